Source: an optimization exercise on an open RTL-to-GDS flow (aim: small area). Production flows keep margins and buffers that such runs may drop. Where RTL was checked, it was by simulation tests only, not by an equivalence proof against the original. The runs stand in the order in which they began. Some may have run side by side, so a run need not build on the results above it, and the first need not be the original design. Some runs may be left out. An edit can pass the tests and still lose a function that they never use. Function not checked in runs 2 and 3: the RTL went through the layout flow alone. No driver is modelled on the clock port, so clocking that relies on it looks cheaper here than on a real chip.

==> flow/design.v <==
`timescale 1ns / 1ps
`default_nettype none
module saa1099s
(
   input wire   clk_sys,
   input wire   ce,       
   input wire   rst_n,
   input wire   cs_n,
   input wire   a0,       
   input wire   wr_n,
   input wire   [7:0] din,
   output wire  [7:0] out_l,
   output wire  [7:0] out_r
);
reg [7:0] amplit0, amplit1, amplit2, amplit3, amplit4, amplit5;
reg [7:0] freq0, freq1, freq2, freq3, freq4, freq5;
reg [7:0] oct10, oct32, oct54;
reg [7:0] freqenable;
reg [7:0] noiseenable;
reg [7:0] noisegen;
reg [7:0] envelope0, envelope1;
reg [7:0] ctrl;
reg [4:0] addr;
wire      rst = ~rst_n | ctrl[1];
reg       wr;
reg       old_wr;
always @(posedge clk_sys) begin
	old_wr <= wr_n;
	wr <= 0;
	if(~rst_n) begin
		addr <= 0;
		{amplit0, amplit1, amplit2, amplit3, amplit4, amplit5} <= 0;
		{freq0, freq1, freq2, freq3, freq4, freq5} <= 0;
		{oct10, oct32, oct54} <= 0;
		{freqenable, noiseenable, noisegen} <= 0;
		{envelope0, envelope1} <= 0;
		ctrl <= 0;
	end
	else begin
		if(!cs_n & old_wr & !wr_n) begin
			wr <= 1;
			if(a0) addr <= din[4:0];
			else begin
				case (addr)
                    5'h00: amplit0    <= din;
                    5'h01: amplit1    <= din;
                    5'h02: amplit2    <= din;
                    5'h03: amplit3    <= din;
                    5'h04: amplit4    <= din;
                    5'h05: amplit5    <= din;
                    5'h08: freq0      <= din;
                    5'h09: freq1      <= din;
                    5'h0A: freq2      <= din;
                    5'h0B: freq3      <= din;
                    5'h0C: freq4      <= din;
                    5'h0D: freq5      <= din;
                    5'h10: oct10      <= din;
                    5'h11: oct32      <= din;
                    5'h12: oct54      <= din;
                    5'h14: freqenable <= din;
                    5'h15: noiseenable<= din;
                    5'h16: noisegen   <= din;
                    5'h18: envelope0  <= din;
                    5'h19: envelope1  <= din;
                    5'h1C: ctrl       <= din;
				endcase
			end
		end
	end
end
wire [21:0] out0;
saa1099_triplet top
(
    .rst        (rst        				),
    .clk_sys    (clk_sys    				),
    .ce         (ce         				),
	.vol		   ({amplit0, amplit1, amplit2}),
	.env			(envelope0					),
	.freq			({freq0, freq1, freq2}	),
	.octave		({oct10[2:0], oct10[6:4], oct32[2:0]}),
	.freq_en		(freqenable [2:0]			),
	.noise_en	(noiseenable[2:0]			),
	.noise_freq	(noisegen   [1:0]			),
	.wr_addr		(wr &  a0 & (din[4:0] == 'h18)),
	.wr_data		(wr & !a0 & (addr == 'h18)),
	.out			(out0							)
);
wire [21:0] out1;
saa1099_triplet bottom
(
    .rst        (rst        				),
    .clk_sys    (clk_sys    				),
    .ce         (ce         				),
	.vol		({amplit3, amplit4, amplit5}),
	.env			(envelope1					),
	.freq			({freq3, freq4, freq5}	),
	.octave		({oct32[6:4], oct54[2:0], oct54[6:4]}),
	.freq_en		(freqenable [5:3]			),
	.noise_en	(noiseenable[5:3]			),
	.noise_freq	(noisegen   [5:4]			),
	.wr_addr		(wr &  a0 & (din[4:0] == 'h19)),
	.wr_data		(wr & !a0 & (addr == 'h19)),
	.out			(out1							)
);
saa1099_output_mixer outmix_l(.ce(ce), .clk_sys(clk_sys), .en(ctrl[0]), .in0(out0[10:0]),  .in1(out1[10:0]),  .out(out_l));
saa1099_output_mixer outmix_r(.ce(ce), .clk_sys(clk_sys), .en(ctrl[0]), .in0(out0[21:11]), .in1(out1[21:11]), .out(out_r));
endmodule
module saa1099_triplet
(
    input wire   rst,
    input wire   clk_sys,
    input wire   ce,
    input wire [23:0] vol,
    input wire [7:0] env,
    input wire [23:0] freq,
    input wire [8:0] octave,
    input wire [2:0] freq_en,
    input wire [2:0] noise_en,
    input wire [1:0] noise_freq,
    input wire  wr_addr,
    input wire  wr_data,
    output wire [21:0] out
);
wire       tone0, tone1, tone2, noise;
wire       pulse_noise, pulse_envelope;
wire[21:0] out0, out1, out2;
saa1099_tone  freq_gen0(.rst(rst), .clk_sys(clk_sys), .ce(ce), .out(tone0), .octave(octave[8:6]), .freq(freq[23:16]), .pulse(pulse_noise));
saa1099_tone  freq_gen1(.rst(rst), .clk_sys(clk_sys), .ce(ce), .out(tone1), .octave(octave[5:3]), .freq(freq[15: 8]), .pulse(pulse_envelope));
saa1099_tone  freq_gen2(.rst(rst), .clk_sys(clk_sys), .ce(ce), .out(tone2), .octave(octave[2:0]), .freq(freq[ 7: 0]), .pulse());
saa1099_noise noise_gen(.rst(rst), .clk_sys(clk_sys), .ce(ce), .pulse_noise(pulse_noise), .noise_freq(noise_freq), .out(noise));
saa1099_amp amp0(.rst(rst), .clk_sys(clk_sys), .noise(noise), .wr_addr(wr_addr), .wr_data(wr_data), .pulse_envelope(pulse_envelope), .mixmode({noise_en[0], freq_en[0]}), .tone(tone0), .envreg(0),   .vol(vol[23:16]), .out(out0));
saa1099_amp amp1(.rst(rst), .clk_sys(clk_sys), .noise(noise), .wr_addr(wr_addr), .wr_data(wr_data), .pulse_envelope(pulse_envelope), .mixmode({noise_en[1], freq_en[1]}), .tone(tone1), .envreg(0),   .vol(vol[15: 8]), .out(out1));
saa1099_amp amp2(.rst(rst), .clk_sys(clk_sys), .noise(noise), .wr_addr(wr_addr), .wr_data(wr_data), .pulse_envelope(pulse_envelope), .mixmode({noise_en[2], freq_en[2]}), .tone(tone2), .envreg(env), .vol(vol[ 7: 0]), .out(out2));
assign out[10: 0] = out0[ 8:0] + out1[ 8:0] + out2[ 8:0];
assign out[21:11] = out0[17:9] + out1[17:9] + out2[17:9];
endmodule
module saa1099_tone
(
    input wire  rst,
    input wire  clk_sys,
    input wire  ce,
    input wire  [ 8:0] octave,
    input wire  [23:0] freq,
    output reg  out,
    output reg  pulse
);
wire [16:0] fcount = ((17'd511 - freq) << (4'd8 - octave)) - 1'd1;
    reg [16:0] count;
always @(posedge clk_sys) begin
    pulse <= 0;
	if(rst) begin
		count <= fcount;
		out   <= 0;
	end else if(ce) begin
		if(!count) begin
			count <= fcount;
			pulse <= 1;
			out <= ~out;
		end else begin
			count <= count - 1'd1;
		end
	end
end
endmodule
module saa1099_noise
(
    input wire       rst,
    input wire       clk_sys,
    input wire       ce,
    input wire       pulse_noise,
    input wire [1:0] noise_freq,
    output wire      out
);
reg  [16:0] lfsr;
wire [16:0] new_lfsr = {(lfsr[0] ^ lfsr[2] ^ !lfsr), lfsr[16:1]};
wire [10:0] fcount = (11'd256 << noise_freq) - 1'b1;
reg [10:0] count;
always @(posedge clk_sys) begin
	if(rst) begin
		count <= fcount;
		lfsr  <= 0;
	end else
	if(noise_freq != 3) begin
		if(ce) begin
			if(!count) begin
				count <= fcount;
				lfsr <= new_lfsr;
			end else begin
				count <= count - 1'd1;
			end
		end
	end else if(pulse_noise) begin
		lfsr <= new_lfsr;
	end
end
assign out = lfsr[0];
endmodule
module saa1099_amp
(
    input wire        rst,
    input wire        clk_sys,
    input wire  [7:0] envreg,
    input wire  [1:0] mixmode,
    input wire        tone,
    input wire        noise,
    input wire        wr_addr,
    input wire        wr_data,
    input wire        pulse_envelope,
    input wire [23:0] vol,
    output reg [17:0] out
);
wire    phases[0:7];
assign  phases[0] = 0;
assign  phases[1] = 0;
assign  phases[2] = 0;
assign  phases[3] = 0;
assign  phases[4] = 1;
assign  phases[5] = 1;
assign  phases[6] = 0;
assign  phases[7] = 0;
wire [1:0] env[0:7][0:1];
assign  env[0][0] = 0;
assign  env[0][1] = 0;
assign  env[1][0] = 1;
assign  env[1][1] = 1;
assign  env[2][0] = 2;
assign  env[2][1] = 0;
assign  env[3][0] = 2;
assign  env[3][1] = 0;
assign  env[4][0] = 3;
assign  env[4][1] = 2;
assign  env[5][0] = 3;
assign  env[5][1] = 2;
assign  env[6][0] = 3;
assign  env[6][1] = 0;
assign  env[7][0] = 3;
assign  env[7][1] = 0;
wire [3:0] levels[0:3][0:15];
assign  levels[0][0]  =  0;
assign  levels[0][1]  =  0;
assign  levels[0][2]  =  0;
assign  levels[0][3]  =  0;
assign  levels[0][4]  =  0;
assign  levels[0][5]  =  0;
assign  levels[0][6]  =  0;
assign  levels[0][7]  =  0;
assign  levels[0][8]  =  0;
assign  levels[0][9]  =  0;
assign  levels[0][10] =  0;
assign  levels[0][11] =  0;
assign  levels[0][12] =  0;
assign  levels[0][13] =  0;
assign  levels[0][14] =  0;
assign  levels[0][15] =  0;
assign  levels[1][0]  =  15;
assign  levels[1][1]  =  15;
assign  levels[1][2]  =  15;
assign  levels[1][3]  =  15;
assign  levels[1][4]  =  15;
assign  levels[1][5]  =  15;
assign  levels[1][6]  =  15;
assign  levels[1][7]  =  15;
assign  levels[1][8]  =  15;
assign  levels[1][9]  =  15;
assign  levels[1][10] =  15;
assign  levels[1][11] =  15;
assign  levels[1][12] =  15;
assign  levels[1][13] =  15;
assign  levels[1][14] =  15;
assign  levels[1][15] =  15;
assign  levels[2][0]  =  15;
assign  levels[2][1]  =  14;
assign  levels[2][2]  =  13;
assign  levels[2][3]  =  12;
assign  levels[2][4]  =  11;
assign  levels[2][5]  =  10;
assign  levels[2][6]  =  9;
assign  levels[2][7]  =  8;
assign  levels[2][8]  =  7;
assign  levels[2][9]  =  6;
assign  levels[2][10] =  5;
assign  levels[2][11] =  4;
assign  levels[2][12] =  3;
assign  levels[2][13] =  2;
assign  levels[2][14] =  1;
assign  levels[2][15] =  0;
assign  levels[3][0]  =  0;
assign  levels[3][1]  =  1;
assign  levels[3][2]  =  2;
assign  levels[3][3]  =  3;
assign  levels[3][4]  =  4;
assign  levels[3][5]  =  5;
assign  levels[3][6]  =  6;
assign  levels[3][7]  =  7;
assign  levels[3][8]  =  8;
assign  levels[3][9]  =  9;
assign  levels[3][10] =  10;
assign  levels[3][11] =  11;
assign  levels[3][12] =  12;
assign  levels[3][13] =  13;
assign  levels[3][14] =  14;
assign  levels[3][15] =  15;
reg [2:0] shape;
reg       stereo;
wire      resolution = envreg[4];
wire      enable     = envreg[7];
reg [3:0] counter;
reg       phase;
wire[3:0] mask = {3'b000, resolution};
    reg clock;
    reg new_data;
always @(posedge clk_sys) begin
	if(rst | ~enable) begin
		new_data <= 0;
		stereo   <= envreg[0];
		shape    <= envreg[3:1];
		clock    <= envreg[5];
		phase    <= 0;
		counter  <= 0;
	end
	else begin
		if(wr_data) new_data <= 1;
		if(clock ? wr_addr : pulse_envelope) begin   
			counter <= counter + resolution + 1'd1;
			if((counter | mask) == 15) begin
				if(phase >= phases[shape]) begin
					if(~shape[0]) counter <= 15;
					if(new_data | shape[0]) begin  
						new_data <= 0;
						stereo   <= envreg[0];
						shape    <= envreg[3:1];
						clock    <= envreg[5];
						phase    <= 0;
						if(new_data) counter <= 0;
					end
				end else begin
					phase <= 1;
				end
			end
		end
	end
end
wire [3:0] env_l = levels[env[shape][phase]][counter] & ~mask;
wire [3:0] env_r = stereo ? (4'd15 & ~mask) - env_l : env_l;  
reg  [1:0] outmix;
    always @* begin
	case(mixmode)
		0: outmix <= 0;
		1: outmix <= {tone,  1'b0};
		2: outmix <= {noise, 1'b0};
		3: outmix <= {tone & ~noise, tone & noise};
	endcase
end
wire [8:0] vol_mix_l = {vol[3:1], vol[0] & ~enable, 5'b00000} >> outmix[0];
wire [8:0] vol_mix_r = {vol[7:5], vol[4] & ~enable, 5'b00000} >> outmix[0];
wire [8:0] env_out_l;
wire [8:0] env_out_r;
saa1099_mul_env mod_l(.vol(vol_mix_l[8:4]), .env(env_l), .out(env_out_l));
saa1099_mul_env mod_r(.vol(vol_mix_r[8:4]), .env(env_r), .out(env_out_r));
    always @* begin
	case({enable, outmix})
        3'b100:       out = {env_out_r, env_out_l};
        3'b101:       out = {env_out_r, env_out_l};
        3'b001:       out = {vol_mix_r, vol_mix_l};
        3'b010:       out = {vol_mix_r, vol_mix_l};
		     default: out = 0;
	endcase
end
endmodule
module saa1099_mul_env
(
    input wire  [4:0] vol,
    input wire  [3:0] env,
    output wire [8:0] out
);
assign out = (env[0] ? {4'b0000, vol        } : 9'd0)+
             (env[1] ? {3'b000 , vol, 1'b0  } : 9'd0)+
             (env[2] ? {2'b00  , vol, 2'b00 } : 9'd0)+
             (env[3] ? {1'b0   , vol, 3'b000} : 9'd0);
endmodule
module saa1099_output_mixer
(
    input wire        clk_sys,
    input wire        ce,
    input wire        en,
    input wire [10:0] in0,
    input wire [10:0] in1,
    output reg [ 7:0] out
);
wire [17:0] o = 18'd91 * ({1'b0,in0} + {1'b0,in1});
    reg ced;
always @(posedge clk_sys) begin
	ced <= ce;
	if(ced) out <= ~en ? 8'h00 : o[17:10];
end
endmodule
==> flow/run.sh <==
#!/bin/bash
# synth_recipe.tcl (not shown) runs the flow's synth.tcl, then flattens the netlist and writes it again
# the make line also repeats each setting of config.mk as NAME=value (left out here)
make -C /OpenROAD-flow-scripts/flow DESIGN_CONFIG=/design/flow/config.mk WORK_HOME=/design/flow/orfs CLKGATE_MAP_FILE= SYNTH_SCRIPT=/design/flow/synth_recipe.tcl finish
==> flow/config.mk <==
export PLATFORM = sky130hd
export DESIGN_NAME = saa1099s
export DESIGN_NICKNAME = saa1099s
export VERILOG_FILES = /design/flow/design.v
export SDC_FILE = /design/flow/constraint.sdc
export NUM_CORES = 4
export LEC_CHECK = 0
export CAP_MARGIN = 20
export CORE_MARGIN = 2
export CORE_UTILIZATION = 40
export SLEW_MARGIN = 20
==> flow/constraint.sdc <==
create_clock -name core_clock -period 20.0 [get_ports {clk_sys}]
set_input_delay 4.0000 -clock core_clock [delete_from_list [all_inputs] [get_ports {clk_sys}]]
set_output_delay 4.0000 -clock core_clock [all_outputs]
set_load 0.01 [all_outputs]
==> impl_metrics.toml, run 1 <==
[yosys]
synthMuxAreaShare = 0.1053
ys_seq_elements = 360
yosys_warnings = 19
synth_fa_ha_area_frac = 0.1471
yosys.area.top_type = "edfxtp_1"
syn-instance-count = 3451
synth_ff_type = "dfxtp_1"
ys_top_cells_by_area = "edfxtp_1 (15%), dfxtp_1 (14%), ha_1 (9.1%)"
synth_area_per_cell_um2 = 8.849
synth_simple_gate_area_frac = 0.2045
synth-compound-area-share = 0.1352
synth_seq_area_share = 0.2852
synth_edf_count = 150
yosys.area.top_type_share = 0.1475
postSynth.asyncResetShare = 0
synth-xor-area-share = 0.07510
syn-cell-area_um2 = 30540
synth.distinct_cells = 94
synth_top_family_by_area = "simple AND/OR/NAND/NOR gates"

[global_route]
grt_max_degree = 123
first_global_vias = 22460
overflow = 0
grt_pass1_wl_um = 118000
grt_usage = 0.1815
antenna_found_initial = 2

[drt]
num_vias = 23860
drt-initial-drc-count = 1418
drt_wl_total_um = 71780
drc = 0
drtPass1Iterations = 5
drt.antenna.violating_nets = 0
wl_per_cell_um = 16.26
via_per_inst = 5.403

[floorplanning]
start_util = 0.4028
die-width_um = 280.3
core_um2 = 75820
die_area_um2 = 78570
pin_count = 30
die_h_um = 280.3
row_count = 101

[timing]
rsz0062_at_grt = "false"
setup_viol_count_final = 0
fin_crit_sh = 0.4962
fin_skew_ps = 26.11
slew_headroom = 0.2650
fmax_ghz = 0.1008
worst_pin_slew_ps = 1099
setup_tns_ps = 0
min_period_ps = 9923
finalMaxSlewViolations = 0
hold_violations = 0

[hold_path]
hold_start = "envelope1[3]"
hold_depth = 0
holdPathEnd = "bottom.amp2.shape[2]"
hp-class = "flip-flop to flip-flop"

[cts]
htree_levels = 2
postCtsSetupBuffers = 0
cts.path.max_buffers = 3
cts_sinks = 360
cts-resized-gates = 0
clkTransAtPathRegs_ps = 60
insertion_delay_ps = 610
cts_buffers = 45
clock-root-buffer = "clkbuf_16"
hold_buffers = 0
cts_tree = "yes"

[setup_path]
crit_type = "flip-flop to flip-flop"
crit_arrival_ps = 10250
crit_top_cell = "inv_1"
required_ps = 20330
reg2reg_setup_slack_ps = 10080
critPathLaunchType = "flip-flop"
cp_slowest_cell = "fa_1"
critPathMaxFanout = 7
regToRegEndpoint = "outmix_r.out[6]"
ff2ff_path_depth = 44
worstReg2RegStart = "bottom.amp2.shape[2]"
cp-end-kind = "flip-flop"
max_stage_delay_ps = 530

[layout]
antennaDiodeCount = 0
area_growth_pct = 8.882
drive_gt1_frac = 0.06517
fin_nets = 3722

[job]
cap_violations = 0

[placement]
portBuffers = 29
hpwl_um = 52210
gp_congestion = 0.8506

[run_status]
status = "timing/DRC/antenna clean"
## flip-flops by register name (all words and copies together), names as in the netlist, 11 cells and up
name,count
top.freq_gen1.count,17
top.freq_gen0.count,17
top.noise_gen.count,11
bottom.freq_gen0.count,17
bottom.noise_gen.lfsr,17
bottom.noise_gen.count,11
top.freq_gen2.count,17
top.noise_gen.lfsr,17
bottom.freq_gen2.count,17
bottom.freq_gen1.count,17
## synthesized netlist by cell type (all sizes together), types with 17 or more instances
| cell | instances |
|---|---|
| nor2 | 306 |
| nand2 | 304 |
| mux2i | 230 |
| ha | 223 |
| dfxtp | 210 |
| inv | 203 |
| nor2b | 161 |
| edfxtp | 150 |
| a21oi | 149 |
| xnor2 | 138 |
| o21ai | 127 |
| xor2 | 120 |
| clkbuf | 113 |
| nor3 | 102 |
| nand3 | 87 |
| fa | 85 |
| buf | 49 |
| nor4 | 48 |
| or3 | 40 |
| and2 | 39 |
| a21o | 38 |
| a21boi | 35 |
| o211ai | 33 |
| o22ai | 32 |
| mux2 | 29 |
| nand2b | 28 |
| mux4 | 26 |
| a211oi | 25 |
| a31oi | 25 |
| o21a | 22 |
| o21bai | 20 |
| nand4 | 19 |
| and3 | 17 |
## logic make-up (layout without fill, tap and decap cells)
kind of cell | after synthesis | after routing
simple gates | 1244 | 1244
compound gates | 626 | 626
buf+inv | 369 | 350
flops | 360 | 360
fa+ha+maj | 308 | 308
mux | 285 | 285
xor+xnor | 258 | 258
other cells | 1 | 6
## how the worst max path moves through the flow
stage                          from               to  slack (ps)  cells past startpoint
6_report       bottom.amp2.shape[2]  outmix_r.out[6]       10080                     44
5_1_grt        bottom.amp2.shape[2]  outmix_r.out[6]        9300                     44
4_1_cts        bottom.amp2.shape[2]  outmix_r.out[6]       10070                     43
3_5_place_dp   bottom.amp2.shape[2]  outmix_r.out[6]       10090                     43
3_3_place_gp   bottom.amp2.shape[2]  outmix_r.out[6]       10240                     44
2_1_floorplan  bottom.amp2.shape[2]  outmix_r.out[6]       10860                     44
## layout by cell type (no fill, tap or decap), drive strengths merged, types with 127 or more instances in the layout
| cell | netlist | final |
|---|---|---|
| nand2 | 304 | 304 |
| a21oi | 149 | 149 |
| o21ai | 127 | 127 |
| xnor2 | 138 | 138 |
| ha | 223 | 223 |
| edfxtp | 150 | 150 |
| inv | 203 | 210 |
| nor2b | 161 | 161 |
| mux2i | 230 | 230 |
| nor2 | 306 | 306 |
| dfxtp | 210 | 210 |
## critical path, delay by kind of cell (launching register included)
family / cells / cell delay, ps
adders and majority gates: 13 / 4790
AOI/OAI and AO/OA: 13 / 2630
and+or+nand+nor: 9 / 1040
buffers and inverters: 8 / 560
DFF: 1 / 460
xor gates and xnor gates: 1 / 160
## final cells by class
| class | instances | area [um^2] |
|---|---|---|
| Multi-Input combinational cell | 2727 | 20440 |
| Tap cell | 978 | 1224 |
| Clock buffer | 61 | 1354 |
| Timing Repair Buffer | 59 | 516.7 |
| Fill cell | 7410 | 42570 |
| Sequential cell | 360 | 8708 |
| Clock inverter | 23 | 236.5 |
| Inverter | 207 | 777.0 |
## metrics by stage
stage            util  cell area, um^2  cells  worst slack, ps  hold WS [ps]
2_1_floorplan       -            30560   3456            10860         408.0
3_3_place_gp   0.4174            31650   4330            10240         412.7
3_5_place_dp   0.4174            31650   4330            10090         416.7
4_1_cts        0.4383            33240   4414            10070         432.0
5_1_grt        0.4385            33250   4415             9301         442.6
6_report       0.4385            33250   4415            10080         429.7
## layer usage
metal,vias up,GRT usage,share of wire
li1,12150,-,-
met1,11300,0.2544,0.49
met2,321,0.2990,0.46
met3,78,0.02332,0.032
met4,4,0.03688,0.015
met5,-,0,0.00032
Power of run 1 is not shown: the default activity estimate is doubtful for this run.
==> run 2, diff against run 1 <==
==> flow/design.v (replaced) <==
`timescale 1ns / 1ps
`default_nettype none
module saa1099s
(
   input wire   clk_sys,
   input wire   ce,       
   input wire   rst_n,
   input wire   cs_n,
   input wire   a0,       
   input wire   wr_n,
   input wire   [7:0] din,
   output wire  [7:0] out_l,
   output wire  [7:0] out_r
);
reg [7:0] amplit0, amplit1, amplit2, amplit3, amplit4, amplit5;
reg [7:0] freq0, freq1, freq2, freq3, freq4, freq5;
reg [2:0] oct0, oct1, oct2, oct3, oct4, oct5;
reg [5:0] freqenable;
reg [5:0] noiseenable;
reg [1:0] noisegen0, noisegen1;
reg [7:0] envelope0, envelope1;    
reg [1:0] ctrl;
reg [4:0] addr;
reg       wr;
reg       old_wr;
wire      we  = !cs_n & old_wr & !wr_n;
wire      wd  = rst_n & we & !a0;
wire [7:0] dw = din & {8{rst_n}};
wire      rst = ~rst_n | ctrl[1];
always @(posedge clk_sys) begin
	old_wr <= wr_n;
	wr     <= rst_n & we;
	if(~rst_n)        addr <= 0;
	else if(we & a0)  addr <= din[4:0];
	if(~rst_n | (wd & (addr == 5'h00))) amplit0 <= dw;
	if(~rst_n | (wd & (addr == 5'h01))) amplit1 <= dw;
	if(~rst_n | (wd & (addr == 5'h02))) amplit2 <= dw;
	if(~rst_n | (wd & (addr == 5'h03))) amplit3 <= dw;
	if(~rst_n | (wd & (addr == 5'h04))) amplit4 <= dw;
	if(~rst_n | (wd & (addr == 5'h05))) amplit5 <= dw;
	if(~rst_n | (wd & (addr == 5'h08))) freq0 <= dw;
	if(~rst_n | (wd & (addr == 5'h09))) freq1 <= dw;
	if(~rst_n | (wd & (addr == 5'h0A))) freq2 <= dw;
	if(~rst_n | (wd & (addr == 5'h0B))) freq3 <= dw;
	if(~rst_n | (wd & (addr == 5'h0C))) freq4 <= dw;
	if(~rst_n | (wd & (addr == 5'h0D))) freq5 <= dw;
	if(~rst_n | (wd & (addr == 5'h10))) {oct1, oct0} <= {dw[6:4], dw[2:0]};
	if(~rst_n | (wd & (addr == 5'h11))) {oct3, oct2} <= {dw[6:4], dw[2:0]};
	if(~rst_n | (wd & (addr == 5'h12))) {oct5, oct4} <= {dw[6:4], dw[2:0]};
	if(~rst_n | (wd & (addr == 5'h14))) freqenable  <= dw[5:0];
	if(~rst_n | (wd & (addr == 5'h15))) noiseenable <= dw[5:0];
	if(~rst_n | (wd & (addr == 5'h16))) {noisegen1, noisegen0} <= {dw[5:4], dw[1:0]};
	if(~rst_n | (wd & (addr == 5'h18))) envelope0 <= dw;
	if(~rst_n | (wd & (addr == 5'h19))) envelope1 <= dw;
	if(~rst_n | (wd & (addr == 5'h1C))) ctrl <= dw[1:0];
end
wire [2:0] tone0, tone1;
wire       noise0, noise1;
wire [3:0] envl0, envr0, envl1, envr1;
saa1099_triplet top
(
	.rst        (rst),
	.clk_sys    (clk_sys),
	.ce         (ce),
	.env        (envelope0),
	.freq0      (freq0),
	.freq1      (freq1),
	.freq2      (freq2),
	.oct0       (oct0),
	.oct1       (oct1),
	.oct2       (oct2),
	.noise_freq (noisegen0),
	.wr_addr    (wr &  a0 & (din[4:0] == 5'h18)),
	.wr_data    (wr & !a0 & (addr == 5'h18)),
	.tone       (tone0),
	.noise      (noise0),
	.env_l      (envl0),
	.env_r      (envr0)
);
saa1099_triplet bottom
(
	.rst        (rst),
	.clk_sys    (clk_sys),
	.ce         (ce),
	.env        (envelope1),
	.freq0      (freq3),
	.freq1      (freq4),
	.freq2      (freq5),
	.oct0       (oct3),
	.oct1       (oct4),
	.oct2       (oct5),
	.noise_freq (noisegen1),
	.wr_addr    (wr &  a0 & (din[4:0] == 5'h19)),
	.wr_data    (wr & !a0 & (addr == 5'h19)),
	.tone       (tone1),
	.noise      (noise1),
	.env_l      (envl1),
	.env_r      (envr1)
);
wire [5:0] tone  = {tone1, tone0};
wire [5:0] noise = {{3{noise1}}, {3{noise0}}};
wire [5:0] fe    = freqenable;
wire [5:0] ne    = noiseenable;
wire [5:0] on_a  = (fe & ~ne & tone) | (ne & ~fe & noise) | (fe & ne & tone & ~noise);
wire [5:0] half_a = fe & ne & tone & noise;
wire       een0  = envelope0[7];
wire       een1  = envelope1[7];
wire [5:0] on    = on_a   & ~{een1, 2'b00, een0, 2'b00};
wire [5:0] half  = half_a & ~{een1, 2'b00, een0, 2'b00};
wire       sh2_0 = een0 & ~on_a[2] & ~half_a[2];
wire       sh1_0 = een0 & half_a[2];
wire       sh2_1 = een1 & ~on_a[5] & ~half_a[5];
wire       sh1_1 = een1 & half_a[5];
wire [4:0] epl2  = ({5{sh2_0}} & {envl0, 1'b0}) | ({5{sh1_0}} & {1'b0, envl0});
wire [4:0] epr2  = ({5{sh2_0}} & {envr0, 1'b0}) | ({5{sh1_0}} & {1'b0, envr0});
wire [4:0] epl5  = ({5{sh2_1}} & {envl1, 1'b0}) | ({5{sh1_1}} & {1'b0, envl1});
wire [4:0] epr5  = ({5{sh2_1}} & {envr1, 1'b0}) | ({5{sh1_1}} & {1'b0, envr1});
wire [7:0] ol, orr;
saa1099_mix mix_l(.v0(amplit0[3:0]), .v1(amplit1[3:0]), .v2(amplit2[3:0]), .v3(amplit3[3:0]), .v4(amplit4[3:0]), .v5(amplit5[3:0]),
                  .on(on), .half(half), .ep2(epl2), .ep5(epl5), .o(ol));
saa1099_mix mix_r(.v0(amplit0[7:4]), .v1(amplit1[7:4]), .v2(amplit2[7:4]), .v3(amplit3[7:4]), .v4(amplit4[7:4]), .v5(amplit5[7:4]),
                  .on(on), .half(half), .ep2(epr2), .ep5(epr5), .o(orr));
reg       ced;
reg [7:0] out_l_r, out_r_r;
always @(posedge clk_sys) begin
	ced <= ce;
	if(ced) begin
		out_l_r <= ol  & {8{ctrl[0]}};
		out_r_r <= orr & {8{ctrl[0]}};
	end
end
assign out_l = out_l_r;
assign out_r = out_r_r;
endmodule
module saa1099_triplet
(
	input  wire       rst,
	input  wire       clk_sys,
	input  wire       ce,
	input  wire [7:0] env,
	input  wire [7:0] freq0, freq1, freq2,
	input  wire [2:0] oct0, oct1, oct2,
	input  wire [1:0] noise_freq,
	input  wire       wr_addr,
	input  wire       wr_data,
	output wire [2:0] tone,
	output wire       noise,
	output wire [3:0] env_l,
	output wire [3:0] env_r
);
wire pulse_noise, pulse_envelope;
saa1099_tone  freq_gen0(.rst(rst), .clk_sys(clk_sys), .ce(ce), .oct(oct0), .freq(freq0), .out(tone[0]), .pulse(pulse_noise));
saa1099_tone  freq_gen1(.rst(rst), .clk_sys(clk_sys), .ce(ce), .oct(oct1), .freq(freq1), .out(tone[1]), .pulse(pulse_envelope));
saa1099_tone  freq_gen2(.rst(rst), .clk_sys(clk_sys), .ce(ce), .oct(oct2), .freq(freq2), .out(tone[2]), .pulse());
saa1099_noise noise_gen(.rst(rst), .clk_sys(clk_sys), .ce(ce), .pulse_noise(pulse_noise), .noise_freq(noise_freq), .out(noise));
saa1099_env   env_gen  (.rst(rst), .clk_sys(clk_sys), .envreg(env), .wr_addr(wr_addr), .wr_data(wr_data),
                        .pulse_envelope(pulse_envelope), .env_l(env_l), .env_r(env_r));
endmodule
module saa1099_tone
(
	input  wire       rst,
	input  wire       clk_sys,
	input  wire       ce,
	input  wire [2:0] oct,
	input  wire [7:0] freq,
	output reg        out,
	output reg        pulse
);
reg [8:0] hi;
reg [7:0] lo;
reg [2:0] octl;
wire       lo_z  = (lo == 8'd0);
wire       zero  = lo_z & (hi == 9'd1);
wire       fire  = ce & zero;
wire       load  = rst | fire;
wire [7:0] lo_d  = lo - {7'd0, ce};
wire [8:0] hi_d  = hi - {8'd0, ce & lo_z};
wire [2:0] octn  = load ? oct : octl;
always @(posedge clk_sys) begin
	octl  <= octn;
	lo    <= (lo_d | {8{rst}}) & (8'hFF >> octn);
	hi    <= load ? {1'b1, ~freq} : hi_d;
	pulse <= ~rst & fire;
	out   <= ~rst & (out ^ fire);
end
endmodule
module saa1099_noise
(
	input  wire       rst,
	input  wire       clk_sys,
	input  wire       ce,
	input  wire       pulse_noise,
	input  wire [1:0] noise_freq,
	output wire       out
);
reg  [16:0] lfsr;
wire [16:0] new_lfsr = {(lfsr[0] ^ lfsr[2] ^ !lfsr), lfsr[16:1]};
reg  [10:0] count;
wire        ext   = (noise_freq == 2'd3);
wire        run   = ce & ~ext;
wire        cz    = (count == 11'd0);
wire [10:0] dec   = count - {10'd0, run};
wire [2:0]  m     = {ext, noise_freq[1], noise_freq != 2'd0};
wire        ld    = rst | (run & cz);
wire        step  = ext ? pulse_noise : (run & cz);
always @(posedge clk_sys) begin
	count[7:0]  <= dec[7:0] | {8{rst}};
	count[10:8] <= ld ? m : dec[10:8];
	if(rst)       lfsr <= 0;
	else if(step) lfsr <= new_lfsr;
end
assign out = lfsr[0];
endmodule
module saa1099_env
(
	input  wire       rst,
	input  wire       clk_sys,
	input  wire [7:0] envreg,
	input  wire       wr_addr,
	input  wire       wr_data,
	input  wire       pulse_envelope,
	output wire [3:0] env_l,
	output wire [3:0] env_r
);
reg [2:0] shape;
reg       stereo;
wire      resolution = envreg[4];
wire      enable     = envreg[7];
reg [3:0] counter;
reg       phase;
wire[3:0] mask = {3'b000, resolution};
reg       clock;
reg       new_data;
wire      phase_ok = ~(shape[2] & ~shape[1]) | phase;    
always @(posedge clk_sys) begin
	if(rst | ~enable) begin
		new_data <= 0;
		stereo   <= envreg[0];
		shape    <= envreg[3:1];
		clock    <= envreg[5];
		phase    <= 0;
		counter  <= 0;
	end
	else begin
		if(wr_data) new_data <= 1;
		if(clock ? wr_addr : pulse_envelope) begin
			counter <= counter + resolution + 1'd1;
			if((counter | mask) == 15) begin
				if(phase_ok) begin
					if(~shape[0]) counter <= 15;
					if(new_data | shape[0]) begin
						new_data <= 0;
						stereo   <= envreg[0];
						shape    <= envreg[3:1];
						clock    <= envreg[5];
						phase    <= 0;
						if(new_data) counter <= 0;
					end
				end else begin
					phase <= 1;
				end
			end
		end
	end
end
reg [1:0] sel;
always @* begin
	case(shape)
		3'd0:       sel = 2'd0;
		3'd1:       sel = 2'd1;
		3'd2, 3'd3: sel = phase ? 2'd0 : 2'd2;
		3'd4, 3'd5: sel = phase ? 2'd2 : 2'd3;
		default:    sel = phase ? 2'd0 : 2'd3;
	endcase
end
wire [3:0] lev = (sel == 2'd0) ? 4'd0 :
                 (sel == 2'd1) ? 4'd15 :
                 (sel == 2'd2) ? ~counter : counter;
assign env_l = lev & ~mask;
assign env_r = env_l ^ ({4{stereo}} & ~mask);
endmodule
module saa1099_mix
(
	input  wire [3:0] v0, v1, v2, v3, v4, v5,
	input  wire [5:0] on,
	input  wire [5:0] half,
	input  wire [4:0] ep2, ep5,
	output wire [7:0] o
);
wire s1 = (v2[1] & ep2[0]) ^ (v5[1] & ep5[0]);
wire s2 = (v2[1] & ep2[0]) & (v5[1] & ep5[0]);
wire s3 = (v2[1] & ep2[1]) ^ (v2[2] & ep2[0]) ^ (v5[1] & ep5[1]);
wire s4 = ((v2[1] & ep2[1]) & (v2[2] & ep2[0])) | ((v2[1] & ep2[1]) & (v5[1] & ep5[1])) | ((v2[2] & ep2[0]) & (v5[1] & ep5[1]));
wire s5 = (v5[2] & ep5[0]) ^ s2 ^ s3;
wire s6 = ((v5[2] & ep5[0]) & s2) | ((v5[2] & ep5[0]) & s3) | (s2 & s3);
wire s7 = (v2[1] & ep2[2]) ^ (v2[2] & ep2[1]) ^ (v2[3] & ep2[0]);
wire s8 = ((v2[1] & ep2[2]) & (v2[2] & ep2[1])) | ((v2[1] & ep2[2]) & (v2[3] & ep2[0])) | ((v2[2] & ep2[1]) & (v2[3] & ep2[0]));
wire s9 = (v5[1] & ep5[2]) ^ (v5[2] & ep5[1]) ^ (v5[3] & ep5[0]);
wire s10 = ((v5[1] & ep5[2]) & (v5[2] & ep5[1])) | ((v5[1] & ep5[2]) & (v5[3] & ep5[0])) | ((v5[2] & ep5[1]) & (v5[3] & ep5[0]));
wire s11 = s4 ^ s7 ^ s9;
wire s12 = (s4 & s7) | (s4 & s9) | (s7 & s9);
wire s13 = s6 ^ s11;
wire s14 = s6 & s11;
wire s15 = (half[0] & v0[0]) ^ (half[1] & v1[0]) ^ (half[3] & v3[0]);
wire s16 = ((half[0] & v0[0]) & (half[1] & v1[0])) | ((half[0] & v0[0]) & (half[3] & v3[0])) | ((half[1] & v1[0]) & (half[3] & v3[0]));
wire s17 = (half[4] & v4[0]) ^ ((v2[1] & ep2[3]) | (half[2] & v2[0])) ^ (v2[2] & ep2[2]);
wire s18 = ((half[4] & v4[0]) & ((v2[1] & ep2[3]) | (half[2] & v2[0]))) | ((half[4] & v4[0]) & (v2[2] & ep2[2])) | (((v2[1] & ep2[3]) | (half[2] & v2[0])) & (v2[2] & ep2[2]));
wire s19 = (v2[3] & ep2[1]) ^ ((v5[1] & ep5[3]) | (half[5] & v5[0])) ^ (v5[2] & ep5[2]);
wire s20 = ((v2[3] & ep2[1]) & ((v5[1] & ep5[3]) | (half[5] & v5[0]))) | ((v2[3] & ep2[1]) & (v5[2] & ep5[2])) | (((v5[1] & ep5[3]) | (half[5] & v5[0])) & (v5[2] & ep5[2]));
wire s21 = (v5[3] & ep5[1]) ^ s15 ^ s8;
wire s22 = ((v5[3] & ep5[1]) & s15) | ((v5[3] & ep5[1]) & s8) | (s15 & s8);
wire s23 = s10 ^ s17 ^ s19;
wire s24 = (s10 & s17) | (s10 & s19) | (s17 & s19);
wire s25 = s12 ^ s21 ^ s23;
wire s26 = (s12 & s21) | (s12 & s23) | (s21 & s23);
wire s27 = s14 ^ s25;
wire s28 = s14 & s25;
wire s29 = ((on[0] & v0[0]) | (half[0] & v0[1])) ^ ((on[1] & v1[0]) | (half[1] & v1[1])) ^ ((on[3] & v3[0]) | (half[3] & v3[1]));
wire s30 = (((on[0] & v0[0]) | (half[0] & v0[1])) & ((on[1] & v1[0]) | (half[1] & v1[1]))) | (((on[0] & v0[0]) | (half[0] & v0[1])) & ((on[3] & v3[0]) | (half[3] & v3[1]))) | (((on[1] & v1[0]) | (half[1] & v1[1])) & ((on[3] & v3[0]) | (half[3] & v3[1])));
wire s31 = ((on[4] & v4[0]) | (half[4] & v4[1])) ^ ((v2[1] & ep2[4]) | ((on[2] & v2[0]) | (half[2] & v2[1]))) ^ (v2[2] & ep2[3]);
wire s32 = (((on[4] & v4[0]) | (half[4] & v4[1])) & ((v2[1] & ep2[4]) | ((on[2] & v2[0]) | (half[2] & v2[1])))) | (((on[4] & v4[0]) | (half[4] & v4[1])) & (v2[2] & ep2[3])) | (((v2[1] & ep2[4]) | ((on[2] & v2[0]) | (half[2] & v2[1]))) & (v2[2] & ep2[3]));
wire s33 = (v2[3] & ep2[2]) ^ ((v5[1] & ep5[4]) | ((on[5] & v5[0]) | (half[5] & v5[1]))) ^ (v5[2] & ep5[3]);
wire s34 = ((v2[3] & ep2[2]) & ((v5[1] & ep5[4]) | ((on[5] & v5[0]) | (half[5] & v5[1])))) | ((v2[3] & ep2[2]) & (v5[2] & ep5[3])) | (((v5[1] & ep5[4]) | ((on[5] & v5[0]) | (half[5] & v5[1]))) & (v5[2] & ep5[3]));
wire s35 = (v5[3] & ep5[2]) ^ s16 ^ s29;
wire s36 = ((v5[3] & ep5[2]) & s16) | ((v5[3] & ep5[2]) & s29) | (s16 & s29);
wire s37 = s18 ^ s20 ^ s31;
wire s38 = (s18 & s20) | (s18 & s31) | (s20 & s31);
wire s39 = s33 ^ s22 ^ s35;
wire s40 = (s33 & s22) | (s33 & s35) | (s22 & s35);
wire s41 = s24 ^ s37 ^ s39;
wire s42 = (s24 & s37) | (s24 & s39) | (s37 & s39);
wire s43 = s26 ^ s28 ^ s41;
wire s44 = (s26 & s28) | (s26 & s41) | (s28 & s41);
wire s45 = ((on[0] & v0[1]) | (half[0] & v0[2])) ^ ((on[1] & v1[1]) | (half[1] & v1[2])) ^ ((on[3] & v3[1]) | (half[3] & v3[2]));
wire s46 = (((on[0] & v0[1]) | (half[0] & v0[2])) & ((on[1] & v1[1]) | (half[1] & v1[2]))) | (((on[0] & v0[1]) | (half[0] & v0[2])) & ((on[3] & v3[1]) | (half[3] & v3[2]))) | (((on[1] & v1[1]) | (half[1] & v1[2])) & ((on[3] & v3[1]) | (half[3] & v3[2])));
wire s47 = ((on[4] & v4[1]) | (half[4] & v4[2])) ^ ((v2[2] & ep2[4]) | ((on[2] & v2[1]) | (half[2] & v2[2]))) ^ (v2[3] & ep2[3]);
wire s48 = (((on[4] & v4[1]) | (half[4] & v4[2])) & ((v2[2] & ep2[4]) | ((on[2] & v2[1]) | (half[2] & v2[2])))) | (((on[4] & v4[1]) | (half[4] & v4[2])) & (v2[3] & ep2[3])) | (((v2[2] & ep2[4]) | ((on[2] & v2[1]) | (half[2] & v2[2]))) & (v2[3] & ep2[3]));
wire s49 = ((v5[2] & ep5[4]) | ((on[5] & v5[1]) | (half[5] & v5[2]))) ^ (v5[3] & ep5[3]) ^ s30;
wire s50 = (((v5[2] & ep5[4]) | ((on[5] & v5[1]) | (half[5] & v5[2]))) & (v5[3] & ep5[3])) | (((v5[2] & ep5[4]) | ((on[5] & v5[1]) | (half[5] & v5[2]))) & s30) | ((v5[3] & ep5[3]) & s30);
wire s51 = s45 ^ s32 ^ s34;
wire s52 = (s45 & s32) | (s45 & s34) | (s32 & s34);
wire s53 = s47 ^ s36 ^ s49;
wire s54 = (s47 & s36) | (s47 & s49) | (s36 & s49);
wire s55 = s38 ^ s51 ^ s40;
wire s56 = (s38 & s51) | (s38 & s40) | (s51 & s40);
wire s57 = s53 ^ s42 ^ s55;
wire s58 = (s53 & s42) | (s53 & s55) | (s42 & s55);
wire s59 = s44 ^ s57;
wire s60 = s44 & s57;
wire s61 = ((on[0] & v0[2]) | (half[0] & v0[3])) ^ ((on[1] & v1[2]) | (half[1] & v1[3])) ^ ((on[3] & v3[2]) | (half[3] & v3[3]));
wire s62 = (((on[0] & v0[2]) | (half[0] & v0[3])) & ((on[1] & v1[2]) | (half[1] & v1[3]))) | (((on[0] & v0[2]) | (half[0] & v0[3])) & ((on[3] & v3[2]) | (half[3] & v3[3]))) | (((on[1] & v1[2]) | (half[1] & v1[3])) & ((on[3] & v3[2]) | (half[3] & v3[3])));
wire s63 = ((on[4] & v4[2]) | (half[4] & v4[3])) ^ ((v2[3] & ep2[4]) | ((on[2] & v2[2]) | (half[2] & v2[3]))) ^ ((v5[3] & ep5[4]) | ((on[5] & v5[2]) | (half[5] & v5[3])));
wire s64 = (((on[4] & v4[2]) | (half[4] & v4[3])) & ((v2[3] & ep2[4]) | ((on[2] & v2[2]) | (half[2] & v2[3])))) | (((on[4] & v4[2]) | (half[4] & v4[3])) & ((v5[3] & ep5[4]) | ((on[5] & v5[2]) | (half[5] & v5[3])))) | (((v2[3] & ep2[4]) | ((on[2] & v2[2]) | (half[2] & v2[3]))) & ((v5[3] & ep5[4]) | ((on[5] & v5[2]) | (half[5] & v5[3]))));
wire s65 = s46 ^ s61 ^ s48;
wire s66 = (s46 & s61) | (s46 & s48) | (s61 & s48);
wire s67 = s50 ^ s63 ^ s52;
wire s68 = (s50 & s63) | (s50 & s52) | (s63 & s52);
wire s69 = s65 ^ s54 ^ s67;
wire s70 = (s65 & s54) | (s65 & s67) | (s54 & s67);
wire s71 = s56 ^ s69 ^ s58;
wire s72 = (s56 & s69) | (s56 & s58) | (s69 & s58);
wire s73 = s60 ^ s71;
wire s74 = s60 & s71;
wire s75 = (on[0] & v0[3]) ^ (on[1] & v1[3]) ^ (on[3] & v3[3]);
wire s76 = ((on[0] & v0[3]) & (on[1] & v1[3])) | ((on[0] & v0[3]) & (on[3] & v3[3])) | ((on[1] & v1[3]) & (on[3] & v3[3]));
wire s77 = (on[4] & v4[3]) ^ (on[2] & v2[3]) ^ (on[5] & v5[3]);
wire s78 = ((on[4] & v4[3]) & (on[2] & v2[3])) | ((on[4] & v4[3]) & (on[5] & v5[3])) | ((on[2] & v2[3]) & (on[5] & v5[3]));
wire s79 = s62 ^ s75 ^ s64;
wire s80 = (s62 & s75) | (s62 & s64) | (s75 & s64);
wire s81 = s77 ^ s66 ^ s79;
wire s82 = (s77 & s66) | (s77 & s79) | (s66 & s79);
wire s83 = s68 ^ s81 ^ s70;
wire s84 = (s68 & s81) | (s68 & s70) | (s81 & s70);
wire s85 = s83 ^ s72 ^ s74;
wire s86 = (s83 & s72) | (s83 & s74) | (s72 & s74);
wire s87 = s76 ^ s78 ^ s80;
wire s88 = (s76 & s78) | (s76 & s80) | (s78 & s80);
wire s89 = s82 ^ s87 ^ s84;
wire s90 = (s82 & s87) | (s82 & s84) | (s87 & s84);
wire s91 = s89 ^ s86;
wire s92 = s89 & s86;
wire s93 = s88 ^ s90 ^ s92;
wire s94 = (s88 & s90) | (s88 & s92) | (s90 & s92);
wire p95 = s1 ^ s5;
wire p96 = s1 & s5;
wire p97 = s5 ^ s13 ^ p96;
wire p98 = (s5 & s13) | (s5 & p96) | (s13 & p96);
wire p99 = s1 ^ s13 ^ p98;
wire p100 = (s1 & s13) | (s1 & p98) | (s13 & p98);
wire p101 = s27 ^ p99;
wire p102 = s27 & p99;
wire p103 = s1 ^ s5 ^ s27;
wire p104 = (s1 & s5) | (s1 & s27) | (s5 & s27);
wire p105 = p100 ^ s43 ^ p103;
wire p106 = (p100 & s43) | (p100 & p103) | (s43 & p103);
wire p107 = p102 ^ p105;
wire p108 = p102 & p105;
wire p109 = s5 ^ s13 ^ p104;
wire p110 = (s5 & s13) | (s5 & p104) | (s13 & p104);
wire p111 = s43 ^ s59 ^ p106;
wire p112 = (s43 & s59) | (s43 & p106) | (s59 & p106);
wire p113 = p109 ^ p108 ^ p111;
wire p114 = (p109 & p108) | (p109 & p111) | (p108 & p111);
wire p115 = s1 ^ s13 ^ s27;
wire p116 = (s1 & s13) | (s1 & s27) | (s13 & s27);
wire p117 = p115 ^ s59 ^ p110;
wire p118 = (p115 & s59) | (p115 & p110) | (s59 & p110);
wire p119 = s73 ^ p112 ^ p117;
wire p120 = (s73 & p112) | (s73 & p117) | (p112 & p117);
wire p121 = p114 ^ p119;
wire p122 = p114 & p119;
wire p123 = s5 ^ s27 ^ p116;
wire p124 = (s5 & s27) | (s5 & p116) | (s27 & p116);
wire p125 = s43 ^ p123 ^ s73;
wire p126 = (s43 & p123) | (s43 & s73) | (p123 & s73);
wire p127 = p118 ^ s85 ^ p125;
wire p128 = (p118 & s85) | (p118 & p125) | (s85 & p125);
wire p129 = p120 ^ p122 ^ p127;
wire p130 = (p120 & p122) | (p120 & p127) | (p122 & p127);
wire p131 = s13 ^ s43 ^ s59;
wire p132 = (s13 & s43) | (s13 & s59) | (s43 & s59);
wire p133 = p124 ^ p131 ^ p126;
wire p134 = (p124 & p131) | (p124 & p126) | (p131 & p126);
wire p135 = s85 ^ s91 ^ p128;
wire p136 = (s85 & s91) | (s85 & p128) | (s91 & p128);
wire p137 = p133 ^ p130 ^ p135;
wire p138 = (p133 & p130) | (p133 & p135) | (p130 & p135);
wire p139 = s27 ^ s59 ^ s73;
wire p140 = (s27 & s59) | (s27 & s73) | (s59 & s73);
wire p141 = p132 ^ p139 ^ s91;
wire p142 = (p132 & p139) | (p132 & s91) | (p139 & s91);
wire p143 = p134 ^ s93 ^ p141;
wire p144 = (p134 & s93) | (p134 & p141) | (s93 & p141);
wire p145 = p136 ^ p143 ^ p138;
wire p146 = (p136 & p143) | (p136 & p138) | (p143 & p138);
wire p147 = s43 ^ s73 ^ p140;
wire p148 = (s43 & s73) | (s43 & p140) | (s73 & p140);
wire p149 = s85 ^ p147 ^ s94;
wire p150 = (s85 & p147) | (s85 & s94) | (p147 & s94);
wire p151 = p142 ^ s93 ^ p144;
wire p152 = (p142 & s93) | (p142 & p144) | (s93 & p144);
wire p153 = p149 ^ p151 ^ p146;
wire p154 = (p149 & p151) | (p149 & p146) | (p151 & p146);
wire p155 = s59 ^ s85 ^ s91;
wire p156 = (s59 & s85) | (s59 & s91) | (s85 & s91);
wire p157 = p148 ^ s94 ^ p155;
wire p158 = (p148 & s94) | (p148 & p155) | (s94 & p155);
wire p159 = p150 ^ p157 ^ p152;
wire p160 = (p150 & p157) | (p150 & p152) | (p157 & p152);
wire p161 = p159 ^ p154;
wire p162 = p159 & p154;
wire p163 = s73 ^ s91 ^ p156;
wire p164 = (s73 & s91) | (s73 & p156) | (s91 & p156);
wire p165 = s93 ^ p158 ^ p163;
wire p166 = (s93 & p158) | (s93 & p163) | (p158 & p163);
wire p167 = p165 ^ p160 ^ p162;
wire p168 = (p165 & p160) | (p165 & p162) | (p160 & p162);
wire p169 = s85 ^ s94 ^ s93;
wire p170 = (s85 & s94) | (s85 & s93) | (s94 & s93);
wire p171 = p164 ^ p169 ^ p166;
wire p172 = (p164 & p169) | (p164 & p166) | (p169 & p166);
wire p173 = p171 ^ p168;
wire p174 = p171 & p168;
wire p175 = s91 ^ s94 ^ p170;
wire p176 = (s91 & s94) | (s91 & p170) | (s94 & p170);
wire p177 = p175 ^ p172 ^ p174;
wire p178 = (p175 & p172) | (p175 & p174) | (p172 & p174);
wire p179 = s93 ^ p176 ^ p178;
wire p180 = (s93 & p176) | (s93 & p178) | (p176 & p178);
wire p181 = s94 ^ p180;
wire p182 = s94 & p180;
assign o = {p181, p179, p177, p173, p167, p161, p153, p145};
endmodule
==> run 2 against run 1 <==
Against the previous run:
- wire length down 38%
- synthesized cell count fell by 43%
- sequential share of layout area increased by 13 points
- cell area down 29%
- still clean on timing, DRC and antenna
- utilization up 1.9 points
==> impl_metrics.toml, run 2 <==
[cts]
cts-resized-gates = 0
insertion_delay_ps = 570
cts_tree = "yes"
htree_levels = 2
hold_buffers = 0
cts_sinks = 378
cts_buffers = 42
postCtsSetupBuffers = 0
clkTransAtPathRegs_ps = 60
clock-root-buffer = "clkbuf_16"
cts.path.max_buffers = 3

[floorplanning]
die_h_um = 232.4
row_count = 83
die_area_um2 = 53990
start_util = 0.4057
die-width_um = 232.4
core_um2 = 51410
pin_count = 30

[yosys]
synth_seq_area_share = 0.4454
synth_common_cells = "inv_1 (212), dfxtp_1 (206), edfxtp_1 (172)"
yosys_warnings = 4
synth.most_common_cell = "inv_1"
ys_seq_elements = 378
yosys.area.top_type = "edfxtp_1"
synth_ff_type = "dfxtp_1"
synth_area_per_cell_um2 = 10.63
syn-cell-area_um2 = 20860
synth.distinct_cells = 86
syn-instance-count = 1962
postSynth.asyncResetShare = 0
yosys.area.top_type_share = 0.2476
synth_edf_count = 172
ys_top_cells_by_area = "edfxtp_1 (25%), dfxtp_1 (20%), fa_1 (13%)"

[setup_path]
worstReg2RegStart = "top.env_gen.shape[2]"
max_stage_delay_ps = 570
crit_arrival_ps = 10200
cp_slowest_cell = "fa_1"
reg2reg_setup_slack_ps = 10090
crit_type = "flip-flop to flip-flop"
cp-end-kind = "flip-flop"
required_ps = 20290
critPathMaxFanout = 12
critPathLaunchType = "flip-flop"
regToRegEndpoint = "out_r_r[7]"
crit_top_cell = "fa_1"
ff2ff_path_depth = 32

[global_route]
top_usage_layer = "met2"
met3_usage = 0.03021
use_met1 = 0.2279
grt_pass1_wl_um = 74370
first_global_vias = 14340
grt_usage = 0.1722
met2_usage = 0.2927
antenna_found_initial = 0
overflow = 0
grt_max_degree = 64

[layout]
top_regs = "bottom.noise_gen.lfsr: 17 flops, top.noise_gen.lfsr: 17 flops"
nFillCells = 4780
most-common-layout-cells = "inv_1 (212), dfxtp_1 (206), edfxtp_1 (172)"
finalInstanceArea_um2 = 23520
regArea_um2 = 9289
area_growth_pct = 12.75
post-route-util = 0.4575
drive_gt1_frac = 0.07143
fin_nets = 2223
multi_input_area_um2 = 10600
final_common_cell = "inv_1"
antennaDiodeCount = 0

[placement]
portBuffers = 29
hpwl_um = 31820
placed_area_um2 = 22000
gp_congestion = 0.8520

[drt]
drt.antenna.violating_nets = 0
drt_wl_total_um = 44810
drt-initial-drc-count = 955
wl_per_cell_um = 16.45
via_per_inst = 5.193
drtPass1Iterations = 5
num_vias = 14150
drc = 0

[timing]
setup_viol_count_final = 0
fin_skew_ps = 41.35
fmax_ghz = 0.1009
min_period_ps = 9909
finalMaxSlewViolations = 0
rsz0062_at_grt = "false"
fin_crit_sh = 0.4955
hold_violations = 0
slew_headroom = 0.2616
setup_tns_ps = 0
worst_pin_slew_ps = 1096

[hold_path]
holdPathEnd = "bottom.freq_gen1.hi[6]"
hold_start = "freq4[6]"
hold_depth = 1
hp-class = "flip-flop to flip-flop"

[job]
cap_violations = 0

[run_status]
status = "timing/DRC/antenna clean"
run 2: changes by cell type after synthesis, moves of 79 or more:
cell | previous run | this run
clkbuf_1 | 112 | 33
xnor2_1 | 136 | 56
nor2_1 | 299 | 119
nor2b_1 | 161 | 15
mux2i_1 | 230 | 62
ha_1 | 223 | 59
nand2_1 | 304 | 164
run 2: area by class of cell:
class / instances / area share
multi-input combinational: 1323 / 0.4507
sequential: 378 / 0.3950
clock buffer: 56 / 0.05081
tap: 680 / 0.03618
inverter: 212 / 0.03384
timing repair buffer: 53 / 0.01990
clock inverter: 22 / 0.01357
run 2: critical path, delay by kind of cell (launching register included):
family | cells | cell delay [ps]
XOR/XNOR | 1 | 130
AND/OR/NAND/NOR | 5 | 960
adder cells (fa/ha/maj) | 17 | 6800
AO/OA/AOI/OAI | 4 | 930
buffers and inverters | 5 | 290
flip-flops | 1 | 520
run 2: cell families (layout without fill, tap and decap cells):
logic type	count (synthesis)	count (layout)	synth area share
AND/OR/NAND/NOR	620	620	0.1533
flip-flops	378	378	0.4454
multiplexers	80	80	0.03965
buffers and inverters	261	343	0.04805
adder cells (fa/ha/maj)	200	200	0.1702
XOR/XNOR	98	98	0.04181
AO/OA/AOI/OAI	325	325	0.1016
run 2: worst max-delay path by stage:
stage	start	endpoint	slack [ps]	cells past startpoint
global route	top.env_gen.shape[2]	out_r_r[7]	9570	32
floorplan	top.env_gen.phase	out_r_r[7]	10610	33
finish	top.env_gen.shape[2]	out_r_r[7]	10090	32
detailed placement	top.env_gen.shape[2]	out_r_r[7]	10150	32
CTS	top.env_gen.shape[2]	out_r_r[7]	10090	32
global placement	top.env_gen.shape[2]	out_r_r[7]	10200	32
run 2: layer usage:
layer | routed length [um] | share of wire | up-vias
met3 | 2007 | 0.045 | 53
met1 | 20360 | 0.45 | 6912
met5 | 0 | 0 | -
li1 | - | - | 6924
met2 | 21690 | 0.48 | 258
met4 | 759 | 0.017 | 0
run 2: metrics by stage:
stage | instances | hold WS (ps) | setup WS (ps)
global placement | 2645 | 402.2 | 10200
global route | 2724 | 423.7 | 9566
detailed placement | 2646 | 404.5 | 10150
floorplan | 1962 | 399.1 | 10610
CTS | 2724 | 416.3 | 10090
finish | 2724 | 411.6 | 10090
Power of run 2 is not shown: the default activity estimate is doubtful for this run.
==> run 3, diff against run 2 <==
--- a/flow/config.mk
+++ b/flow/config.mk
@@ -8,4 +8,5 @@
 export CAP_MARGIN = 20
 export CORE_MARGIN = 2
-export CORE_UTILIZATION = 40
+export CORE_UTILIZATION = 60
+export CTS_BUF_LIST = sky130_fd_sc_hd__clkbuf_2 sky130_fd_sc_hd__clkbuf_4
 export SLEW_MARGIN = 20
==> run 3 against run 2 <==
Against the previous run:
- still clean on timing, DRC and antenna
- cell count down 4.5%
- cell area shrank 2.2%
- flip-flop and latch count did not move
- via count up 2.9%
- clock-buffer cell count grew 102
- clock skew up 37 ps
- wire length fell by 2.0%
- sequential share of layout area up 0.87 points
- first-iteration DRC count down 21%
- register-to-register slack better by 130 ps
- synthesized cell count stayed put
==> impl_metrics.toml, run 3 <==
[setup_path]
regToRegEndpoint = "out_r_r[7]"
required_ps = 20510
max_stage_delay_ps = 570
cp-end-kind = "flip-flop"
cp_slowest_cell = "fa_1"
crit_top_cell = "fa_1"
crit_type = "flip-flop to flip-flop"
ff2ff_path_depth = 32
critPathLaunchType = "flip-flop"
crit_arrival_ps = 10290
critPathMaxFanout = 12
reg2reg_setup_slack_ps = 10220
worstReg2RegStart = "top.env_gen.shape[2]"

[cts]
htree_levels = 3
hold_buffers = 0
insertion_delay_ps = 780
clock-root-buffer = "clkbuf_4"
cts_sinks = 378
clkTransAtPathRegs_ps = 60
cts.path.max_buffers = 3
postCtsSetupBuffers = 0
cts_tree = "yes"
cts-resized-gates = 0
cts_buffers = 97

[yosys]
syn-cell-area_um2 = 20860
synth_seq_area_share = 0.4454
yosys.area.top_type = "edfxtp_1"
synth.most_common_cell = "inv_1"
ys_seq_elements = 378
syn-instance-count = 1962
yosys_warnings = 4
synth_ff_type = "dfxtp_1"
synth_edf_count = 172
synth_area_per_cell_um2 = 10.63
ys_top_cells_by_area = "edfxtp_1 (25%), dfxtp_1 (20%), fa_1 (13%)"
synth.distinct_cells = 86
postSynth.asyncResetShare = 0
synth_common_cells = "inv_1 (212), dfxtp_1 (206), edfxtp_1 (172)"
yosys.area.top_type_share = 0.2476

[global_route]
grt_max_degree = 53
overflow = 0
antenna_found_initial = 2
grt_usage = 0.2527
grt_pass1_wl_um = 72060
first_global_vias = 14490

[floorplanning]
pin_count = 30
die_h_um = 190.4
die-width_um = 190.4
die_area_um2 = 36270
start_util = 0.6068
row_count = 68
core_um2 = 34370

[layout]
multi_input_area_um2 = 10590
top_regs = "bottom.noise_gen.lfsr: 17 flops, top.noise_gen.lfsr: 17 flops"
area_growth_pct = 10.32
fin_cells = 2601
regArea_um2 = 9289
final_common_cell = "inv_1"
nFillCells = 2731
fin_nets = 2276
most-common-layout-cells = "inv_1 (212), dfxtp_1 (206), edfxtp_1 (172)"
drive_gt1_frac = 0.1128

[timing]
fmax_ghz = 0.1023
min_period_ps = 9776
setup_viol_count_final = 0
finalMaxSlewViolations = 0
rsz0062_at_grt = "false"
slew_headroom = 0.2371
fin_skew_ps = 78.16
fin_crit_sh = 0.4888
setup_tns_ps = 0
worst_pin_slew_ps = 1132
hold_violations = 0

[drt]
drtPass1Iterations = 5
wl_per_cell_um = 16.89
num_vias = 14560
drt-initial-drc-count = 759
drc = 0
drt_wl_total_um = 43930
drt.antenna.violating_nets = 0
via_per_inst = 5.599

[placement]
hpwl_um = 31010
gp_congestion = 0.9120
portBuffers = 29
dp.cells = 2419

[hold_path]
hp-class = "flip-flop to flip-flop"
holdPathEnd = "top.freq_gen2.hi[1]"
hold_start = "freq2[1]"
hold_depth = 1

[job]
cap_violations = 0

[run_status]
status = "timing/DRC/antenna clean"
## run 3: cell families after synthesis
logic type	after synthesis	synth area share
multiplexers	80	0.03965
adder cells (fa/ha/maj)	200	0.1702
flip-flops	378	0.4454
buffers and inverters	261	0.04805
AO/OA/AOI/OAI	325	0.1016
XOR/XNOR	98	0.04181
AND/OR/NAND/NOR	620	0.1533
## run 3: worst max-delay path by stage
stage	slack [ps]	from	endpoint	cells past startpoint
floorplan	10610	top.env_gen.phase	out_r_r[7]	33
global placement	10230	top.env_gen.shape[2]	out_r_r[7]	32
detailed placement	10230	top.env_gen.shape[2]	out_r_r[7]	32
CTS	10200	top.env_gen.shape[2]	out_r_r[7]	32
global route	9680	top.env_gen.shape[2]	out_r_r[7]	32
finish	10220	top.env_gen.shape[2]	out_r_r[7]	32
## run 3: through the flow
step                      hold slack (ps)    util  area (um^2)  setup slack, ps
after floorplan                     399.1       -        20860            10610
after global placement              401.1  0.6310        21690            10230
after detailed placement            404.5  0.6314        21700            10230
after CTS                           392.6  0.6694        23010            10200
after global routing                420.1  0.6694        23010             9680
final                               375.6  0.6694        23010            10220
## run 3: worst max-delay path: cells and delay by family (launching register included)
kind,cells,cell delay [ps]
adders and majority gates,17,6710
buffers and inverters,5,280
DFF,1,520
and+or+nand+nor,5,970
AOI/OAI and AO/OA,4,940
xor gates and xnor gates,1,130
## run 3: metal layers
| layer | routed length (um) | part of all wire | vias up | global-route usage |
|---|---|---|---|---|
| met3 | 2318 | 0.053 | 80 | 0.05263 |
| met4 | 1216 | 0.028 | 0 | 0.09869 |
| met1 | 19570 | 0.45 | 7032 | 0.3305 |
| met2 | 20820 | 0.47 | 326 | 0.4144 |
| li1 | - | - | 7124 | - |
| met5 | 0 | 0 | - | 0 |
## run 3: area by class of cell
class	instances	share of cell area
Inverter	212	0.03458
Antenna cell	1	0.0001087
Sequential cell	378	0.4037
Multi-Input combinational cell	1323	0.4603
Clock buffer	158	0.05155
Timing Repair Buffer	51	0.01979
Tap cell	455	0.02474
Clock inverter	23	0.005220
Power of run 3 is not shown: the default activity estimate is doubtful for this run.
==> run 4, diff against run 3 <==
--- a/flow/design.v
+++ b/flow/design.v
@@ -167,18 +167,25 @@
 	output reg        pulse
 );
-reg [8:0] hi;
-reg [7:0] lo;
+reg [8:0] nh;
+reg [7:0] nl;
 reg [2:0] octl;
-wire       lo_z  = (lo == 8'd0);
-wire       zero  = lo_z & (hi == 9'd1);
-wire       fire  = ce & zero;
+reg [17:0] c;
+reg [16:0] s;
+integer i;
+always @* begin
+	c[0] = ce;
+	for(i = 0; i < 17; i = i + 1) begin
+		s[i]   = (i < 8 ? nl[i] : nh[i-8]) ^ c[i];
+		c[i+1] = c[i] & (i < 8 ? nl[i] : nh[i-8]);
+	end
+end
+wire       fire  = c[8] & ~nh[0] & &nh[8:1];      
 wire       load  = rst | fire;
-wire [7:0] lo_d  = lo - {7'd0, ce};
-wire [8:0] hi_d  = hi - {8'd0, ce & lo_z};
 wire [2:0] octn  = load ? oct : octl;
+wire [7:0] nmask = ~(8'hFF >> octn);
 always @(posedge clk_sys) begin
 	octl  <= octn;
-	lo    <= (lo_d | {8{rst}}) & (8'hFF >> octn);
-	hi    <= load ? {1'b1, ~freq} : hi_d;
+	nl    <= (s[7:0] & {8{~rst}}) | nmask;
+	nh    <= load ? {1'b0, freq} : s[16:8];
 	pulse <= ~rst & fire;
 	out   <= ~rst & (out ^ fire);
@@ -196,15 +203,22 @@
 reg  [16:0] lfsr;
 wire [16:0] new_lfsr = {(lfsr[0] ^ lfsr[2] ^ !lfsr), lfsr[16:1]};
-reg  [10:0] count;
+reg  [10:0] ncount;
 wire        ext   = (noise_freq == 2'd3);
-wire        run   = ce & ~ext;
-wire        cz    = (count == 11'd0);
-wire [10:0] dec   = count - {10'd0, run};
-wire [2:0]  m     = {ext, noise_freq[1], noise_freq != 2'd0};
-wire        ld    = rst | (run & cz);
-wire        step  = ext ? pulse_noise : (run & cz);
+reg  [11:0] c;
+reg  [10:0] s;
+integer i;
+always @* begin
+	c[0] = ce & ~ext;
+	for(i = 0; i < 11; i = i + 1) begin
+		s[i]   = ncount[i] ^ c[i];
+		c[i+1] = c[i] & ncount[i];
+	end
+end
+wire [2:0]  nm    = ~{ext, noise_freq[1], noise_freq != 2'd0};
+wire        ld    = rst | c[11];
+wire        step  = ext ? pulse_noise : c[11];
 always @(posedge clk_sys) begin
-	count[7:0]  <= dec[7:0] | {8{rst}};
-	count[10:8] <= ld ? m : dec[10:8];
+	ncount[7:0]  <= s[7:0] & {8{~rst}};
+	ncount[10:8] <= ld ? nm : s[10:8];
 	if(rst)       lfsr <= 0;
 	else if(step) lfsr <= new_lfsr;
--- a/flow/config.mk
+++ b/flow/config.mk
@@ -6,7 +6,10 @@
 export NUM_CORES = 4
 export LEC_CHECK = 0
+export ABC_AREA = 1
 export CAP_MARGIN = 20
 export CORE_MARGIN = 2
 export CORE_UTILIZATION = 60
-export CTS_BUF_LIST = sky130_fd_sc_hd__clkbuf_2 sky130_fd_sc_hd__clkbuf_4
+export CTS_BUF_LIST = sky130_fd_sc_hd__clkbuf_16
+export CTS_CLUSTER_DIAMETER = 100
+export CTS_CLUSTER_SIZE = 30
 export SLEW_MARGIN = 20
==> run 4 against run 3 <==
Against the previous run:
- still clean on timing, DRC and antenna
- die area down 2.5%
- utilization shrank 2.4 points
- flip-flop and latch count is the same
- global-route usage down 2.1 points
- synthesized area is 2.6% lower
- worst setup slack improved by 950 ps
- clock-buffer cell count decreased by 141
- synthesized cell count increased by 6.7%
- non-clock buffer count decreased by 7
- register-to-register slack improved by 950 ps
- maximum frequency up 11%
==> impl_metrics.toml, run 4 <==
[run_status]
status = "timing/DRC/antenna clean"

[cts]
cts-resized-gates = 0
hold_buffers = 0
htree_levels = 1
postCtsSetupBuffers = 0
clock-root-buffer = "clkbuf_16"
cts_tree = "yes"
cts.path.max_buffers = 3
cts_buffers = 17
insertion_delay_ps = 540
cts_sinks = 378
clkTransAtPathRegs_ps = 110

[layout]
top_regs = "bottom.noise_gen.lfsr: 17 flops, top.noise_gen.lfsr: 17 flops"
antennaDiodeCount = 0
fin_nets = 2423
drive_gt1_frac = 0.03060
area_growth_pct = 6.239
most-common-layout-cells = "nand2_1 (414), inv_1 (398), dfxtp_1 (206)"
final_common_cell = "nand2_1"

[timing]
slew_headroom = 0.2458
worst_pin_slew_ps = 1117
finalMaxSlewViolations = 0
min_period_ps = 8826
setup_tns_ps = 0
setup_viol_count_final = 0
hold_violations = 0
fin_crit_sh = 0.4413
fin_skew_ps = 31.23
rsz0062_at_grt = "false"
fmax_ghz = 0.1133

[drt]
via_per_inst = 5.215
drc = 0
drt.antenna.violating_nets = 0
wl_per_cell_um = 15.03
drt-initial-drc-count = 699
drtPass1Iterations = 5
num_vias = 13410
drt_wl_total_um = 38660

[yosys]
synth_common_cells = "nand2_1 (414), inv_1 (391), dfxtp_1 (206)"
synth_edf_count = 172
syn-cell-area_um2 = 20320
synth_seq_area_share = 0.4572
synth.distinct_cells = 44
synth_ff_type = "dfxtp_1"
yosys.area.top_type = "edfxtp_1"
ys_seq_elements = 378
ys_top_cells_by_area = "edfxtp_1 (25%), dfxtp_1 (20%), fa_1 (14%)"
syn-instance-count = 2093
yosys.area.top_type_share = 0.2542
postSynth.asyncResetShare = 0
synth_area_per_cell_um2 = 9.707
synth.most_common_cell = "nand2_1"
yosys_warnings = 4

[floorplanning]
pin_count = 30
start_util = 0.6074
core_um2 = 33450
row_count = 67
die-width_um = 188.0
die_area_um2 = 35350
die_h_um = 188.0

[setup_path]
crit_top_cell = "fa_1"
max_stage_delay_ps = 580
cp-end-kind = "flip-flop"
crit_type = "flip-flop to flip-flop"
reg2reg_setup_slack_ps = 11170
critPathLaunchType = "flip-flop"
cp_slowest_cell = "fa_1"
required_ps = 20260
crit_arrival_ps = 9090
critPathMaxFanout = 7

[placement]
hpwl_um = 28840
portBuffers = 29
gp_congestion = 0.8918

[global_route]
overflow = 0
grt_usage = 0.2317
grt_pass1_wl_um = 65900
grt_max_degree = 87
antenna_found_initial = 0
first_global_vias = 13560

[job]
cap_violations = 0

[hold_path]
hp-class = "flip-flop to flip-flop"
[run 4: cell count changes in the layout (fill, tap and decap cells not counted), moves of 48 or more]
cell / change
mux2i_1: -62
inv_1: +186
nand3_1: +48
ha_1: +96
clkbuf_4: -158
nand2_1: +250
[run 4: cells by family (layout without fill, tap and decap cells)]
family                   count (synthesis)  in the layout  synth area share
AO/OA/AOI/OAI                          233            233           0.06362
XOR/XNOR                                16             16          0.006898
adder cells (fa/ha/maj)                295            295            0.2334
buffers and inverters                  438            469           0.08376
flip-flops                             378            378            0.4572
multiplexers                             7              7          0.005173
AND/OR/NAND/NOR                        726            726            0.1499
[run 4: critical path: cells and delay by family, from the launching register on]
kind	cells	cell delay, ps
DFF	1	470
and+or+nand+nor	7	720
adders and majority gates	17	6450
AOI/OAI and AO/OA	5	530
buffers and inverters	6	390
[run 4: worst paths after layout]
kind / start / end / depth (start not counted)
max: top.env_gen.shape[2] / out_r_r[7] / 35
min: freq1[2] / top.freq_gen1.nh[2] / 2
max reg2reg: top.env_gen.shape[2] / out_r_r[7] / 35
min reg2reg: freq1[2] / top.freq_gen1.nh[2] / 2
[run 4: area by class of cell]
| cell class | instances | area, um^2 |
|---|---|---|
| multi-input combinational | 1277 | 9338 |
| tap | 448 | 560.5 |
| clock buffer | 17 | 425.4 |
| sequential | 378 | 9289 |
| fill | 2785 | 11870 |
| inverter | 396 | 1486 |
| clock inverter | 12 | 91.34 |
| timing repair buffer | 44 | 392.9 |
[run 4: layer usage]
layer | wire (um) | track usage | part of all wire
met5 | 0 | 0 | 0
met4 | 669 | 0.04634 | 0.017
met3 | 1414 | 0.02227 | 0.037
met2 | 19020 | 0.4124 | 0.49
met1 | 17560 | 0.3104 | 0.45
[run 4: stage by stage]
stage                     setup WS (ps)    util  instances  area (um^2)  hold slack [ps]
after floorplan                   11670       -       2093        20320            400.3
after global placement            11300  0.6295       2541        21060            401.3
after detailed placement          11200  0.6298       2543        21070            404.5
after CTS                         11150  0.6453       2572        21580            432.6
after global routing              10590  0.6453       2572        21580            438.5
final                             11170  0.6453       2572        21580            425.4
Power of run 4 is not shown: the default activity estimate is doubtful for this run.
==> run 5, diff against run 4 <==
--- a/flow/design.v
+++ b/flow/design.v
@@ -396,92 +396,84 @@
 wire s93 = s88 ^ s90 ^ s92;
 wire s94 = (s88 & s90) | (s88 & s92) | (s90 & s92);
-wire p95 = s1 ^ s5;
-wire p96 = s1 & s5;
-wire p97 = s5 ^ s13 ^ p96;
-wire p98 = (s5 & s13) | (s5 & p96) | (s13 & p96);
-wire p99 = s1 ^ s13 ^ p98;
-wire p100 = (s1 & s13) | (s1 & p98) | (s13 & p98);
-wire p101 = s27 ^ p99;
-wire p102 = s27 & p99;
-wire p103 = s1 ^ s5 ^ s27;
-wire p104 = (s1 & s5) | (s1 & s27) | (s5 & s27);
-wire p105 = p100 ^ s43 ^ p103;
-wire p106 = (p100 & s43) | (p100 & p103) | (s43 & p103);
-wire p107 = p102 ^ p105;
-wire p108 = p102 & p105;
-wire p109 = s5 ^ s13 ^ p104;
-wire p110 = (s5 & s13) | (s5 & p104) | (s13 & p104);
-wire p111 = s43 ^ s59 ^ p106;
-wire p112 = (s43 & s59) | (s43 & p106) | (s59 & p106);
-wire p113 = p109 ^ p108 ^ p111;
-wire p114 = (p109 & p108) | (p109 & p111) | (p108 & p111);
-wire p115 = s1 ^ s13 ^ s27;
-wire p116 = (s1 & s13) | (s1 & s27) | (s13 & s27);
-wire p117 = p115 ^ s59 ^ p110;
-wire p118 = (p115 & s59) | (p115 & p110) | (s59 & p110);
-wire p119 = s73 ^ p112 ^ p117;
-wire p120 = (s73 & p112) | (s73 & p117) | (p112 & p117);
-wire p121 = p114 ^ p119;
-wire p122 = p114 & p119;
-wire p123 = s5 ^ s27 ^ p116;
-wire p124 = (s5 & s27) | (s5 & p116) | (s27 & p116);
-wire p125 = s43 ^ p123 ^ s73;
-wire p126 = (s43 & p123) | (s43 & s73) | (p123 & s73);
-wire p127 = p118 ^ s85 ^ p125;
-wire p128 = (p118 & s85) | (p118 & p125) | (s85 & p125);
-wire p129 = p120 ^ p122 ^ p127;
-wire p130 = (p120 & p122) | (p120 & p127) | (p122 & p127);
-wire p131 = s13 ^ s43 ^ s59;
-wire p132 = (s13 & s43) | (s13 & s59) | (s43 & s59);
-wire p133 = p124 ^ p131 ^ p126;
-wire p134 = (p124 & p131) | (p124 & p126) | (p131 & p126);
-wire p135 = s85 ^ s91 ^ p128;
-wire p136 = (s85 & s91) | (s85 & p128) | (s91 & p128);
-wire p137 = p133 ^ p130 ^ p135;
-wire p138 = (p133 & p130) | (p133 & p135) | (p130 & p135);
-wire p139 = s27 ^ s59 ^ s73;
-wire p140 = (s27 & s59) | (s27 & s73) | (s59 & s73);
-wire p141 = p132 ^ p139 ^ s91;
-wire p142 = (p132 & p139) | (p132 & s91) | (p139 & s91);
-wire p143 = p134 ^ s93 ^ p141;
-wire p144 = (p134 & s93) | (p134 & p141) | (s93 & p141);
-wire p145 = p136 ^ p143 ^ p138;
-wire p146 = (p136 & p143) | (p136 & p138) | (p143 & p138);
-wire p147 = s43 ^ s73 ^ p140;
-wire p148 = (s43 & s73) | (s43 & p140) | (s73 & p140);
-wire p149 = s85 ^ p147 ^ s94;
-wire p150 = (s85 & p147) | (s85 & s94) | (p147 & s94);
-wire p151 = p142 ^ s93 ^ p144;
-wire p152 = (p142 & s93) | (p142 & p144) | (s93 & p144);
-wire p153 = p149 ^ p151 ^ p146;
-wire p154 = (p149 & p151) | (p149 & p146) | (p151 & p146);
-wire p155 = s59 ^ s85 ^ s91;
-wire p156 = (s59 & s85) | (s59 & s91) | (s85 & s91);
-wire p157 = p148 ^ s94 ^ p155;
-wire p158 = (p148 & s94) | (p148 & p155) | (s94 & p155);
-wire p159 = p150 ^ p157 ^ p152;
-wire p160 = (p150 & p157) | (p150 & p152) | (p157 & p152);
-wire p161 = p159 ^ p154;
-wire p162 = p159 & p154;
-wire p163 = s73 ^ s91 ^ p156;
-wire p164 = (s73 & s91) | (s73 & p156) | (s91 & p156);
-wire p165 = s93 ^ p158 ^ p163;
-wire p166 = (s93 & p158) | (s93 & p163) | (p158 & p163);
-wire p167 = p165 ^ p160 ^ p162;
-wire p168 = (p165 & p160) | (p165 & p162) | (p160 & p162);
-wire p169 = s85 ^ s94 ^ s93;
-wire p170 = (s85 & s94) | (s85 & s93) | (s94 & s93);
-wire p171 = p164 ^ p169 ^ p166;
-wire p172 = (p164 & p169) | (p164 & p166) | (p169 & p166);
-wire p173 = p171 ^ p168;
-wire p174 = p171 & p168;
-wire p175 = s91 ^ s94 ^ p170;
-wire p176 = (s91 & s94) | (s91 & p170) | (s94 & p170);
-wire p177 = p175 ^ p172 ^ p174;
-wire p178 = (p175 & p172) | (p175 & p174) | (p172 & p174);
-wire p179 = s93 ^ p176 ^ p178;
-wire p180 = (s93 & p176) | (s93 & p178) | (p176 & p178);
-wire p181 = s94 ^ p180;
-wire p182 = s94 & p180;
-assign o = {p181, p179, p177, p173, p167, p161, p153, p145};
+wire p95 = 1'b1 ^ ~s1;
+wire p96 = 1'b1 & ~s1;
+wire p97 = p96 ^ ~s5;
+wire p98 = p96 & ~s5;
+wire p99 = 1'b1 ^ ~s1 ^ ~s13;
+wire p100 = (1'b1 & ~s1) | (1'b1 & ~s13) | (~s1 & ~s13);
+wire p101 = p98 ^ p99;
+wire p102 = p98 & p99;
+wire p103 = ~s5 ^ p100 ^ ~s27;
+wire p104 = (~s5 & p100) | (~s5 & ~s27) | (p100 & ~s27);
+wire p105 = p102 ^ p103;
+wire p106 = p102 & p103;
+wire p107 = ~s13 ^ p104 ^ ~s43;
+wire p108 = (~s13 & p104) | (~s13 & ~s43) | (p104 & ~s43);
+wire p109 = p106 ^ p107;
+wire p110 = p106 & p107;
+wire p111 = s1 ^ ~s27 ^ ~s59;
+wire p112 = (s1 & ~s27) | (s1 & ~s59) | (~s27 & ~s59);
+wire p113 = p108 ^ p111 ^ p110;
+wire p114 = (p108 & p111) | (p108 & p110) | (p111 & p110);
+wire p115 = s1 ^ s5 ^ ~s43;
+wire p116 = (s1 & s5) | (s1 & ~s43) | (s5 & ~s43);
+wire p117 = ~s73 ^ p112 ^ p115;
+wire p118 = (~s73 & p112) | (~s73 & p115) | (p112 & p115);
+wire p119 = p117 ^ p114;
+wire p120 = p117 & p114;
+wire p121 = s5 ^ s13 ^ ~s59;
+wire p122 = (s5 & s13) | (s5 & ~s59) | (s13 & ~s59);
+wire p123 = p116 ^ p121 ^ p118;
+wire p124 = (p116 & p121) | (p116 & p118) | (p121 & p118);
+wire p125 = ~s85 ^ p120 ^ p123;
+wire p126 = (~s85 & p120) | (~s85 & p123) | (p120 & p123);
+wire p127 = s13 ^ s27 ^ ~s73;
+wire p128 = (s13 & s27) | (s13 & ~s73) | (s27 & ~s73);
+wire p129 = p122 ^ p127 ^ ~s91;
+wire p130 = (p122 & p127) | (p122 & ~s91) | (p127 & ~s91);
+wire p131 = p124 ^ p129 ^ p126;
+wire p132 = (p124 & p129) | (p124 & p126) | (p129 & p126);
+wire p133 = s27 ^ s43 ^ p128;
+wire p134 = (s27 & s43) | (s27 & p128) | (s43 & p128);
+wire p135 = ~s85 ^ p133 ^ p130;
+wire p136 = (~s85 & p133) | (~s85 & p130) | (p133 & p130);
+wire p137 = ~s93 ^ p135 ^ p132;
+wire p138 = (~s93 & p135) | (~s93 & p132) | (p135 & p132);
+wire p139 = s43 ^ s59 ^ ~s91;
+wire p140 = (s43 & s59) | (s43 & ~s91) | (s59 & ~s91);
+wire p141 = p134 ^ ~s94 ^ p139;
+wire p142 = (p134 & ~s94) | (p134 & p139) | (~s94 & p139);
+wire p143 = p136 ^ p141 ^ p138;
+wire p144 = (p136 & p141) | (p136 & p138) | (p141 & p138);
+wire p145 = 1'b1 ^ s59 ^ s73;
+wire p146 = (1'b1 & s59) | (1'b1 & s73) | (s59 & s73);
+wire p147 = p145 ^ p140 ^ ~s93;
+wire p148 = (p145 & p140) | (p145 & ~s93) | (p140 & ~s93);
+wire p149 = p142 ^ p147 ^ p144;
+wire p150 = (p142 & p147) | (p142 & p144) | (p147 & p144);
+wire p151 = 1'b1 ^ s73 ^ p146;
+wire p152 = (1'b1 & s73) | (1'b1 & p146) | (s73 & p146);
+wire p153 = s85 ^ p151 ^ ~s94;
+wire p154 = (s85 & p151) | (s85 & ~s94) | (p151 & ~s94);
+wire p155 = p148 ^ p153 ^ p150;
+wire p156 = (p148 & p153) | (p148 & p150) | (p153 & p150);
+wire p157 = s85 ^ s91 ^ p152;
+wire p158 = (s85 & s91) | (s85 & p152) | (s91 & p152);
+wire p159 = p157 ^ p154 ^ p156;
+wire p160 = (p157 & p154) | (p157 & p156) | (p154 & p156);
+wire p161 = 1'b1 ^ s91 ^ s93;
+wire p162 = (1'b1 & s91) | (1'b1 & s93) | (s91 & s93);
+wire p163 = p158 ^ p161 ^ p160;
+wire p164 = (p158 & p161) | (p158 & p160) | (p161 & p160);
+wire p165 = 1'b1 ^ s94 ^ s93;
+wire p166 = (1'b1 & s94) | (1'b1 & s93) | (s94 & s93);
+wire p167 = p162 ^ p165 ^ p164;
+wire p168 = (p162 & p165) | (p162 & p164) | (p165 & p164);
+wire p169 = 1'b1 ^ s94 ^ p166;
+wire p170 = (1'b1 & s94) | (1'b1 & p166) | (s94 & p166);
+wire p171 = p169 ^ p168;
+wire p172 = p169 & p168;
+wire p173 = p170 ^ p172;
+wire p174 = p170 & p172;
+assign o = {p171, p167, p163, p159, p155, p149, p143, p137};
 endmodule
==> run 5 against run 4 <==
Against the previous run:
- still clean
- cell count shrank 4.2%
- cell area decreased by 2.6%
- maximum frequency is 1.0% lower
- critical path type unchanged
- critical endpoint is now out_l_r[6]
==> impl_metrics.toml, run 5 <==
[setup_path]
required_ps = 20380
cp-startpoint = "bottom.noise_gen.lfsr[0]"
crit_arrival_ps = 9300
worstReg2RegStart = "bottom.noise_gen.lfsr[0]"
cp-end-kind = "flip-flop"
reg2reg_setup_slack_ps = 11080
crit_top_cell = "fa_1"
critPathLaunchType = "flip-flop"
regToRegEndpoint = "out_l_r[6]"
ff2ff_path_depth = 26
critPathCapture = "out_l_r[6]"
critPathMaxFanout = 8
crit_type = "flip-flop to flip-flop"
cp_slowest_cell = "dfxtp_1"
max_stage_delay_ps = 520

[floorplanning]
die_area_um2 = 34340
die-width_um = 185.3
die_h_um = 185.3
row_count = 66
pin_count = 30
core_um2 = 32450
start_util = 0.6078

[job]
cap_violations = 0

[yosys]
synth.most_common_cell = "nand2_1"
synth_area_per_cell_um2 = 9.947
ys_seq_elements = 378
yosys.area.top_type = "edfxtp_1"
synth_seq_area_share = 0.4709
postSynth.asyncResetShare = 0
yosys.area.top_type_share = 0.2619
syn-instance-count = 1983
synth_ff_type = "dfxtp_1"
ys_top_cells_by_area = "edfxtp_1 (26%), dfxtp_1 (21%), fa_1 (13%)"
syn-cell-area_um2 = 19720
synth_edf_count = 172
yosys_warnings = 4
synth.distinct_cells = 45
synth_common_cells = "nand2_1 (403), inv_1 (351), dfxtp_1 (206)"

[cts]
cts_sinks = 378
htree_levels = 1
insertion_delay_ps = 540
cts.path.max_buffers = 3
cts-resized-gates = 0
clock-root-buffer = "clkbuf_16"
postCtsSetupBuffers = 0
clkTransAtPathRegs_ps = 110
cts_tree = "yes"
cts_buffers = 17
hold_buffers = 0

[timing]
fmax_ghz = 0.1121
finalMaxSlewViolations = 0
slew_headroom = 0.2533
fin_skew_ps = 40.65
hold_violations = 0
setup_tns_ps = 0
rsz0062_at_grt = "false"
min_period_ps = 8919
fin_crit_sh = 0.4459
setup_viol_count_final = 0
worst_pin_slew_ps = 1119

[layout]
antennaDiodeCount = 0
fin_cells = 2465
final_common_cell = "nand2_1"
most-common-layout-cells = "nand2_1 (403), inv_1 (359), dfxtp_1 (206)"
top_regs = "bottom.noise_gen.lfsr: 17 flops, top.noise_gen.lfsr: 17 flops"
finalInstanceArea_um2 = 21010
area_growth_pct = 6.528
fin_nets = 2308
drive_gt1_frac = 0.04103
post-route-util = 0.6474

[global_route]
grt_max_degree = 80
grt_pass1_wl_um = 63090
grt_usage = 0.2349
first_global_vias = 12660
overflow = 0
antenna_found_initial = 0

[placement]
dp.cells = 2435
portBuffers = 29
placed_area_um2 = 20500
gp_congestion = 0.8705
hpwl_um = 28280

[drt]
drt.antenna.violating_nets = 0
drtPass1Iterations = 5
drt_wl_total_um = 38340
num_vias = 12880
drt-initial-drc-count = 692
via_per_inst = 5.224
wl_per_cell_um = 15.55
drc = 0

[run_status]
status = "timing/DRC/antenna clean"

[hold_path]
hp-class = "flip-flop to flip-flop"
[run 5: cell count changes in the layout (fill, tap and decap cells not counted), sizes merged, moves of 8 or more]
cell | previous run | this run
fa | 140 | 128
nand3 | 130 | 116
inv | 405 | 368
o21ai | 101 | 87
nor2 | 132 | 124
mux2 | 7 | 21
[run 5: how the worst min path moves through the flow]
stage	from	endpoint	depth (start not counted)
floorplan	envelope1[5]	bottom.env_gen.clock	0
global placement	envelope1[3]	bottom.env_gen.shape[2]	0
detailed placement	envelope1[0]	bottom.env_gen.stereo	0
CTS	envelope1[3]	bottom.env_gen.shape[2]	0
global route	envelope0[2]	top.env_gen.shape[1]	0
finish	envelope1[3]	bottom.env_gen.shape[2]	0
[run 5: metal layers]
layer | wire, um | vias up | global-route usage | part of all wire
li1 | - | 6444 | - | -
met1 | 17500 | 6196 | 0.3139 | 0.46
met2 | 18770 | 195 | 0.4212 | 0.49
met3 | 1341 | 42 | 0.01809 | 0.035
met4 | 731 | 0 | 0.04794 | 0.019
met5 | 0 | - | 0 | 0
[run 5: per-stage QoR]
| stage | worst slack (ps) | hold WS [ps] |
|---|---|---|
| final | 11080 | 432.4 |
| after global routing | 10530 | 438.1 |
| after CTS | 11080 | 433.9 |
| after detailed placement | 11120 | 404.5 |
| after global placement | 11240 | 401.8 |
| after floorplan | 11600 | 400.3 |
[run 5: critical path, delay by kind of cell (launching register included)]
kind                       cells  cell delay, ps
AOI/OAI and AO/OA              1             280
adders and majority gates     17            7130
buffers and inverters          5             400
DFF                            1             520
and+or+nand+nor                3             460
[run 5: logic make-up (layout without fill, tap and decap cells)]
| family | after synthesis | after routing | synth area share |
|---|---|---|---|
| XOR/XNOR | 11 | 11 | 0.004885 |
| adder cells (fa/ha/maj) | 282 | 282 | 0.2276 |
| AO/OA/AOI/OAI | 205 | 205 | 0.05639 |
| multiplexers | 21 | 21 | 0.01332 |
| flip-flops | 378 | 378 | 0.4709 |
| AND/OR/NAND/NOR | 691 | 691 | 0.1477 |
| buffers and inverters | 395 | 435 | 0.07917 |
[run 5: final cells by class]
class / count / area, um^2
fillers: 2729 / 11440
multi-input cells: 1210 / 8881
clock buffers: 17 / 425.4
inverters: 357 / 1343
repair buffers: 48 / 432.9
clock inverters: 13 / 87.58
well taps: 442 / 553.0
flip-flops and latches: 378 / 9289
Power of run 5 is not shown: the default activity estimate is doubtful for this run.
==> run 6, diff against run 5 <==
==> flow/flow/run.sh (new file) <==
#!/bin/bash
# Layout flow: the standard flow, with two changes to synthesis:
#  1. the final ABC mapping uses an area-oriented script (flow/area.abc);
#  2. after synthesis, flow/polarity.py removes inverters around full
#     adders (a full adder is self-dual) from the netlist.
# Registers are those of the standard synthesis (same RTL, same passes up
# to and including flip-flop mapping). Each step logs to its own file here.
set -euo pipefail
F=$(pwd)
R=$F/orfs/results/$FLOW_PLATFORM/saa1099s/base

# synthesis script: the standard flow's, with abc's -script argument pointed at area.abc
{
  echo "proc abc {args} { set i [lsearch \$args -script]; if {\$i >= 0} { lset args [expr {\$i + 1}] $F/flow/area.abc }; yosys abc {*}\$args }"
  cat $F/synth_recipe.tcl
} > $F/own_synth.tcl
sed "s#SYNTH_SCRIPT=[^ ]*#SYNTH_SCRIPT=$F/own_synth.tcl#" $F/standard.sh > $F/own_standard.sh

bash $F/own_standard.sh synth > $F/log_synth.txt 2>&1
cp $R/1_2_yosys.v $F/synth_before_polarity.v
python3 $F/flow/polarity.py $F/synth_before_polarity.v $R/1_2_yosys.v > $F/log_polarity.txt 2>&1
rm -f $R/1_synth.odb $R/1_synth.sdc
bash $F/own_standard.sh > $F/log_layout.txt 2>&1
test -f $FLOW_OUT/final.def
==> flow/flow/area.abc (new file) <==
&get -n
&st
&dch
&nf -a
&put
topo
dnsize -c
==> flow/flow/polarity.py (new file) <==
#!/usr/bin/env python3
"""Remove inverters around full adders in a Yosys-written flat netlist.

A full adder is self-dual: FA(~a, ~b, ~c) = ~FA(a, b, c) on both outputs.
Synthesis (extract_fa after a generic ABC pass) leaves many full adders whose
inputs come through inverters. This pass flips such adders when that lowers
the inverter count, then removes double inversions and merges inverters that
share an input. Flip-flops are not touched.

usage: polarity.py in.v out.v
"""
import re, sys, collections

INV = "sky130_fd_sc_hd__inv_1"

def parse(path):
    txt = open(path).read()
    m = re.search(r'module\s+(\S+)\s*\((.*?)\);', txt, re.S)
    head_end = m.end()
    body = txt[head_end:txt.rindex('endmodule')]
    decls = []
    cells = []
    pos = 0
    cell_re = re.compile(r'\s*(sky130_fd_sc_hd__\w+)\s+(\S+(?:\s)?)\s*\((.*?)\);', re.S)
    stmt_re = re.compile(r'\s*(input|output|inout|wire)\b(.*?);', re.S)
    while True:
        mm = stmt_re.match(body, pos)
        if mm:
            decls.append((mm.group(1), mm.group(2).strip()))
            pos = mm.end(); continue
        mm = cell_re.match(body, pos)
        if mm:
            pins = collections.OrderedDict()
            for p, n in re.findall(r'\.(\w+)\(\s*((?:\\\S+\s)|[^)\s]*)\s*\)', mm.group(3)):
                pins[p] = n.strip()
            cells.append([mm.group(1), mm.group(2).strip(), pins])
            pos = mm.end(); continue
        if body[pos:].strip() == '':
            break
        raise SystemExit("parse error near: " + body[pos:pos+200])
    return txt[:head_end], decls, cells

OUTPINS = {'X', 'Y', 'Q', 'Q_N', 'SUM', 'COUT', 'HI', 'LO'}

class Net:
    pass

def main(src, dst):
    head, decls, cells = parse(src)
    ports_out = set()
    for kind, rest in decls:
        if kind == 'output':
            m = re.match(r'(\[\d+:\d+\])?\s*(.*)', rest)
            rng, name = m.group(1), m.group(2).strip()
            if rng:
                hi, lo = map(int, rng[1:-1].split(':'))
                for i in range(min(hi, lo), max(hi, lo) + 1):
                    ports_out.add('%s[%d]' % (name, i))
            else:
                ports_out.add(name)
    cells = {c[1]: c for c in cells}
    order = list(cells)
    newwires = []
    cnt = [0]
    def fresh():
        cnt[0] += 1
        n = '_pol%d_' % cnt[0]
        newwires.append(n)
        return n
    def inst():
        cnt[0] += 1
        return '_polc%d_' % cnt[0]

    def maps():
        drv = {}; loads = collections.defaultdict(list)
        for name in order:
            if name not in cells: continue
            typ, _, pins = cells[name]
            for p, n in pins.items():
                if p in OUTPINS: drv[n] = (name, p)
                else: loads[n].append((name, p))
        return drv, loads

    def is_inv(name):
        return name in cells and re.match(r'sky130_fd_sc_hd__(clk)?inv_\d+$', cells[name][0])

    def is_fa(name):
        return name in cells and re.match(r'sky130_fd_sc_hd__fa_\d+$', cells[name][0])

    def inv_of(net, drv, loads):
        """an existing inverter whose input is net, or None"""
        for (c, p) in loads.get(net, []):
            if is_inv(c) and p == 'A':
                return c
        return None

    def flip_cost(f, drv, loads):
        typ, _, pins = cells[f]
        delta = 0
        for p in ('A', 'B', 'CIN'):
            n = pins[p]
            d = drv.get(n)
            if d and is_inv(d[0]):
                # input comes through an inverter; it is freed if f is its only load
                ls = loads[n]
                if len(ls) == 1 and pins[p] == n and n not in ports_out:
                    delta -= 1
            else:
                if inv_of(n, drv, loads) is None:
                    delta += 1
        for p in ('SUM', 'COUT'):
            n = pins[p]
            ls = loads.get(n, [])
            nonInv = [l for l in ls if not (is_inv(l[0]) and l[1] == 'A')]
            invs = [l for l in ls if is_inv(l[0]) and l[1] == 'A']
            delta -= len(invs)
            if nonInv or n in ports_out:
                delta += 1
        return delta

    def do_flip(f, drv, loads):
        typ, _, pins = cells[f]
        for p in ('A', 'B', 'CIN'):
            n = pins[p]
            d = drv.get(n)
            if d and is_inv(d[0]):
                pins[p] = cells[d[0]][2]['A']
            else:
                e = inv_of(n, drv, loads)
                if e is None:
                    nn = fresh()
                    c = inst()
                    cells[c] = [INV, c, collections.OrderedDict([('A', n), ('Y', nn)])]
                    order.append(c)
                    pins[p] = nn
                else:
                    pins[p] = cells[e][2]['Y']
        for p in ('SUM', 'COUT'):
            n = pins[p]
            ls = loads.get(n, [])
            nn = fresh()
            pins[p] = nn
            keep = False
            for (c, q) in ls:
                if c == f: continue
                if is_inv(c) and q == 'A':
                    # this inverter's output equals nn now: move its loads to nn
                    y = cells[c][2]['Y']
                    if y in ports_out:
                        # keep a buffer-free path: re-drive the port from an inverter of nn... keep the inverter
                        cells[c][2]['A'] = nn  # now gives ~nn = original n ... wrong polarity
                        # undo: port needs ~n = nn; so connect through two inverters is wasteful;
                        # simply leave inverter chain: nn -> inv -> n -> inv -> y
                        cells[c][2]['A'] = n
                        keep = True
                        continue
                    for name in order:
                        if name not in cells: continue
                        for pp, nx in cells[name][2].items():
                            if nx == y and pp not in OUTPINS:
                                cells[name][2][pp] = nn
                    del cells[c]
                else:
                    keep = True
            if keep or n in ports_out:
                c = inst()
                cells[c] = [INV, c, collections.OrderedDict([('A', nn), ('Y', n)])]
                order.append(c)

    def cleanup():
        changed = True
        while changed:
            changed = False
            drv, loads = maps()
            # remove inverters without loads
            for name in list(order):
                if is_inv(name):
                    y = cells[name][2]['Y']
                    if not loads.get(y) and y not in ports_out:
                        del cells[name]; changed = True
            if changed: continue
            # double inversion: inv2(inv1(x)) -> x
            for name in list(order):
                if not is_inv(name): continue
                a = cells[name][2]['A']; y = cells[name][2]['Y']
                d = drv.get(a)
                if d and is_inv(d[0]) and y not in ports_out:
                    x = cells[d[0]][2]['A']
                    for (c, p) in loads.get(y, []):
                        cells[c][2][p] = x
                    del cells[name]
                    changed = True
                    break
            if changed: continue
            # merge inverters with the same input
            seen = {}
            for name in list(order):
                if not is_inv(name): continue
                a = cells[name][2]['A']; y = cells[name][2]['Y']
                if a in seen and y not in ports_out:
                    y0 = cells[seen[a]][2]['Y']
                    for (c, p) in loads.get(y, []):
                        cells[c][2][p] = y0
                    del cells[name]
                    changed = True
                    break
                seen.setdefault(a, name)

    def count_inv():
        return sum(1 for n in order if is_inv(n))

    before = count_inv()
    cleanup()
    improved = True
    passes = 0
    while improved and passes < 50:
        improved = False
        passes += 1
        drv, loads = maps()
        for f in [n for n in order if is_fa(n)]:
            if f not in cells: continue
            drv, loads = maps()
            c = flip_cost(f, drv, loads)
            if c < 0:
                n0 = count_inv()
                do_flip(f, drv, loads)
                cleanup()
                n1 = count_inv()
                if n1 < n0:
                    improved = True
    after = count_inv()
    sys.stderr.write("inverters: %d -> %d\n" % (before, after))

    out = [head]
    for kind, rest in decls:
        out.append('  %s %s ;' % (kind, rest))
    for n in newwires:
        out.append('  wire %s ;' % n)
    for name in order:
        if name not in cells: continue
        typ, nm, pins = cells[name]
        out.append('  %s %s (' % (typ, nm))
        out.append(',\n'.join('    .%s(%s)' % (p, (n + ' ') if n.startswith('\\') else n) for p, n in pins.items()))
        out.append('  );')
    out.append('endmodule')
    open(dst, 'w').write('\n'.join(out) + '\n')

if __name__ == '__main__':
    main(sys.argv[1], sys.argv[2])
==> flow/standard.sh (new file) <==
#!/bin/bash
# synth_recipe.tcl (not shown) runs the flow's synth.tcl, then flattens the netlist and writes it again
# the make line also repeats each setting of config.mk as NAME=value (left out here)
make -C /OpenROAD-flow-scripts/flow DESIGN_CONFIG=/design/flow/config.mk WORK_HOME=/design/flow/orfs CLKGATE_MAP_FILE= SYNTH_SCRIPT=/design/flow/synth_recipe.tcl "${@:-finish}"
removed: flow/run.sh
==> run 6 against run 5 <==
Against the previous run:
- clock-buffer cell count is the same
- die area shrank 5.9%
- worst setup slack lost 770 ps
- wire length shrank 11%
- synthesized area shrank 6.1%
- flip-flop and latch count is the same
- via count shrank 15%
- cell count shrank 20%
- still clean on timing, DRC and antenna
==> impl_metrics.toml, run 6 <==
[drt]
drt.antenna.violating_nets = 0
num_vias = 11000
wl_per_cell_um = 17.39
drtPass1Iterations = 5
drt-initial-drc-count = 627
drt_wl_total_um = 34260
via_per_inst = 5.581
drc = 0

[cts]
htree_levels = 1
hold_buffers = 0
cts_tree = "yes"
clock-root-buffer = "clkbuf_16"
cts-resized-gates = 0
cts_buffers = 17
cts_sinks = 378
cts.path.max_buffers = 3
clkTransAtPathRegs_ps = 110
insertion_delay_ps = 530
postCtsSetupBuffers = 0

[placement]
hpwl_um = 25530
portBuffers = 29
gp_congestion = 0.8795

[floorplanning]
die_area_um2 = 32300
start_util = 0.6072
die-width_um = 179.7
die_h_um = 179.7
pin_count = 30
row_count = 64
core_um2 = 30510

[timing]
slew_headroom = 0.3002
fmax_ghz = 0.1032
finalMaxSlewViolations = 0
min_period_ps = 9686
fin_skew_ps = 24.84
fin_crit_sh = 0.4843
setup_tns_ps = 0
worst_pin_slew_ps = 1050
rsz0062_at_grt = "false"
setup_viol_count_final = 0
hold_violations = 0
hold_ws_ps = 432.0

[global_route]
first_global_vias = 11180
grt_usage = 0.2196
overflow = 0
antenna_found_initial = 0
grt_pass1_wl_um = 56990
grt_max_degree = 105

[yosys]
synth_area_per_cell_um2 = 12.43
syn-cell-area_um2 = 18530
syn-instance-count = 1490
yosys_warnings = 4

[hold_path]
hold_start = "envelope0[1]"
hp-class = "flip-flop to flip-flop"

[layout]
post-route-util = 0.6578
final_common_cell = "dfxtp_1"
fin_nets = 1860
antennaDiodeCount = 0
area_growth_pct = 8.341
drive_gt1_frac = 0.03304
most-common-layout-cells = "dfxtp_1 (206), edfxtp_1 (172), ha_1 (154)"
top_regs = "bottom.noise_gen.lfsr: 17 flops, top.noise_gen.lfsr: 17 flops"

[setup_path]
cp-end-kind = "flip-flop"
crit_type = "flip-flop to flip-flop"
reg2reg_setup_slack_ps = 10310
cp-startpoint = "top.env_gen.shape[1]"
critPathMaxFanout = 5
crit_arrival_ps = 10080
critPathCapture = "out_r_r[6]"
critPathLaunchType = "flip-flop"
worstReg2RegStart = "top.env_gen.shape[1]"
required_ps = 20390
ff2ff_path_depth = 27
regToRegEndpoint = "out_r_r[6]"

[job]
cap_violations = 0

[run_status]
status = "timing/DRC/antenna clean"
run 6: changes by cell type in the layout (fill, tap and decap cells not counted), moves of 9 or more:
cell / previous run / this run
inv_1: 359 / 40
nand2_1: 403 / 118
nand3_1: 114 / 30
clkinv_1: 1 / 73
and2_0: 0 / 66
a21oi_1: 77 / 28
mux2_1: 0 / 48
a22o_1: 0 / 44
nand4_1: 32 / 10
mux2i_1: 0 / 18
a211o_1: 0 / 16
mux2_2: 14 / 0
nor2b_1: 0 / 12
nand2b_1: 0 / 9
run 6: metrics by stage:
step                      instance area (um^2)  setup slack, ps  std cells
after floorplan                          18530            10860       1490
after global placement                   19510            10500       1939
after detailed placement                 19540            10280       1941
after CTS                                20050            10250       1970
after global routing                     20070             9816       1970
final                                    20070            10310       1970
run 6: layout make-up:
type | instances | area (um^2)
well taps | 396 | 495.5
multi-input cells | 1007 | 8882
repair buffers | 55 | 500.5
flip-flops and latches | 378 | 9289
clock buffers | 17 | 425.4
inverters | 105 | 394.1
clock inverters | 12 | 83.83
fillers | 2392 | 10440
run 6: worst min path at each step:
stage                           endpoint  slack [ps]  depth (start not counted)
floorplan           bottom.env_gen.clock         400                          0
global placement      top.env_gen.stereo         400                          0
detailed placement  top.env_gen.shape[0]         410                          0
CTS                 top.env_gen.shape[0]         430                          0
global route        top.env_gen.shape[0]         440                          0
finish              top.env_gen.shape[0]         430                          0
run 6: per-layer routing:
layer | up-vias | part of all wire | global-route usage
met3 | 49 | 0.034 | 0.02168
met1 | 5387 | 0.47 | 0.3077
met5 | - | 0 | 0
met2 | 173 | 0.48 | 0.3746
li1 | 5386 | - | -
met4 | 0 | 0.021 | 0.04943
run 6: worst max-delay path, stage by stage (launching register included):
cell and delay [ps]:
edfxtp_1 440, nor3b_1 520, nor2_1 80, a211o_1 360, xnor2_1 260, o22ai_1 160, and2_0 230, fa_1 420
fa_1 410, fa_1 480, fa_1 400, fa_1 470, ha_1 360, clkinv_1 200, fa_1 490, fa_1 420
fa_1 440, maj3_1 360, maj3_1 380, fa_1 380, fa_1 390, fa_1 390, fa_1 380, fa_1 370
clkinv_1 60, fa_1 170, fa_1 410, nor2b_1 110
Power of run 6 is not shown: the default activity estimate is doubtful for this run.
==> run 7, diff against run 6 <==
--- a/flow/flow/run.sh
+++ b/flow/flow/run.sh
@@ -15,5 +15,8 @@
   cat $F/synth_recipe.tcl
 } > $F/own_synth.tcl
-sed "s#SYNTH_SCRIPT=[^ ]*#SYNTH_SCRIPT=$F/own_synth.tcl#" $F/standard.sh > $F/own_standard.sh
+# and the port buffers are the smallest buffer cell
+sed -e "s#SYNTH_SCRIPT=[^ ]*#SYNTH_SCRIPT=$F/own_synth.tcl#" \
+    -e "s#\"\${@:-finish}\"#BUFFER_PORTS_ARGS='-buffer_cell sky130_fd_sc_hd__buf_1' \"\${@:-finish}\"#" \
+    $F/standard.sh > $F/own_standard.sh
 
 bash $F/own_standard.sh synth > $F/log_synth.txt 2>&1
==> run 7 against run 6 <==
Against the previous run:
- global-route usage shrank 0.067 points
- register-to-register slack hardly changed
- clock-buffer cell count is the same
- flip-flop and latch count unchanged
- highest routed layer unchanged
- synthesized area unchanged
==> impl_metrics.toml, run 7 <==
[setup_path]
critPathBufInv = 2
ff2ff_path_depth = 27
crit_type = "flip-flop to flip-flop"
worstReg2RegStart = "top.env_gen.shape[1]"
regToRegEndpoint = "out_r_r[6]"
cp_top_family = "adder cells"
max_stage_delay_ps = 490
critPathMaxFanout = 5
required_ps = 20390
cp_slowest_cell = "nor3b_1"
crit_arrival_ps = 10090
critPathLaunchType = "flip-flop"
reg2reg_setup_slack_ps = 10300
cp-end-kind = "flip-flop"
crit_top_cell = "fa_1"

[drt]
via_per_inst = 5.555
drt-initial-drc-count = 641
drt_wl_total_um = 34290
drc = 0
num_vias = 10930
drt.antenna.violating_nets = 0
wl_per_cell_um = 17.43
drtPass1Iterations = 5

[timing]
min_period_ps = 9698
slew_headroom = 0.2443
worst_pin_slew_ps = 1124
fmax_ghz = 0.1031
rsz0062_at_grt = "false"
setup_viol_count_final = 0
fin_crit_sh = 0.4849
setup_tns_ps = 0
hold_violations = 0
fin_skew_ps = 40.66
finalMaxSlewViolations = 0

[placement]
hpwl_um = 25270
dp.cells = 1936
gp_congestion = 0.8736
portBuffers = 29

[cts]
clock-root-buffer = "clkbuf_16"
cts_buffers = 17
cts_tree = "yes"
htree_levels = 1
clkTransAtPathRegs_ps = 120
cts-resized-gates = 0
cts.path.max_buffers = 3
cts_sinks = 378
hold_buffers = 0
insertion_delay_ps = 540
postCtsSetupBuffers = 0

[global_route]
antenna_found_initial = 0
grt_pass1_wl_um = 56930
first_global_vias = 11080
overflow = 0
grt_max_degree = 105
grt_usage = 0.2190

[yosys]
syn-instance-count = 1490
synth_area_per_cell_um2 = 12.43
syn-cell-area_um2 = 18530
yosys_warnings = 4

[hold_path]
hold_depth = 0
holdPathEnd = "top.env_gen.stereo"
hp-class = "flip-flop to flip-flop"
hold_start = "envelope0[0]"

[job]
cap_violations = 0

[floorplanning]
die-width_um = 179.7
core_um2 = 30510
die_area_um2 = 32300
die_h_um = 179.7
pin_count = 30
start_util = 0.6072
row_count = 64

[layout]
final_common_cell = "dfxtp_1"
most-common-layout-cells = "dfxtp_1 (206), edfxtp_1 (172), ha_1 (154)"
drive_gt1_frac = 0.03183
area_growth_pct = 7.173
antennaDiodeCount = 0
top_regs = "bottom.noise_gen.lfsr: 17 flops, top.noise_gen.lfsr: 17 flops"
fin_nets = 1856
fin_cells = 1967

[run_status]
status = "timing/DRC/antenna clean"
[run 7: final cells by class]
type	count	area, um^2
fillers	2420	10660
repair buffers	51	271.5
multi-input cells	1007	8886
inverters	105	394.1
clock inverters	13	92.59
clock buffers	17	425.4
well taps	396	495.5
flip-flops and latches	378	9289
[run 7: stage by stage]
stage	worst slack [ps]	utilization	instance area (um^2)	hold WS, ps
after detailed placement	10290	0.6327	19300	406.8
final	10300	0.6508	19850	437.2
after global placement	10500	0.6327	19300	401.6
after CTS	10230	0.6497	19820	438.8
after global routing	9827	0.6508	19850	443.7
after floorplan	10860	-	18530	400.3
[run 7: worst max-delay path by stage]
stage	from	to	slack (ps)	cells past startpoint
3_5_place_dp	top.env_gen.shape[1]	out_r_r[6]	10290	27
2_1_floorplan	rst_n	top.freq_gen0.nl[5]	10860	5
6_report	top.env_gen.shape[1]	out_r_r[6]	10300	27
4_1_cts	top.env_gen.shape[1]	out_r_r[6]	10230	27
3_3_place_gp	top.env_gen.shape[1]	out_r_r[6]	10500	27
5_1_grt	top.env_gen.shape[1]	out_r_r[6]	9830	27
[run 7: metal layers]
metal  vias to the layer above  global-route usage  wire, um
li1                       5375                   -         -
met1                      5354              0.3023     16050
met2                       162              0.3790     16440
met3                        35             0.02350      1125
met4                         0             0.04455       665
met5                         -                   0         0
Power of run 7 is not shown: the default activity estimate is doubtful for this run.
==> run 8, diff against run 7 <==
--- a/flow/design.v
+++ b/flow/design.v
@@ -187,5 +187,5 @@
 	octl  <= octn;
 	nl    <= (s[7:0] & {8{~rst}}) | nmask;
-	nh    <= load ? {1'b0, freq} : s[16:8];
+	nh    <= (s[16:8] | {9{rst}}) & ({9{~load}} | {1'b0, freq});
 	pulse <= ~rst & fire;
 	out   <= ~rst & (out ^ fire);
--- a/flow/config.mk
+++ b/flow/config.mk
@@ -13,3 +13,4 @@
 export CTS_CLUSTER_DIAMETER = 100
 export CTS_CLUSTER_SIZE = 30
+export GPL_TIMING_DRIVEN = 0
 export SLEW_MARGIN = 20
==> run 8 against run 7 <==
Against the previous run:
- die area down 0.66%
- clock skew shrank 8.2 ps
- worst hold slack got worse by 6.7 ps
- global-route usage rose by 0.36 points
- worst setup slack got worse by 300 ps
- critical endpoint is now out_l_r[6]
- first-iteration DRC count rose by 0.78%
- flip-flop and latch count is the same
- synthesized cell count down 1.5%
==> impl_metrics.toml, run 8 <==
[run_status]
status = "timing/DRC/antenna clean"

[cts]
insertion_delay_ps = 530
cts_buffers = 17
clock-root-buffer = "clkbuf_16"
cts_sinks = 378
cts-resized-gates = 0
htree_levels = 1
postCtsSetupBuffers = 0
hold_buffers = 0
cts_tree = "yes"
cts.path.max_buffers = 3
clkTransAtPathRegs_ps = 110

[setup_path]
cp-startpoint = "top.noise_gen.lfsr[0]"
crit_type = "flip-flop to flip-flop"
crit_arrival_ps = 10360
critPathMaxFanout = 8
critPathLaunchType = "flip-flop"
worstReg2RegStart = "top.noise_gen.lfsr[0]"
cp-end-kind = "flip-flop"
required_ps = 20370

[yosys]
syn-instance-count = 1468
yosys_warnings = 4
syn-cell-area_um2 = 18400
synth_area_per_cell_um2 = 12.54

[placement]
gp_congestion = 0.8749
portBuffers = 29
hpwl_um = 24960
place_ws_ps = 10020

[layout]
fin_nets = 1823
drive_gt1_frac = 0.03381
top_regs = "bottom.noise_gen.lfsr: 17 flops, top.noise_gen.lfsr: 17 flops"
final_common_cell = "dfxtp_1"
nFillCells = 2408
regArea_um2 = 9289
antennaDiodeCount = 0
multi_input_area_um2 = 8826
most-common-layout-cells = "dfxtp_1 (206), edfxtp_1 (172), ha_1 (154)"
area_growth_pct = 7.547

[floorplanning]
start_util = 0.6047
core_um2 = 30430
pin_count = 30
die_h_um = 179.1
die_area_um2 = 32090
row_count = 64
die-width_um = 179.1

[drt]
drt-initial-drc-count = 646
via_per_inst = 5.633
drtPass1Iterations = 5
drt_wl_total_um = 34020
drc = 0
num_vias = 10890
wl_per_cell_um = 17.59
drt.antenna.violating_nets = 0

[timing]
fin_crit_sh = 0.4997
hold_violations = 0
setup_tns_ps = 0
fmax_ghz = 0.1001
fin_ws_ps = 10010
fin_skew_ps = 32.46
min_period_ps = 9993
rsz0062_at_grt = "false"
setup_viol_count_final = 0
slew_headroom = 0.2350
worst_pin_slew_ps = 1133
finalMaxSlewViolations = 0

[job]
cap_violations = 0

[global_route]
grt_usage = 0.2226
first_global_vias = 10900
top_usage_layer = "met2"
grt_pass1_wl_um = 55910
met2_usage = 0.3726
grt_max_degree = 60
overflow = 0
met3_usage = 0.02290
use_met1 = 0.3184
antenna_found_initial = 0

[hold_path]
hold_start = "envelope1[1]"
hp-class = "flip-flop to flip-flop"
run 8: stage by stage:
stage / hold WS [ps] / instances / cell area [um^2] / utilization
finish: 430.5 / 1934 / 19790 / 0.6504
global route: 435.8 / 1934 / 19790 / 0.6504
CTS: 428.9 / 1934 / 19780 / 0.6500
detailed placement: 404.5 / 1904 / 19260 / 0.6329
global placement: 400.6 / 1893 / 19010 / 0.6246
floorplan: 400.3 / 1468 / 18400 / -
run 8: area by class of cell:
type	count	share of cell area
inverters	102	0.01935
flip-flops and latches	378	0.4694
clock inverters	13	0.004742
clock buffers	17	0.02150
repair buffers	40	0.01404
well taps	396	0.02504
multi-input cells	988	0.4460
run 8: routing by layer:
layer / routed length (um) / part of all wire
met5: 0 / 0
met1: 16140 / 0.47
met2: 15860 / 0.47
met3: 1370 / 0.040
met4: 647 / 0.019
run 8: final timing paths:
path,cells after the start,endpoint,slack (ps)
min reg2reg,0,bottom.env_gen.shape[0],430
max,24,out_l_r[6],10010
max reg2reg,24,out_l_r[6],10010
min,0,bottom.env_gen.shape[0],430
run 8: critical path, cell delays in order, from the launching register on:
cell and delay, ps:
dfxtp_1 590, nand2_1 170, o21ai_0 790, a22o_1 270, fa_1 470, fa_1 520
fa_1 440, fa_1 410, fa_1 460, ha_1 370, clkinv_1 180, fa_1 480
fa_1 430, fa_1 450, maj3_1 360, maj3_1 380, fa_1 450, fa_1 460
fa_1 460, fa_1 460, fa_1 430, clkinv_1 80, fa_1 200, fa_1 390
nor2b_1 110
Power of run 8 is not shown: the default activity estimate is doubtful for this run.
==> run 9, diff against run 8 <==
--- a/flow/flow/run.sh
+++ b/flow/flow/run.sh
@@ -15,7 +15,9 @@
   cat $F/synth_recipe.tcl
 } > $F/own_synth.tcl
-# and the port buffers are the smallest buffer cell
+# and the port buffers are the smallest buffer cell; clock tree synthesis
+# without dummy loads and with a smaller root buffer
+CTS="-sink_clustering_enable -repair_clock_nets -dont_use_dummy_load -sink_clustering_size 30 -sink_clustering_max_diameter 100 -buf_list sky130_fd_sc_hd__clkbuf_16 -root_buf sky130_fd_sc_hd__clkbuf_8"
 sed -e "s#SYNTH_SCRIPT=[^ ]*#SYNTH_SCRIPT=$F/own_synth.tcl#" \
-    -e "s#\"\${@:-finish}\"#BUFFER_PORTS_ARGS='-buffer_cell sky130_fd_sc_hd__buf_1' \"\${@:-finish}\"#" \
+    -e "s#\"\${@:-finish}\"#BUFFER_PORTS_ARGS='-buffer_cell sky130_fd_sc_hd__buf_1' CTS_ARGS='$CTS' \"\${@:-finish}\"#" \
     $F/standard.sh > $F/own_standard.sh
 
==> flow/config.mk (replaced) <==
export PLATFORM = sky130hd
export DESIGN_NAME = saa1099s
export DESIGN_NICKNAME = saa1099s
export VERILOG_FILES = /design/flow/design.v
export SDC_FILE = /design/flow/constraint.sdc
export NUM_CORES = 4
export LEC_CHECK = 0
export ABC_AREA = 1
export CAP_MARGIN = 5
export CORE_MARGIN = 2
export CORE_UTILIZATION = 60
export GPL_TIMING_DRIVEN = 0
export SLEW_MARGIN = 5
==> run 9 against run 8 <==
Against the previous run:
- via count down 0.19%
- cell area is 0.69% lower
- maximum frequency is 0.35% lower
- sequential share of layout area grew 0.33 points
- clock-buffer cell count unchanged
- worst setup slack worse by 35 ps
- synthesized area did not move
- flip-flop and latch count unchanged
- critical path depth unchanged
- wire length is 0.80% lower
- critical path type unchanged
==> impl_metrics.toml, run 9 <==
[hold_path]
hp-class = "flip-flop to flip-flop"

[timing]
min_period_ps = 10030
fin_skew_ps = 97.62
setup_viol_count_final = 0
fin_crit_sh = 0.5014
rsz0062_at_grt = "false"
setup_tns_ps = 0
worst_pin_slew_ps = 1351
finalMaxSlewViolations = 0
hold_violations = 0
slew_headroom = 0.09014
fmax_ghz = 0.09972

[setup_path]
critPathLaunchType = "flip-flop"
cp-end-kind = "flip-flop"
critPathBufInv = 2
crit_top_cell = "fa_1"
required_ps = 20410
worstPathCellList = "nand2_1, o21ai_0, a22o_1, fa_1, fa_1, fa_1, fa_1, fa_1, ha_1, clkinv_1, fa_1, fa_1, fa_1, maj3_1, maj3_1, fa_1, fa_1, fa_1, fa_1, fa_1, clkinv_1, fa_1, fa_1, nor2b_1"
crit_arrival_ps = 10430
crit_type = "flip-flop to flip-flop"
cp_slowest_cell = "o21ai_0"
critPathMaxFanout = 8
max_stage_delay_ps = 810
reg2reg_setup_slack_ps = 9970
cp_top_family = "adder cells"

[cts]
cts_buffers = 17
clkTransAtPathRegs_ps = 110
postCtsSetupBuffers = 0
hold_buffers = 0
cts-resized-gates = 0
cts_tree = "yes"
cts.path.max_buffers = 3
cts_sinks = 378
insertion_delay_ps = 600
clock-root-buffer = "clkbuf_8"
htree_levels = 1

[drt]
drt_wl_total_um = 33750
via_per_inst = 5.654
drtPass1Iterations = 5
drt-initial-drc-count = 654
num_vias = 10870
drc = 0
drt.antenna.violating_nets = 0
wl_per_cell_um = 17.55

[layout]
antennaDiodeCount = 0
drive_gt1_frac = 0.02554
top_regs = "bottom.noise_gen.lfsr: 17 flops, top.noise_gen.lfsr: 17 flops"
fin_nets = 1825
most-common-layout-cells = "dfxtp_1 (206), edfxtp_1 (172), ha_1 (154)"
final_common_cell = "dfxtp_1"
area_growth_pct = 6.806

[placement]
gp_congestion = 0.8749
hpwl_um = 25210
portBuffers = 29

[global_route]
grt_pass1_wl_um = 55590
antenna_found_initial = 0
grt_max_degree = 42
grt_usage = 0.2216
first_global_vias = 10800
overflow = 0

[floorplanning]
start_util = 0.6047
die_h_um = 179.1
row_count = 64
core_um2 = 30430
die_area_um2 = 32090
pin_count = 30
die-width_um = 179.1

[yosys]
synth_area_per_cell_um2 = 12.54
syn-instance-count = 1468
syn-cell-area_um2 = 18400
yosys_warnings = 4

[job]
cap_violations = 0

[run_status]
status = "timing/DRC/antenna clean"
[run 9: worst paths after layout]
path / start / end / cells past startpoint
min: envelope1[1] / bottom.env_gen.shape[0] / 0
max reg2reg: top.noise_gen.lfsr[0] / out_l_r[6] / 24
max: top.noise_gen.lfsr[0] / out_l_r[6] / 24
min reg2reg: envelope1[1] / bottom.env_gen.shape[0] / 0
[run 9: metal layers]
layer  track usage  vias to the layer above  share of wire
li1              -                     5343              -
met1        0.3176                     5317           0.48
met2        0.3691                      185           0.47
met3       0.02460                       28          0.036
met4       0.04435                        0          0.015
met5             0                        -              0
[run 9: per-stage QoR]
stage	cell area [um^2]	instances	worst slack, ps	hold WS, ps	util
floorplan	18400	1468	10870	400.3	-
global placement	19010	1893	6942	400.6	0.6246
detailed placement	19250	1905	9994	404.5	0.6326
CTS	19640	1922	9901	421.4	0.6455
global route	19650	1923	9513	434.7	0.6459
finish	19650	1923	9972	425.1	0.6459
[run 9: area by class of cell]
type,count,area [um^2]
Clock buffer,17,391.6
Fill cell,2396,10780
Inverter,102,382.9
Multi-Input combinational cell,988,8782
Sequential cell,378,9289
Tap cell,396,495.5
Timing Repair Buffer,42,312.8
Power of run 9 is not shown: the default activity estimate is doubtful for this run.
==> run 10, diff against run 9 <==
--- a/flow/config.mk
+++ b/flow/config.mk
@@ -7,7 +7,10 @@
 export LEC_CHECK = 0
 export ABC_AREA = 1
-export CAP_MARGIN = 5
+export CAP_MARGIN = 20
 export CORE_MARGIN = 2
 export CORE_UTILIZATION = 60
+export CTS_BUF_LIST = sky130_fd_sc_hd__clkbuf_16
+export CTS_CLUSTER_DIAMETER = 100
+export CTS_CLUSTER_SIZE = 30
 export GPL_TIMING_DRIVEN = 0
-export SLEW_MARGIN = 5
+export SLEW_MARGIN = 20
==> run 10 against run 9 <==
Against the previous run:
- synthesized area is the same
- wire length grew 0.37%
- synthesized cell count is the same
- die area is the same
- clock-buffer cell count is the same
- cell count shrank 0.10%
- maximum frequency shrank 0.36%
- clock skew grew 7.0 ps
- register-to-register slack lost 40 ps
- non-clock buffer count shrank 2
- worst setup slack lost 36 ps
- first-iteration DRC count shrank 1.8%
- critical endpoint unchanged
==> impl_metrics.toml, run 10 <==
[yosys]
syn-cell-area_um2 = 18400
syn-instance-count = 1468
yosys_warnings = 4
synth_area_per_cell_um2 = 12.54

[layout]
fin_nets = 1823
antennaDiodeCount = 0
drive_gt1_frac = 0.03082
multi_input_area_um2 = 8826
final_common_cell = "dfxtp_1"
regArea_um2 = 9289
top_regs = "bottom.noise_gen.lfsr: 17 flops, top.noise_gen.lfsr: 17 flops"
most-common-layout-cells = "dfxtp_1 (206), edfxtp_1 (172), ha_1 (154)"
nFillCells = 2423
post-route-util = 0.6462
area_growth_pct = 6.854

[setup_path]
max_stage_delay_ps = 800
cp_slowest_cell = "o21ai_0"
required_ps = 20370
critPathLaunchType = "flip-flop"
cp-startpoint = "top.noise_gen.lfsr[0]"
critPathMaxFanout = 8
crit_top_cell = "fa_1"
worstReg2RegStart = "top.noise_gen.lfsr[0]"
ff2ff_path_depth = 24
reg2reg_setup_slack_ps = 9940
critPathCapture = "out_l_r[6]"
cp-end-kind = "flip-flop"
worstPathCellList = "nand2_1, o21ai_0, a22o_1, fa_1, fa_1, fa_1, fa_1, fa_1, ha_1, clkinv_1, fa_1, fa_1, fa_1, maj3_1, maj3_1, fa_1, fa_1, fa_1, fa_1, fa_1, clkinv_1, fa_1, fa_1, nor2b_1"
regToRegEndpoint = "out_l_r[6]"
crit_type = "flip-flop to flip-flop"
crit_arrival_ps = 10430

[cts]
postCtsSetupBuffers = 0
cts_sinks = 378
cts_tree = "yes"
cts.path.max_buffers = 3
clkTransAtPathRegs_ps = 110
insertion_delay_ps = 610
htree_levels = 1
cts-resized-gates = 0
clock-root-buffer = "clkbuf_8"
hold_buffers = 0
cts_buffers = 17

[timing]
rsz0062_at_grt = "false"
setup_tns_ps = 0
fmax_ghz = 0.09936
hold_violations = 0
finalMaxSlewViolations = 0
min_period_ps = 10060
worst_pin_slew_ps = 1122
slew_headroom = 0.2420
fin_crit_sh = 0.5032
fin_skew_ps = 104.6
setup_viol_count_final = 0

[floorplanning]
pin_count = 30
core_um2 = 30430
die_area_um2 = 32090
row_count = 64
start_util = 0.6047
die-width_um = 179.1
die_h_um = 179.1

[drt]
wl_per_cell_um = 17.63
drt-initial-drc-count = 642
drtPass1Iterations = 5
via_per_inst = 5.650
num_vias = 10850
drt.antenna.violating_nets = 0
drc = 0
drt_wl_total_um = 33870

[run_status]
status = "timing/DRC/antenna clean"

[placement]
portBuffers = 29
hpwl_um = 24960
gp_congestion = 0.8749

[global_route]
antenna_found_initial = 0
grt_max_degree = 60
grt_usage = 0.2222
first_global_vias = 10800
overflow = 0
grt_pass1_wl_um = 55700

[job]
cap_violations = 0

[hold_path]
hp-class = "flip-flop to flip-flop"
-- run 10: layout make-up --
class	count	share of cell area
repair buffers	40	0.01413
multi-input cells	988	0.4489
flip-flops and latches	378	0.4724
clock buffers	17	0.01992
inverters	102	0.01947
well taps	396	0.02520
-- run 10: worst min path at each step --
stage                              end    startpoint  slack (ps)  cells after the start
3_3_place_gp         top.env_gen.clock  envelope0[5]         400                      0
3_5_place_dp   bottom.env_gen.shape[0]  envelope1[1]         400                      0
4_1_cts        bottom.env_gen.shape[0]  envelope1[1]         430                      0
5_1_grt          bottom.env_gen.stereo  envelope1[0]         440                      0
6_report       bottom.env_gen.shape[0]  envelope1[1]         430                      0
2_1_floorplan     bottom.env_gen.clock  envelope1[5]         400                      0
-- run 10: per-layer routing --
metal	GRT usage	up-vias	wire, um
met5	0	-	0
met4	0.04503	0	609
met3	0.02332	37	1276
met1	0.3192	5302	16200
met2	0.3699	179	15790
li1	-	5335	-
-- run 10: critical path: cells and delay by family, from the launching register on --
family,cells,cell delay [ps]
buf+inv,2,260
flops,1,580
simple gates,2,270
compound gates,2,1070
fa+ha+maj,18,7630
-- run 10: per-stage QoR --
step | area [um^2] | instances | setup WS, ps | hold WS [ps]
floorplan | 18400 | 1468 | 10870 | 400.3
global placement | 19010 | 1893 | 6942 | 400.6
detailed placement | 19260 | 1904 | 10020 | 404.5
CTS | 19650 | 1921 | 9869 | 431.2
global route | 19660 | 1921 | 9446 | 439.9
finish | 19660 | 1921 | 9936 | 430.4
Power of run 10 is not shown: the default activity estimate is doubtful for this run.
==> run 11, diff against run 10 <==
--- a/flow/flow/run.sh
+++ b/flow/flow/run.sh
@@ -17,5 +17,5 @@
 # and the port buffers are the smallest buffer cell; clock tree synthesis
 # without dummy loads and with a smaller root buffer
-CTS="-sink_clustering_enable -repair_clock_nets -dont_use_dummy_load -sink_clustering_size 30 -sink_clustering_max_diameter 100 -buf_list sky130_fd_sc_hd__clkbuf_16 -root_buf sky130_fd_sc_hd__clkbuf_8"
+CTS="-sink_clustering_enable -repair_clock_nets -dont_use_dummy_load -sink_clustering_size 36 -sink_clustering_max_diameter 80 -buf_list sky130_fd_sc_hd__clkbuf_16 -root_buf sky130_fd_sc_hd__clkbuf_8"
 sed -e "s#SYNTH_SCRIPT=[^ ]*#SYNTH_SCRIPT=$F/own_synth.tcl#" \
     -e "s#\"\${@:-finish}\"#BUFFER_PORTS_ARGS='-buffer_cell sky130_fd_sc_hd__buf_1' CTS_ARGS='$CTS' \"\${@:-finish}\"#" \
--- a/flow/config.mk
+++ b/flow/config.mk
@@ -9,8 +9,5 @@
 export CAP_MARGIN = 20
 export CORE_MARGIN = 2
-export CORE_UTILIZATION = 60
-export CTS_BUF_LIST = sky130_fd_sc_hd__clkbuf_16
-export CTS_CLUSTER_DIAMETER = 100
-export CTS_CLUSTER_SIZE = 30
+export CORE_UTILIZATION = 78
 export GPL_TIMING_DRIVEN = 0
 export SLEW_MARGIN = 20
==> run 11 against run 10 <==
Against the previous run:
- global-route usage increased by 7.0 points
- flip-flop and latch count unchanged
- wire length increased by 2.6%
- utilization increased by 19 points
- synthesized cell count unchanged
- synthesized area unchanged
- cell count decreased by 4.2%
- maximum frequency decreased by 0.54%
- critical path type unchanged
- highest routed layer unchanged
==> impl_metrics.toml, run 11 <==
[cts]
hold_buffers = 0
postCtsSetupBuffers = 0
clock-root-buffer = "clkbuf_8"
cts.path.max_buffers = 3
cts_tree = "yes"
clkTransAtPathRegs_ps = 120
cts_buffers = 15
htree_levels = 1
insertion_delay_ps = 590
cts-resized-gates = 0
cts_sinks = 378

[setup_path]
regToRegEndpoint = "out_l_r[6]"
critPathLaunchType = "flip-flop"
crit_arrival_ps = 10480
reg2reg_setup_slack_ps = 9880
ff2ff_path_depth = 24
required_ps = 20360
cp-end-kind = "flip-flop"
worstReg2RegStart = "top.noise_gen.lfsr[0]"
cp_slowest_cell = "o21ai_0"
max_stage_delay_ps = 780
critPathBufInv = 2
worstPathCellList = "nand2_1, o21ai_0, a22o_1, fa_1, fa_1, fa_1, fa_1, fa_1, ha_1, clkinv_1, fa_1, fa_1, fa_1, maj3_1, maj3_1, fa_1, fa_1, fa_1, fa_1, fa_1, clkinv_1, fa_1, fa_1, nor2b_1"
critPathMaxFanout = 8
cp-startpoint = "top.noise_gen.lfsr[0]"
crit_type = "flip-flop to flip-flop"
cp_top_family = "adder cells"
crit_top_cell = "fa_1"

[layout]
antennaDiodeCount = 0
nFillCells = 1287
area_growth_pct = 5.650
final_common_cell = "dfxtp_1"
fin_cells = 1840
drive_gt1_frac = 0.02630
regArea_um2 = 9289
top_regs = "bottom.noise_gen.lfsr: 17 flops, top.noise_gen.lfsr: 17 flops"
fin_nets = 1819
finalInstanceArea_um2 = 19440
most-common-layout-cells = "dfxtp_1 (206), edfxtp_1 (172), ha_1 (154)"
multi_input_area_um2 = 8816

[run_status]
status = "timing/DRC/antenna clean"

[drt]
drt-initial-drc-count = 1043
via_per_inst = 6.104
drtPass1Iterations = 5
wl_per_cell_um = 18.88
drc = 0
drt_wl_total_um = 34740
num_vias = 11230
drt.antenna.violating_nets = 0

[timing]
setup_viol_count_final = 0
rsz0062_at_grt = "false"
fmax_ghz = 0.09883
setup_tns_ps = 0
hold_violations = 0
fin_skew_ps = 100.9
min_period_ps = 10120
fin_crit_sh = 0.5059
worst_pin_slew_ps = 1220
finalMaxSlewViolations = 0
slew_headroom = 0.1761

[hold_path]
hp-class = "flip-flop to flip-flop"
hold_start = "envelope0[1]"
hold_depth = 0
holdPathEnd = "top.env_gen.shape[0]"

[placement]
placed_area_um2 = 19080
dp.cells = 1824
gp_congestion = 0.9191
hpwl_um = 25700
portBuffers = 29

[floorplanning]
pin_count = 30
start_util = 0.7887
core_um2 = 23330
die_area_um2 = 24840
die_h_um = 157.6
die-width_um = 157.6
row_count = 56

[global_route]
grt_max_degree = 60
grt_usage = 0.2926
first_global_vias = 11330
grt_pass1_wl_um = 56360
overflow = 0
antenna_found_initial = 0

[yosys]
yosys_warnings = 4
synth_area_per_cell_um2 = 12.54
syn-instance-count = 1468
syn-cell-area_um2 = 18400

[job]
cap_violations = 0
==> run 11: routing by layer <==
layer	vias to the layer above	routed length, um	track usage
met5	-	0	0
met4	0	1005	0.07792
met3	76	2265	0.02956
met2	403	17230	0.5130
met1	5417	14240	0.3964
li1	5335	-	-
==> run 11: layout make-up <==
class	instances	area share
sequential	378	0.4778
multi-input combinational	988	0.4535
tap	319	0.02053
inverter	102	0.01969
clock buffer	15	0.01757
timing repair buffer	38	0.01094
==> run 11: worst max-delay path by stage <==
| stage | slack, ps | to | cells after the start |
|---|---|---|---|
| floorplan | 10870 | out_l_r[6] | 26 |
| CTS | 9870 | out_l_r[6] | 24 |
| global route | 9490 | out_l_r[6] | 24 |
| global placement | 7770 | bottom.env_gen.shape[1] | 3 |
| detailed placement | 9990 | out_l_r[6] | 24 |
| finish | 9880 | out_l_r[6] | 24 |
==> run 11: metrics by stage <==
stage               worst slack [ps]  hold slack, ps  utilization
floorplan                      10870           400.3            -
global placement                7773           401.3       0.8104
detailed placement              9989           405.4       0.8178
CTS                             9873           402.7       0.8324
global route                    9489           400.0       0.8332
finish                          9881           399.3       0.8332
Power of run 11 is not shown: the default activity estimate is doubtful for this run.
==> run 12, diff against run 11 <==
--- a/flow/flow/run.sh
+++ b/flow/flow/run.sh
@@ -17,5 +17,5 @@
 # and the port buffers are the smallest buffer cell; clock tree synthesis
 # without dummy loads and with a smaller root buffer
-CTS="-sink_clustering_enable -repair_clock_nets -dont_use_dummy_load -sink_clustering_size 36 -sink_clustering_max_diameter 80 -buf_list sky130_fd_sc_hd__clkbuf_16 -root_buf sky130_fd_sc_hd__clkbuf_8"
+CTS="-sink_clustering_enable -repair_clock_nets -dont_use_dummy_load -sink_clustering_size 30 -sink_clustering_max_diameter 100 -buf_list sky130_fd_sc_hd__clkbuf_16 -root_buf sky130_fd_sc_hd__clkbuf_8"
 sed -e "s#SYNTH_SCRIPT=[^ ]*#SYNTH_SCRIPT=$F/own_synth.tcl#" \
     -e "s#\"\${@:-finish}\"#BUFFER_PORTS_ARGS='-buffer_cell sky130_fd_sc_hd__buf_1' CTS_ARGS='$CTS' \"\${@:-finish}\"#" \
==> run 12 against run 11 <==
Against the previous run:
- critical path type unchanged
- cell area rose by 0.26%
- cell count barely moved
- largest cell class unchanged
- die area did not move
- still clean on timing, DRC and antenna
- global-route usage rose by 0.14 points
- clock skew rose by 11 ps
- critical path depth did not move
==> impl_metrics.toml, run 12 <==
[floorplanning]
die-width_um = 157.6
die_h_um = 157.6
die_area_um2 = 24840
pin_count = 30
row_count = 56
start_util = 0.7887
core_um2 = 23330

[layout]
antennaDiodeCount = 0
top_regs = "bottom.noise_gen.lfsr: 17 flops, top.noise_gen.lfsr: 17 flops"
area_growth_pct = 5.922
drive_gt1_frac = 0.02760
finalInstanceArea_um2 = 19490
final_common_cell = "dfxtp_1"
nFillCells = 1265
fin_nets = 1820
post-route-util = 0.8354
most-common-layout-cells = "dfxtp_1 (206), edfxtp_1 (172), ha_1 (154)"
fin_cells = 1841

[setup_path]
reg2reg_setup_slack_ps = 9880
critPathMaxFanout = 8
crit_arrival_ps = 10470
required_ps = 20350
cp_slowest_cell = "o21ai_0"
worstReg2RegStart = "top.noise_gen.lfsr[0]"
cp-startpoint = "top.noise_gen.lfsr[0]"
critPathCapture = "out_l_r[6]"
worstPathCellList = "nand2_1, o21ai_0, a22o_1, fa_1, fa_1, fa_1, fa_1, fa_1, ha_1, clkinv_1, fa_1, fa_1, fa_1, maj3_1, maj3_1, fa_1, fa_1, fa_1, fa_1, fa_1, clkinv_1, fa_1, fa_1, nor2b_1"
ff2ff_path_depth = 24
regToRegEndpoint = "out_l_r[6]"
crit_top_cell = "fa_1"
cp-end-kind = "flip-flop"
max_stage_delay_ps = 750
critPathLaunchType = "flip-flop"
crit_type = "flip-flop to flip-flop"

[placement]
gp_congestion = 0.9191
hpwl_um = 25700
dp.cells = 1824
placed_area_um2 = 19080
portBuffers = 29

[cts]
cts_tree = "yes"
cts-resized-gates = 0
postCtsSetupBuffers = 0
cts.path.max_buffers = 3
cts_buffers = 17
clock-root-buffer = "clkbuf_8"
insertion_delay_ps = 600
clkTransAtPathRegs_ps = 110
hold_buffers = 0
cts_sinks = 378
htree_levels = 1

[timing]
setup_tns_ps = 0
fin_crit_sh = 0.5058
min_period_ps = 10120
fmax_ghz = 0.09886
hold_violations = 0
fin_skew_ps = 112.1
setup_viol_count_final = 0
worst_pin_slew_ps = 1153
slew_headroom = 0.2212
finalMaxSlewViolations = 0
rsz0062_at_grt = "false"

[hold_path]
hp-class = "flip-flop to flip-flop"

[job]
cap_violations = 0

[global_route]
grt_pass1_wl_um = 56740
first_global_vias = 11380
overflow = 0
grt_usage = 0.2941
antenna_found_initial = 0
grt_max_degree = 60

[drt]
drt_wl_total_um = 35220
drc = 0
via_per_inst = 6.125
drt-initial-drc-count = 1133
wl_per_cell_um = 19.13
drtPass1Iterations = 5
num_vias = 11280
drt.antenna.violating_nets = 0

[yosys]
yosys_warnings = 4
syn-instance-count = 1468
syn-cell-area_um2 = 18400
synth_area_per_cell_um2 = 12.54

[run_status]
status = "timing/DRC/antenna clean"
## run 12: cell count changes in the layout (fill, tap and decap cells not counted), sizes merged
| cell | before | now |
|---|---|---|
| buf | 38 | 37 |
| clkbuf | 15 | 17 |
## run 12: layout make-up
class	count	area (um^2)	share of cell area
inverter	102	382.9	0.01964
clock buffer	17	391.6	0.02009
timing repair buffer	37	207.7	0.01066
sequential	378	9289	0.4766
multi-input combinational	988	8821	0.4526
tap	319	399.1	0.02048
## run 12: metrics by stage
stage | setup slack [ps] | hold slack (ps)
final | 9885 | 429.1
after CTS | 9878 | 430.2
after detailed placement | 9989 | 405.4
after floorplan | 10870 | 400.3
after global placement | 7773 | 401.3
after global routing | 9479 | 434.5
## run 12: critical path, delay by kind of cell, from the launching register on
| family | cells | cell delay (ps) |
|---|---|---|
| DFF | 1 | 610 |
| and+or+nand+nor | 2 | 290 |
| buffers and inverters | 2 | 260 |
| adders and majority gates | 18 | 7720 |
| AOI/OAI and AO/OA | 2 | 1010 |
## run 12: layer usage
metal / wire length [um] / track usage
met5: 0 / 0
met2: 17570 / 0.5140
met4: 864 / 0.07749
met1: 14560 / 0.3998
met3: 2227 / 0.03011
## run 12: how the worst min path moves through the flow
stage | depth (start not counted) | endpoint | slack [ps] | start
after floorplan | 0 | bottom.env_gen.clock | 400 | envelope1[5]
after global placement | 0 | bottom.env_gen.shape[2] | 400 | envelope1[3]
after detailed placement | 0 | bottom.env_gen.shape[0] | 410 | envelope1[1]
after CTS | 0 | bottom.env_gen.shape[0] | 430 | envelope1[1]
after global routing | 0 | bottom.env_gen.shape[1] | 430 | envelope1[2]
final | 0 | top.env_gen.shape[0] | 430 | envelope0[1]
Power of run 12 is not shown: the default activity estimate is doubtful for this run.

-- re-timing with driven ports --
In the flow no input, the clock included, has a driving cell. The finished layouts below were timed again as built, in two steps.
Step 1 sets driving cells, clkbuf_16 on the clock port and buf_2 on the other inputs (assumed; they add their load-dependent delay and slew).
Step 2 times the ports against the registers' clock, not the clock port: input delays grow and output delays shrink by t, the midpoint of the rising clock arrivals with the driver on.
Slacks: no drivers / after step 1 / after step 2; pairs: no drivers / after step 1.
run | shift t [ns] | setup WS [ns] | worst setup path after step 2 | slew at the worst register clock pin (ns) | worst data-port slew with drivers (ns)
run 1 | 0.655 | 10.077 / 10.077 / 10.077 | register to register | 0.06 / 0.06 | 0.09
run 2 | 0.609 | 10.091 / 10.091 / 10.091 | register to register | 0.06 / 0.06 | 0.04
run 3 | 0.802 | 10.224 / 10.224 / 10.224 | register to register | 0.09 / 0.09 | 0.04
run 4 | 0.573 | 11.174 / 11.174 / 11.174 | register to register | 0.11 / 0.11 | 0.04
run 5 | 0.572 | 11.081 / 11.081 / 11.081 | register to register | 0.11 / 0.11 | 0.04
run 6 | 0.573 | 10.314 / 10.314 / 10.314 | register to register | 0.12 / 0.12 | 0.03
run 7 | 0.569 | 10.303 / 10.303 / 10.303 | register to register | 0.12 / 0.12 | 0.03
run 8 | 0.568 | 10.007 / 10.007 / 10.007 | register to register | 0.12 / 0.12 | 0.03
run 9 | 0.601 | 9.972 / 9.972 / 9.972 | register to register | 0.11 / 0.11 | 0.03
run 10 | 0.606 | 9.936 / 9.936 / 9.936 | register to register | 0.11 / 0.11 | 0.03
run 11 | 0.589 | 9.881 / 9.881 / 9.881 | register to register | 0.12 / 0.12 | 0.03
run 12 | 0.592 | 9.885 / 9.885 / 9.885 | register to register | 0.11 / 0.11 | 0.03
After both steps setup and hold are still met in every run listed.
